Source: an optimization exercise on an open RTL-to-GDS flow (aim: small area and a short achievable clock period). Production flows keep margins and buffers that such runs may drop.
Where RTL was checked, it was by simulation tests only, not by an equivalence proof against the original.
The runs stand in the order in which they began. Some may have run side by side, so a run need not build on the results above it, and the first need not be the original design.
Not every run is shown, and edits may drop behaviour that the tests do not exercise.
Function not checked in runs 3 to 5 and 11: the RTL went through the layout flow alone.
No activity file was given, so power comes from the tool's default toggle rates.

## flow/run.sh

```bash
#!/bin/bash
# synth_recipe.tcl (not shown) runs the flow's synth.tcl, then flattens the netlist and writes it again
# the make line also repeats each setting of config.mk as NAME=value (left out here)
make -C /OpenROAD-flow-scripts/flow DESIGN_CONFIG=/design/flow/config.mk WORK_HOME=/design/flow/orfs CLKGATE_MAP_FILE= SYNTH_SCRIPT=/design/flow/synth_recipe.tcl finish
```

## flow/design.v

```verilog
 `timescale 1ns / 1ps
module test1 (clk,reset,num_input,cal_input,enter,ans); 
    input clk;
    input reset; 
    input num_input;
    input cal_input;
    input enter;
    output [7:0]ans;
    reg [7:0]ans; 
    reg [127:0]stack_num;
    reg [127:0]stack_cal;
    reg [7:0]tmp_num;
    reg [7:0]tmp_cal;
    reg [7:0]index_cal;
    reg [127:0]tmp;
    reg [7:0]tail;
    reg [7:0]num1;
    reg [7:0]num2;
    reg [7:0]cal1;
    always @(posedge clk) begin
    tmp=tmp+1;
    if(~reset) begin
        tmp=0;
        ans = 0;
        tmp_num=0;
        tmp_cal=0;
        index_cal=0;
        stack_num=0;
        stack_cal=0;
    end
    else begin
        if(tmp>15)begin
            if(num_input==0)
                begin
                tmp=0;
                    if(tmp_cal!=0)begin
                            repeat(3) begin
                                    if(stack_cal[7:0]>=tmp_cal && index_cal) begin
                                        num1= stack_num[7:0];
                                        num2 = stack_num[15:8];
                                        stack_num = stack_num>>8;
                                        cal1 = stack_cal[7:0];
                                        stack_cal = stack_cal>>8;
                                        index_cal = index_cal-1;
                                        if(cal1==2) begin
                                           num1=num1+num2;
                                        end
                                        else if(cal1==3) begin
                                            num1=num2-num1;
                                        end
                                        else if(cal1==4) begin
                                            num1=num1*num2;
                                        end
                                        else if(cal1==5) begin
                                            num1=(num1==0) ? 8'hFF : num2/num1;
                                        end
                                        stack_num[7:0] = num1;
                                    end
                            end
                        stack_cal =(stack_cal<<8);
                        stack_cal = stack_cal + tmp_cal ;
                        index_cal = index_cal+1;
                        tmp_cal= 0;
                    end
                    tmp_num=tmp_num+1;
                    ans=tmp_num;
                end
            else begin
                if(cal_input==0) begin
                    tmp=0;
                    if(tmp_num!=0)begin
                        stack_num =(stack_num<<8);
                        stack_num = stack_num + tmp_num ;
                        tmp_num = 0 ;
                    end
                    tmp_cal=tmp_cal+1;
                    ans=tmp_cal;
                end
                else begin
                    if(enter==0) begin
                        tmp=0;
                        if(tmp_num!=0 || tmp_cal!=0) begin
                            if(tmp_num!=0)begin
                                stack_num =(stack_num<<8);
                                stack_num = stack_num + tmp_num ;
                                tmp_num = 0 ;
                            end 
                            else begin
                            if(tmp_cal!=0)begin
                                stack_cal =(stack_cal<<8);
                                stack_cal = stack_cal + tmp_cal ;
                                index_cal = index_cal+1;
                                tmp_cal= 0;
                            end
                            end
                        end
                        else  begin
                            repeat(4) begin
                                    if(index_cal) begin
                                    num1= stack_num[7:0];
                                    num2 = stack_num[15:8];
                                    stack_num = stack_num>>8;
                                    cal1 = stack_cal[7:0];
                                    stack_cal = stack_cal>>8;
                                    index_cal = index_cal-1;
                                    if(cal1==2) begin
                                       num1=num1+num2;
                                    end
                                    else if(cal1==3) begin
                                        num1=num2-num1;
                                    end
                                    else if(cal1==4) begin
                                        num1=num1*num2;
                                    end
                                    else if(cal1==5) begin
                                        num1=(num1==0) ? 8'hFF : num2/num1;
                                    end
                                    stack_num[7:0] = num1;
                                    end
                            end
                        ans=stack_num[7:0];
                        end
                    end
                end
            end
        end
    end
    end
endmodule
```

## flow/config.mk

```make
export PLATFORM = sky130hd
export DESIGN_NAME = test1
export DESIGN_NICKNAME = test1
export VERILOG_FILES = /design/flow/design.v
export SDC_FILE = /design/flow/constraint.sdc
export NUM_CORES = 4
export LEC_CHECK = 0
export CAP_MARGIN = 20
export CORE_MARGIN = 2
export CORE_UTILIZATION = 25
export SLEW_MARGIN = 20
```

## flow/constraint.sdc

```tcl
create_clock -name core_clock -period 45.0 [get_ports {clk}]
set_input_delay 9.0000 -clock core_clock [delete_from_list [all_inputs] [get_ports {clk}]]
set_output_delay 9.0000 -clock core_clock [all_outputs]
set_load 0.01 [all_outputs]
```

==> out/qor.yml, run 1 <==
status: "complete, no violations"
cts_buffer_depth: 3
first_global_vias: 60620
synth_area_leader_cell: "dfxtp_1"
relSlewSlack: 0.2018
setup_ws_ns: 2.652
wl_met1_mm: 99.37
syn_area_sq_um: 60560
synth_top_area_share: 0.1375
tritoncts: "built"
synth_nets: 9598
hold_viol_final: 0
yosysWarnings: 1
synth_top_cells_by_area: "dfxtp_1 14%, nor2_1 10%, ha_1 9.6%"
dp_slack_ns: -0.5488
clk_pin_slew_ns: 0.06
critical_path_arrival_ns: 42.90
drt_iter0_markers: 8482
vdd_drop_max_v: 0.00003089
wl_met3_mm: 21.23
clock.fmax_mhz: 23.61
cellPowerDensity_nw_per_um2: 14.00
ant_nets: 0
period_needed_ns: 42.35
die_area_sq_um: 246200
vias_per_cell: 5.658
avgSynthCellArea_sq_um: 6.697
leakagePower_nw: 26.08
finalClockSkew_ns: 0.03839
cts_max_level: 2
drc: 0
ys.flop_type: "dfxtp_1"
drt_wl_total_mm: 226.2
holdBufCountCts: 0
final_common_cell: "nor2_1"
yosys.cell_types.count: 126
io_buffer_count: 12
clock_sinks: 416
postSynthCellCount: 9043
vias: 66170
cts_buffers: 56
whs_ns: 0.4553
fin_crit_sh: 0.9411
async_flop_share: 0
startpoint: "stack_num[7]"
wl_met2_mm: 98.51
min_path_type: "reg -> reg"
place_inst: 11550
die_h_um: 496.2
area_growth_pct: 8.516
cp_max_fo: 15
hp-start: "tmp_cal[7]"
design_area_sq_um: 65720
max_stage_delay_ns: 0.64
root_buffer: "clkbuf_16"
synth-seq-cells: 416
stdcell_count: 11690
setup_viol: 0
dp_hpwl_mm: 148.3
report.final.slew_viol_count: 0
r2r_slack_ns: 2.65
placed_area_sq_um: 63080
rr_startpoint: "stack_num[7]"
grt_pass1_wl_mm: 353.1
drtPass1Iterations: 11
crit_required_ns: 45.55
cpMostUsedCell: "o21a_1"
worstSkewPairLatency_ns: 0.68
top_layer: "met5"
die_x_um: 496.2
slowest_stage: "or4b_2"
worstSetupPathType: "reg -> reg"
core-area_sq_um: 240800
gp_congestion: 1.018
synth_edf_count: 0
yosysSeqAreaShare: 0.1375
final_cell_mix: "1589 x nor2_1, 1069 x nand2_1, 578 x a21oi_1, 462 x ha_1, 416 x dfxtp_1"
cap_violations: 0
antenna_found_initial: 8
worst_pin_slew_ns: 1.188
cp-end-kind: "flip-flop"
critPathLaunchType: "flip-flop"
std_cell_rows: 180
track_usage: 0.1745
post_drt_wl_per_cell_um: 19.34
initial_core_util: 0.2515
num-nets-final: 9018
ios: 13
grt-ovfl-total: 0
grt_max_degree: 190
drive_gt1_frac: 0.07794
worst paths after layout:
check            endpoint  depth (start not counted)
max          stack_num[0]                        248
min            tmp_cal[7]                          2
max reg2reg  stack_num[0]                        248
min reg2reg    tmp_cal[7]                          2
registers in the layout, indices dropped and copies added, names as in the netlist:
signal	count
tmp_num	8
tmp	128
ans	8
index_cal	8
tmp_cal	8
stack_cal	128
stack_num	128
worst max-delay path, delay by kind of cell, from the launching register on:
family                     cells  cell delay (ns)
AOI/OAI and AO/OA            119            18.36
adders and majority gates     31             8.76
and+or+nand+nor               64             8.02
muxes                         14             3.71
buffers and inverters         20             3.03
DFF                            1             0.34
cell families (layout without fill, tap and decap cells):
family | after synthesis | count (layout) | share of synthesized area
and+or+nand+nor | 3573 | 3573 | 0.2544
AOI/OAI and AO/OA | 2575 | 2575 | 0.2960
buffers and inverters | 1253 | 717 | 0.07874
adders and majority gates | 550 | 550 | 0.1240
DFF | 416 | 416 | 0.1375
xor gates and xnor gates | 390 | 390 | 0.05893
muxes | 286 | 286 | 0.05037
other | 0 | 2 | 0
repair_timing:
| action | CTS | global route |
|---|---|---|
| buffers inserted | 3 | 38 |
| endpoints found under the setup margin | 2 | 6 |
| gates resized for setup | 7 | 101 |
| pin swaps | 2 | 34 |
cell usage after synthesis (38+ instances only):
| cell | number |
|---|---|
| dfxtp_1 | 416 |
| o21a_1 | 90 |
| o311ai_0 | 46 |
| a21oi_1 | 600 |
| a221oi_1 | 62 |
| a31oi_1 | 119 |
| nor2_1 | 1609 |
| inv_1 | 363 |
| a222oi_1 | 221 |
| a211oi_1 | 119 |
| a21o_1 | 71 |
| ha_1 | 466 |
| o22a_1 | 44 |
| clkbuf_1 | 739 |
| or3_1 | 71 |
| buf_1 | 96 |
| o31ai_1 | 51 |
| fa_1 | 84 |
| nor2b_1 | 42 |
| o211ai_1 | 161 |
| buf_2 | 38 |
| nand4_1 | 58 |
| o21ai_0 | 381 |
| nand2b_1 | 74 |
| o22ai_1 | 186 |
| a311oi_1 | 46 |
| nand2_1 | 1075 |
| and2_1 | 38 |
| mux2_2 | 133 |
| xor2_1 | 141 |
| nand3_1 | 172 |
| nor3_1 | 229 |
| mux2i_1 | 150 |
| xnor2_1 | 238 |
| o211a_1 | 82 |
| and3_1 | 68 |
per-layer routing:
layer | vias to the layer above | global-route usage
li1 | 31280 | -
met1 | 31360 | 0.2454
met2 | 3124 | 0.2700
met3 | 405 | 0.02765
met4 | 4 | 0.05610
met5 | - | 0
per-stage QoR:
step | setup TNS [ns] | total power (W) | utilization
3_3_place_gp | 0 | 0.0004480 | 0.2620
2_1_floorplan | 0 | 0.0004309 | -
3_5_place_dp | -1.002 | 0.0004484 | 0.2620
5_1_grt | -0.4564 | 0.0009507 | 0.2729
6_report | 0 | 0.0009203 | 0.2730
4_1_cts | 0 | 0.0009266 | 0.2701
report_power, final:
| group | internal (W) | switching (W) | total [W] |
|---|---|---|---|
| clock network | 0.000279 | 0.000195 | 0.000474 |
| registers | 0.000369 | 0.000000341 | 0.000369 |
| logic | 0.0000271 | 0.0000506 | 0.0000778 |
cell type report:
| cell class | count | area [sq um] |
|---|---|---|
| clock inverter | 15 | 160.2 |
| clock buffer | 87 | 1729 |
| antenna | 2 | 5.005 |
| timing repair buffer | 242 | 1928 |
| inverter | 373 | 1418 |
| multi-input combinational | 7374 | 48160 |
| sequential | 416 | 8328 |
| tap | 3185 | 3985 |
| fill | 26650 | 175000 |
==> run 2, diff against run 1 <==
==> flow/design.v (replaced) <==
`timescale 1ns / 1ps
module test1 (clk, reset, num_input, cal_input, enter, ans);
    input clk;
    input reset;
    input num_input;
    input cal_input;
    input enter;
    output [7:0] ans;
    reg [7:0] ans;           
    reg rst_q, num_q, cal_q, ent_q;
    reg [3:0] cnt;           
    reg [7:0] tmp_num, tmp_cal, index_cal;
    reg [7:0] ns [0:15];     
    reg [7:0] cs [0:15];     
    reg busy, clr, ment;     
    reg [2:0] left;          
    reg [1:0] step;          
    reg x8;                  
    wire ready  = (cnt == 4'd15);
    wire accept = rst_q & ready & ~(num_q & cal_q & ent_q);
    wire k_num  = accept & ~num_q;
    wire k_cal  = accept & num_q & ~cal_q;
    wire k_ent  = accept & num_q & cal_q;
    wire num_nz = |tmp_num;
    wire cal_nz = |tmp_cal;
    wire idx_nz = |index_cal;
    wire [7:0] a  = ns[0];
    wire [7:0] b  = ns[1];
    wire [7:0] op = cs[0];
    wire is_add = (op == 8'd2);
    wire is_sub = (op == 8'd3);
    wire is_mul = (op == 8'd4);
    wire is_div = (op == 8'd5);
    wire run    = busy & ~clr;
    wire cond   = idx_nz & (left != 3'd0) & (ment | (op >= tmp_cal));
    wire red0   = run & (step == 2'd0) & cond;    
    wire redm   = run & (step == 2'd1);
    wire redl   = run & (step == 2'd2);           
    wire finish = run & (step == 2'd0) & ~cond;
    wire inv = is_sub | is_div;
    wire [7:0] ai = inv ? ~a : a;
    wire [2:0] xb = {x8, b[7], b[6]};
    reg  [7:0] r [0:3];
    reg  [2:0] q;
    reg  [8:0] s;
    reg  [8:0] t;
    reg        en;
    integer j;
    always @* begin
        r[0] = ans;
        for (j = 0; j < 3; j = j + 1) begin
            t  = {r[j], xb[2-j] & ~is_mul};
            en = is_div | (is_mul & xb[2-j]) | ((is_add | is_sub) & redl & (j == 2));
            s  = {1'b0, t[7:0]} + {1'b0, en ? ai : 8'd0} + {8'd0, en & inv};
            q[2-j] = t[8] | s[8];
            r[j+1] = (is_div & ~q[2-j]) ? t[7:0] : s[7:0];
        end
    end
    wire [7:0] quo = {b[4:0], q};
    wire [7:0] res = is_div ? quo : (is_add | is_sub | is_mul) ? r[3] : a;
    wire push_n = (k_cal | k_ent) & num_nz;
    wire push_c = (k_ent & ~num_nz & cal_nz) | (finish & ~ment);
    wire pop    = redl | clr | ~rst_q;
    integer i;
    always @(posedge clk) begin
        rst_q <= reset;
        num_q <= num_input;
        cal_q <= cal_input;
        ent_q <= enter;
        if (push_n) begin
            for (i = 15; i > 0; i = i - 1) ns[i] <= ns[i-1];
            ns[0] <= tmp_num;
        end else if (pop) begin
            for (i = 1; i < 15; i = i + 1) ns[i] <= ns[i+1];
            ns[15] <= 8'd0;
            ns[0] <= clr ? 8'd0 : res;
        end else if (red0 | redm) begin
            ns[1] <= {b[4:0], q};
        end
        if (push_c) begin
            for (i = 15; i > 0; i = i - 1) cs[i] <= cs[i-1];
            cs[0] <= tmp_cal;
        end else if (pop) begin
            for (i = 0; i < 15; i = i + 1) cs[i] <= cs[i+1];
            cs[15] <= 8'd0;
        end
        x8 <= (red0 | redm) ? b[5] : 1'b0;
        if (~rst_q) begin
            cnt <= 4'd0;
            tmp_num <= 8'd0;
            tmp_cal <= 8'd0;
            index_cal <= 8'd0;
            ans <= 8'd0;
            busy <= 1'b1;
            clr <= 1'b1;
            ment <= 1'b0;
            left <= 3'd0;
            step <= 2'd0;
        end else begin
            if (accept) cnt <= 4'd0;
            else if (!ready) cnt <= cnt + 4'd1;
            if (clr) begin
                if (cnt == 4'd14) begin
                    clr <= 1'b0;
                    busy <= 1'b0;
                end
            end else if (k_num) begin
                tmp_num <= tmp_num + 8'd1;
                if (cal_nz) begin
                    busy <= 1'b1;
                    ment <= 1'b0;
                    left <= 3'd3;
                    step <= 2'd0;
                    ans <= 8'd0;
                end else begin
                    ans <= tmp_num + 8'd1;
                end
            end else if (k_cal) begin
                if (num_nz) tmp_num <= 8'd0;
                tmp_cal <= tmp_cal + 8'd1;
                ans <= tmp_cal + 8'd1;
            end else if (k_ent) begin
                if (num_nz) begin
                    tmp_num <= 8'd0;
                end else if (cal_nz) begin
                    tmp_cal <= 8'd0;
                    index_cal <= index_cal + 8'd1;
                end else begin
                    busy <= 1'b1;
                    ment <= 1'b1;
                    left <= 3'd4;
                    step <= 2'd0;
                    ans <= 8'd0;
                end
            end else if (finish) begin
                busy <= 1'b0;
                if (ment) begin
                    ans <= a;
                end else begin
                    ans <= tmp_num;
                    tmp_cal <= 8'd0;
                    index_cal <= index_cal + 8'd1;
                end
            end else if (red0 | redm) begin
                ans <= r[3];
                step <= step + 2'd1;
            end else if (redl) begin
                ans <= 8'd0;
                step <= 2'd0;
                left <= left - 3'd1;
                index_cal <= index_cal - 8'd1;
            end
        end
    end
endmodule
==> out/qor.yml, run 2 <==
antenna_found_initial: 0  # -8
max_stage_delay_ns: 0.65  # about the same
root_buffer: "clkbuf_16"
place_inst: 2097  # -82%
post_drt_wl_per_cell_um: 16.04  # -17%
crit_required_ns: 36.00  # -9.55 ns
yosys.area_share.adder: 0.03996  # -0.08409
antenna_cells: 0  # -2
core-area_sq_um: 62850  # -74%
area_growth_pct: 14.77
path_cells: "clkdlybuf4s50_1"
yosys.cell_types.count: 70  # -44%
critical_path_arrival_ns: 1.68  # -41.22 ns
r2r-end: "ans[2]"
synth_mux_area_frac: 0.1703  # +0.1200
yosysSeqAreaShare: 0.5471  # +0.4095
synth_compound_area_frac: 0.08812  # -0.2079
ant_nets: 0  # unchanged
gp_congestion: 0.8993  # -12%
io_buffer_count: 12  # unchanged
clock.fmax_mhz: 93.61  # +300%
clock_sinks: 305  # -27%
synth_top_area_share: 0.4852  # +0.3476
dp_hpwl_mm: 23.97  # -84%
cp-end-kind: "primary output"
hold_path_depth: 2  # unchanged
ys.flop_type: "edfxtp_1"
cts_max_level: 2  # unchanged
synth_top_cells_by_area: "edfxtp_1 49%, mux2_2 16%, dfxtp_1 6.2%"
yosysWarnings: 4  # +3
synth_most_common_cell: "edfxtp_1"
critical_path_depth: 1  # -99.6%
cts_resized: 0  # -7
r2r_slack_ns: 35.50  # +32.85 ns
slowest_stage: "clkdlybuf4s50_1"
fin_crit_sh: 0.2374  # -0.7037
hold_viol_final: 0  # unchanged
final.fill_count: 6435  # -76%
holdBufCountCts: 0  # unchanged
grt_pass1_wl_mm: 55.28  # -84%
relSlewSlack: 0.2196  # +0.01781
first_global_vias: 9907  # -84%
rr_startpoint: "cs[0][5]"
stdcell_count: 2160  # -82%
drc: 0  # unchanged
critPathLaunchType: "flip-flop"
postSynthCellCount: 1289  # -86%
tritoncts: "built"
avgSynthCellArea_sq_um: 12.29  # +84%
busiest_layer: "met2"
clk_pin_slew_ns: 0.07  # about the same
period_needed_ns: 10.68  # -31.67 ns
yosys.area_share.xor_xnor: 0.02266  # -0.03626
finalSetupTns_ns: 0  # unchanged
synthTopCellsByCount: "256 x edfxtp_1, 221 x mux2_2, 92 x nor2_1"
drt_wl_total_mm: 34.66  # -85%
cp_top_family: "buffers and inverters"
final_cell_mix: "256 x edfxtp_1, 221 x mux2_2, 91 x nor2_1, 69 x nand2_1, 66 x o21ai_0"
cts_buffer_depth: 3  # unchanged
gr-usage-met2: 0.1566  # -0.1134
track_usage: 0.1038  # -0.07067
initial_core_util: 0.2521  # +0.0005771
grt-ovfl-total: 0  # unchanged
yosys.area_share.simple: 0.1061  # -0.1483
status: "complete, no violations"
synth_area_leader_cell: "edfxtp_1"
vias_per_cell: 4.701  # -17%
worst-path-buf-inv: 1  # -95%
worstSkewPairLatency_ns: 0.56  # -0.12 ns
final_common_cell: "edfxtp_1"
drive_gt1_frac: 0.2344  # +0.1565
ios: 13  # unchanged
num-nets-final: 1341  # -85%
die_area_sq_um: 65410  # -73%
cap_violations: 0  # unchanged
synth_top_family_by_area: "multiplexers"
synth_nets: 1341  # -86%
syn_area_sq_um: 15850  # -74%
std_cell_rows: 92  # -49%
drtPass1Iterations: 5  # -6
min_path_type: "reg -> reg"
worstSetupPathType: "reg -> out"
vias: 10160  # -85%
report.final.slew_viol_count: 0  # unchanged
synth-seq-cells: 305  # -27%
rsz0062_at_grt: "no"
r2r_cells: 26  # -90%
cp_max_fo: 6  # -9
grt_max_degree: 97  # -49%
postCtsSetupBuffers: 0  # -3
setup_viol: 0  # unchanged
min_to: "left[2]"
worst_pin_slew_ns: 1.161  # -0.02745 ns
met1_usage: 0.1452  # -0.1002
finalClockSkew_ns: 0.03504  # -0.003353 ns
cts_buffers: 36  # -36%
met3_usage: 0.02297  # -0.004678
die_h_um: 255.8  # -48%
die_x_um: 255.8  # -48%
async_flop_share: 0  # unchanged
hp-start: "left[2]"
synth_edf_count: 256  # +256
drt_iter0_markers: 1000  # -88%
==> run 2: cell types whose count changed after synthesis, moves of 214 or more <==
cell and change:
a21oi_1 -555, o21ai_0 -314, nand2_1 -1005, nor2_1 -1517, edfxtp_1 +256, a222oi_1 -221
dfxtp_1 -367, xnor2_1 -214, inv_1 -318, ha_1 -425, clkbuf_1 -683
==> run 2: worst min-delay path, delay by kind of cell, from the launching register on <==
family          cells  cell delay (ns)
compound gates      1             0.05
flops               1             0.31
simple gates        1             0.06
==> run 2: metrics by stage <==
step	hold slack, ns	worst slack [ns]	cell area, sq um	utilization
floorplan	0.4319	34.42	15850	-
global placement	0.4411	34.94	16910	0.2690
detailed placement	0.4541	34.90	16910	0.2690
CTS	0.4760	34.29	18180	0.2893
global route	0.4960	34.27	18180	0.2893
finish	0.4658	34.32	18180	0.2893
==> run 2: worst max-delay path by stage <==
stage / startpoint / endpoint / slack, ns
after global placement: ans[6] / ans[6] / 34.94
after CTS: ans[6] / ans[6] / 34.29
after detailed placement: ans[6] / ans[6] / 34.90
final: ans[6] / ans[6] / 34.32
after floorplan: cnt[0] / ns[1][0] / 34.42
after global routing: ans[6] / ans[6] / 34.27
==> run 2: area by class of cell <==
type	count	area (sq um)	area share
Clock buffer	50	1013	0.05573
Multi-Input combinational cell	878	6812	0.3746
Inverter	46	172.7	0.009495
Tap cell	846	1059	0.05821
Sequential cell	305	8668	0.4767
Clock inverter	13	261.5	0.01438
Timing Repair Buffer	22	198.9	0.01094
==> run 2: cells by family after synthesis <==
logic type               after synthesis
AND/OR/NAND/NOR                      331
flip-flops                           305
multiplexers                         242
AO/OA/AOI/OAI                        217
buffers and inverters                106
adder cells (fa/ha/maj)               47
XOR/XNOR                              41
==> run 2: layer usage <==
layer / up-vias / share of wire
li1: 4875 / -
met1: 4964 / 0.48
met2: 257 / 0.44
met3: 59 / 0.058
met4: 0 / 0.027
met5: - / 0
Power of run 2 is not shown: the default activity estimate is doubtful for this run.
==> run 3, diff against run 2 <==
--- a/flow/design.v
+++ b/flow/design.v
@@ -10,12 +10,12 @@
     reg rst_q, num_q, cal_q, ent_q;
     reg [3:0] cnt;           
     reg [7:0] tmp_num, tmp_cal, index_cal;
-    reg [7:0] ns [0:15];     
-    reg [7:0] cs [0:15];     
     reg busy, clr, ment;     
     reg [2:0] left;          
     reg [1:0] step;          
     reg x8;                  
+    reg [7:0] ns0, ns1, cs0;  
+    reg nh, nu, nd, ch, cu;   
     wire ready  = (cnt == 4'd15);
     wire accept = rst_q & ready & ~(num_q & cal_q & ent_q);
     wire k_num  = accept & ~num_q;
@@ -24,9 +24,9 @@
     wire num_nz = |tmp_num;
     wire cal_nz = |tmp_cal;
     wire idx_nz = |index_cal;
-    wire [7:0] a  = ns[0];
-    wire [7:0] b  = ns[1];
-    wire [7:0] op = cs[0];
+    wire [7:0] a  = ns0;
+    wire [7:0] b  = ns1;
+    wire [7:0] op = cs0;
     wire is_add = (op == 8'd2);
     wire is_sub = (op == 8'd3);
     wire is_mul = (op == 8'd4);
@@ -58,32 +58,48 @@
     end
     wire [7:0] quo = {b[4:0], q};
     wire [7:0] res = is_div ? quo : (is_add | is_sub | is_mul) ? r[3] : a;
-    wire push_n = (k_cal | k_ent) & num_nz;
-    wire push_c = (k_ent & ~num_nz & cal_nz) | (finish & ~ment);
-    wire pop    = redl | clr | ~rst_q;
+    wire p_pop = ~rst_q | clr | redm;
+    wire p_pn  = (k_cal | k_ent) & num_nz;
+    wire p_pc  = (k_ent & ~num_nz & cal_nz) | (finish & ~ment);
+    reg ph;
+    reg [7:0] nsp [2:15];
+    reg [7:0] csp [1:15];
+    wire [7:0] phv = {8{ph}};
+    wire [7:0] n1e = ns1 ^ phv;         
+    wire [7:0] c0e = cs0 ^ phv;         
+    wire [7:0] n2v = nsp[2] ^ phv;      
+    wire [7:0] c1v = csp[1] ^ phv;      
     integer i;
     always @(posedge clk) begin
         rst_q <= reset;
         num_q <= num_input;
         cal_q <= cal_input;
         ent_q <= enter;
-        if (push_n) begin
-            for (i = 15; i > 0; i = i - 1) ns[i] <= ns[i-1];
-            ns[0] <= tmp_num;
-        end else if (pop) begin
-            for (i = 1; i < 15; i = i + 1) ns[i] <= ns[i+1];
-            ns[15] <= 8'd0;
-            ns[0] <= clr ? 8'd0 : res;
+        nd <= p_pop;
+        nu <= p_pn & ~p_pop;
+        nh <= ~(p_pn | p_pop);
+        cu <= p_pc & ~p_pop;
+        ch <= ~(p_pc | p_pop);
+        ph <= rst_q & ~ph;
+        nsp[2] <= ~(({8{nh}} & nsp[2]) | ({8{nu}} & n1e) | ({8{nd}} & nsp[3]));
+        for (i = 3; i < 15; i = i + 1)
+            nsp[i] <= ~(({8{nh}} & nsp[i]) | ({8{nu}} & nsp[i-1]) | ({8{nd}} & nsp[i+1]));
+        nsp[15] <= ~(({8{nh}} & nsp[15]) | ({8{nu}} & nsp[14]) | ({8{nd}} & phv));
+        csp[1] <= ~(({8{ch}} & csp[1]) | ({8{cu}} & c0e) | ({8{nd}} & csp[2]));
+        for (i = 2; i < 15; i = i + 1)
+            csp[i] <= ~(({8{ch}} & csp[i]) | ({8{cu}} & csp[i-1]) | ({8{nd}} & csp[i+1]));
+        csp[15] <= ~(({8{ch}} & csp[15]) | ({8{cu}} & csp[14]) | ({8{nd}} & phv));
+        if (nu) begin
+            ns1 <= ns0;
+            ns0 <= tmp_num;
+        end else if (nd) begin
+            ns1 <= n2v;
+            ns0 <= redl ? res : 8'd0;
         end else if (red0 | redm) begin
-            ns[1] <= {b[4:0], q};
+            ns1 <= {b[4:0], q};
         end
-        if (push_c) begin
-            for (i = 15; i > 0; i = i - 1) cs[i] <= cs[i-1];
-            cs[0] <= tmp_cal;
-        end else if (pop) begin
-            for (i = 0; i < 15; i = i + 1) cs[i] <= cs[i+1];
-            cs[15] <= 8'd0;
-        end
+        if (cu) cs0 <= tmp_cal;
+        else if (nd) cs0 <= c1v;
         x8 <= (red0 | redm) ? b[5] : 1'b0;
         if (~rst_q) begin
             cnt <= 4'd0;
@@ -99,6 +115,11 @@
         end else begin
             if (accept) cnt <= 4'd0;
             else if (!ready) cnt <= cnt + 4'd1;
+            if (nu) tmp_num <= 8'd0;
+            if (cu) begin
+                tmp_cal <= 8'd0;
+                index_cal <= index_cal + 8'd1;
+            end
             if (clr) begin
                 if (cnt == 4'd14) begin
                     clr <= 1'b0;
@@ -116,16 +137,10 @@
                     ans <= tmp_num + 8'd1;
                 end
             end else if (k_cal) begin
-                if (num_nz) tmp_num <= 8'd0;
                 tmp_cal <= tmp_cal + 8'd1;
                 ans <= tmp_cal + 8'd1;
             end else if (k_ent) begin
-                if (num_nz) begin
-                    tmp_num <= 8'd0;
-                end else if (cal_nz) begin
-                    tmp_cal <= 8'd0;
-                    index_cal <= index_cal + 8'd1;
-                end else begin
+                if (~num_nz & ~cal_nz) begin
                     busy <= 1'b1;
                     ment <= 1'b1;
                     left <= 3'd4;
@@ -134,13 +149,7 @@
                 end
             end else if (finish) begin
                 busy <= 1'b0;
-                if (ment) begin
-                    ans <= a;
-                end else begin
-                    ans <= tmp_num;
-                    tmp_cal <= 8'd0;
-                    index_cal <= index_cal + 8'd1;
-                end
+                ans <= ment ? a : tmp_num;
             end else if (red0 | redm) begin
                 ans <= r[3];
                 step <= step + 2'd1;
==> out/qor.yml, run 3 <==
yosysSeqAreaShare: 0.4695  # -0.07754
antenna_cells: 0  # unchanged
avgSynthCellArea_sq_um: 10.15  # -17%
drt_wl_total_mm: 32.55  # -6.1%
synth_most_common_cell: "dfxtp_1"
min_path_type: "reg -> reg"
cts_buffer_depth: 3  # unchanged
final.fill_count: 5620  # -13%
synth_top_area_share: 0.4172  # -0.06797
cp-end-kind: "primary output"
drive_gt1_frac: 0.07245  # -0.1619
syn_area_sq_um: 13770  # -13%
std_cell_rows: 86  # -6.5%
cellPowerDensity_nw_per_um2: 39.18
postCtsSetupBuffers: 0  # unchanged
final_cell_mix: "281 x dfxtp_1, 216 x a222oi_1, 78 x nand2_1, 69 x nor2_1, 67 x o21ai_0"
pwr-share-clk: 0.441
r2r_slack_ns: 35.68  # +0.18 ns
synth_nets: 1408  # +5.0%
crit_required_ns: 36.00  # about the same
seqPwrFrac: 0.512
p_int_w: 0.0004694
leakagePower_nw: 5.741
synth_top_cells_by_area: "dfxtp_1 42%, a222oi_1 16%, edfxtp_1 5.2%"
critPathLaunchType: "flip-flop"
cap_violations: 0  # unchanged
rr_startpoint: "cs0[3]"
drt_iter0_markers: 1918  # +92%
largest_reg_flops: 120
postSynthCellCount: 1357  # +5.3%
tritoncts: "built"
track_usage: 0.1106  # +0.006751
first_global_vias: 10090  # +1.8%
cts_buffers: 35  # -2.8%
grt_pass1_wl_mm: 52.41  # -5.2%
die_area_sq_um: 56980  # -13%
post-route-util: 0.2840  # -0.005333
comb_power_share: 0.047
slowest_stage: "clkdlybuf4s50_1"
synth_area_leader_cell: "dfxtp_1"
post_drt_wl_per_cell_um: 16.04  # about the same
yosys.area_share.simple: 0.1117  # +0.005619
synth-seq-cells: 311  # +2.0%
top_register: "csp"
r2r-end: "ans[1]"
die_x_um: 238.7  # -6.7%
gp_congestion: 0.8833  # -1.8%
synth_top_family_by_area: "compound AO/OA/AOI/OAI gates"
placed_area_sq_um: 14410  # -15%
ant_nets: 0  # unchanged
cts_max_level: 2  # unchanged
report.final.slew_viol_count: 0  # unchanged
switching_share: 0.2298
area_growth_pct: 12.95
ios: 13  # unchanged
period_needed_ns: 10.55  # -0.1277 ns
initial_core_util: 0.2515  # -0.0006596
finalSetupTns_ns: 0  # unchanged
holdBufCountCts: 0  # unchanged
hold_path_depth: 1  # -1
max_stage_delay_ns: 0.59  # -0.06 ns
synthTopCellsByCount: "287 x dfxtp_1, 216 x a222oi_1, 105 x clkbuf_1"
vias_per_cell: 5.477  # +16%
vdd_drop_max_v: 0.00002665
yosys.cell_types.count: 76  # +8.6%
cp_top_family: "buffers and inverters"
final_common_cell: "dfxtp_1"
die_h_um: 238.7  # -6.7%
clk_pin_slew_ns: 0.07  # about the same
worstSkewPairLatency_ns: 0.54  # -0.02 ns
antenna_found_initial: 0  # unchanged
hold_viol_final: 0  # unchanged
status: "complete, no violations"
grt_max_degree: 121  # +25%
core-area_sq_um: 54770  # -13%
cts_resized: 0  # unchanged
drtPass1Iterations: 15  # +10
yosys.area_share.adder: 0.04661  # +0.006651
hp-start: "nsp[15][7]"
ys.flop_type: "dfxtp_1"
worst-path-buf-inv: 1  # unchanged
fin_crit_sh: 0.2346  # -0.002838
synth_edf_count: 24  # -91%
root_buffer: "clkbuf_16"
whs_ns: 0.4330  # -0.03279 ns
setup_viol: 0  # unchanged
clock_sinks: 311  # +2.0%
grt-ovfl-total: 0  # unchanged
finalClockSkew_ns: 0.02093  # -0.01410 ns
p_sw_w: 0.0001401
drc: 0  # unchanged
dp_hpwl_mm: 21.26  # -11%
design_area_sq_um: 15550  # -14%
synth_compound_area_frac: 0.2685  # +0.1803
yosysWarnings: 4  # unchanged
worst_pin_slew_ns: 0.9887  # -0.1721 ns
rsz0062_at_grt: "no"
clock.fmax_mhz: 94.74  # +1.2%
num-nets-final: 1352  # +0.82%
cp_max_fo: 5  # -1
r2r_cells: 33  # +27%
vias: 11110  # +9.4%
yosys.area_share.xor_xnor: 0.04888  # +0.02622
async_flop_share: 0  # unchanged
synth_mux_area_frac: 0.01154  # -0.1588
min_to: "nsp[14][7]"
relSlewSlack: 0.3408  # +0.1212
worstSetupPathType: "reg -> out"
critical_path_arrival_ns: 1.55  # -0.13 ns
io_buffer_count: 12  # unchanged
path_cells: "clkdlybuf4s50_1"
[run 3: cell count changes after synthesis, sizes merged, moves of 17 or more]
cell | before | now
a221oi | 0 | 17
a222oi | 0 | 216
clkbuf | 57 | 105
dfxtp | 49 | 287
edfxtp | 256 | 24
mux2 | 221 | 7
nor2 | 92 | 70
xor2 | 17 | 37
[run 3: per-stage QoR]
stage	setup slack, ns	power, W	instances
6_report	34.45	0.0006095	2029
5_1_grt	34.38	0.0006366	2029
4_1_cts	34.42	0.0006195	2027
3_5_place_dp	35.01	0.0003464	1966
3_3_place_gp	35.02	0.0003447	1966
2_1_floorplan	35.60	0.0003377	1357
[run 3: power groups by stage]
stage / clock [W] / combinational (W) / sequential (W)
4_1_cts: 0.000279 / 0.0000288 / 0.000312
5_1_grt: 0.000290 / 0.0000318 / 0.000314
6_report: 0.000269 / 0.0000285 / 0.000312
2_1_floorplan: 0 / 0.0000247 / 0.000313
3_5_place_dp: 0 / 0.0000287 / 0.000318
3_3_place_gp: 0 / 0.0000278 / 0.000317
[run 3: metal layers]
layer | GRT usage | up-vias | routed length (um)
met5 | 0 | - | 0
met4 | 0.04432 | 0 | 1016
met3 | 0.02182 | 66 | 1532
met2 | 0.1743 | 276 | 14720
met1 | 0.1479 | 5459 | 15280
li1 | - | 5312 | -
[run 3: logic make-up after synthesis]
group | Yosys count
DFF | 311
and+or+nand+nor | 301
muxes | 15
AOI/OAI and AO/OA | 450
adders and majority gates | 48
buffers and inverters | 156
xor gates and xnor gates | 76
[run 3: worst max-delay path by stage]
stage	start	endpoint	cells after the start
after floorplan	ans[0]	ans[0]	0
final	ans[6]	ans[6]	1
after global routing	ans[0]	ans[0]	1
after global placement	ans[0]	ans[0]	1
after CTS	ans[6]	ans[6]	1
after detailed placement	ans[0]	ans[0]	1
[run 3: layout make-up]
type / instances / area, sq um / area share
multi-input combinational: 890 / 6710 / 0.4314
clock inverter: 11 / 100.1 / 0.006435
clock buffer: 50 / 992.2 / 0.06379
sequential: 311 / 6486 / 0.4170
timing repair buffer: 21 / 227.7 / 0.01464
tap: 704 / 880.8 / 0.05663
inverter: 42 / 157.7 / 0.01014
==> run 4, diff against run 3 <==
--- a/flow/config.mk
+++ b/flow/config.mk
@@ -8,4 +8,5 @@
 export CAP_MARGIN = 20
 export CORE_MARGIN = 2
 export CORE_UTILIZATION = 25
+export CTS_BUF_LIST = sky130_fd_sc_hd__clkbuf_4
 export SLEW_MARGIN = 20
==> out/qor.yml, run 4 <==
status: "complete, no violations"
std_cell_rows: 86  # unchanged
min_to: "nsp[14][7]"
dp_slack_ns: 35.01  # unchanged
ys.flop_type: "dfxtp_1"
cellPowerDensity_nw_per_um2: 37.45  # -4.4%
grt_max_degree: 121  # unchanged
rsz0062_at_grt: "no"
cts_resized: 0  # unchanged
drive_gt1_frac: 0.1229  # +0.05040
syn_area_sq_um: 13770  # unchanged
synth_edf_count: 24  # unchanged
max_stage_delay_ns: 0.58  # about the same
power_w: 0.0005795  # -4.9%
worstSkewPairLatency_ns: 0.78  # +0.24 ns
finalClockSkew_ns: 0.06000  # +0.03907 ns
grt_pass1_wl_mm: 53.20  # +1.5%
fin_crit_sh: 0.2391  # +0.004536
drc: 0  # unchanged
gp_congestion: 0.8833  # unchanged
drt_wl_total_mm: 33.05  # +1.5%
period_needed_ns: 10.76  # +0.2041 ns
postCtsSetupBuffers: 0  # unchanged
holdBufCountCts: 0  # unchanged
r2r_slack_ns: 35.63  # -0.05 ns
cts_buffers: 83  # +140%
die_h_um: 238.7  # unchanged
ios: 13  # unchanged
final_common_cell: "dfxtp_1"
synthTopCellsByCount: "287 x dfxtp_1, 216 x a222oi_1, 105 x clkbuf_1"
cp_top_family: "buffers and inverters"
leakagePower_nw: 5.802  # +1.1%
p_int_w: 0.0004392  # -6.4%
initial_core_util: 0.2515  # unchanged
ant_nets: 0  # unchanged
rr_startpoint: "cs0[3]"
dp_hpwl_mm: 21.26  # unchanged
yosysWarnings: 4  # unchanged
report.final.slew_viol_count: 0  # unchanged
r2r-end: "ans[1]"
die_x_um: 238.7  # unchanged
setup_ws_ns: 34.24  # -0.2041 ns
yosysSeqAreaShare: 0.4695  # unchanged
synth_area_leader_cell: "dfxtp_1"
cap_violations: 0  # unchanged
setup_viol: 0  # unchanged
clock.fmax_mhz: 92.95  # -1.9%
async_flop_share: 0  # unchanged
vdd_drop_max_v: 0.00001422  # -47%
avgSynthCellArea_sq_um: 10.15  # unchanged
path_cells: "clkdlybuf4s50_1"
worstSetupPathType: "reg -> out"
finalSetupTns_ns: 0  # unchanged
synth_nets: 1408  # unchanged
post_drt_wl_per_cell_um: 15.69  # -2.2%
core-area_sq_um: 54770  # unchanged
relSlewSlack: 0.3525  # +0.01165
switching_share: 0.2420  # +0.01222
die_area_sq_um: 56980  # unchanged
slowest_stage: "clkdlybuf4s50_1"
synth_top_area_share: 0.4172  # unchanged
hold_path_depth: 1  # unchanged
seqPwrFrac: 0.538  # +0.026
cp_max_fo: 5  # unchanged
worst_pin_slew_ns: 0.9713  # -0.01748 ns
vias: 11370  # +2.3%
r2r_cells: 33  # unchanged
clock_sinks: 311  # unchanged
cts_max_level: 3  # +1
synth-seq-cells: 311  # unchanged
io_buffer_count: 12  # unchanged
min_path_type: "reg -> reg"
final_cell_mix: "281 x dfxtp_1, 216 x a222oi_1, 117 x clkbuf_4, 78 x nand2_1, 69 x nor2_1"
synth_top_cells_by_area: "dfxtp_1 42%, a222oi_1 16%, edfxtp_1 5.2%"
yosys.cell_types.count: 76  # unchanged
clk_pin_slew_ns: 0.06  # about the same
vias_per_cell: 5.398  # -1.4%
antenna_found_initial: 2  # +2
top_register: "csp"
track_usage: 0.1129  # +0.002313
p_sw_w: 0.0001403  # +0.13%
critPathLaunchType: "flip-flop"
drtPass1Iterations: 17  # +2
cts_buffer_depth: 3  # unchanged
crit_required_ns: 36.00  # about the same
final.fill_count: 5693  # +1.3%
post-route-util: 0.2825  # -0.001462
tritoncts: "built"
grt-ovfl-total: 0  # unchanged
synth_most_common_cell: "dfxtp_1"
area_growth_pct: 12.36
largest_reg_flops: 120  # unchanged
comb_power_share: 0.049  # +0.002
critical_path_arrival_ns: 1.76  # +0.21 ns
root_buffer: "clkbuf_4"
drt_iter0_markers: 1962  # +2.3%
first_global_vias: 10550  # +4.5%
hold_viol_final: 0  # unchanged
worst-path-buf-inv: 1  # unchanged
hp-start: "nsp[15][7]"
pwr-share-clk: 0.412  # -0.029
num-nets-final: 1400  # +3.6%
cp-end-kind: "primary output"
postSynthCellCount: 1357  # unchanged
[run 4: cell count changes in the layout (fill, tap and decap cells not counted), moves of 2 or more]
cell	previous run	this run
clkbuf_8	6	0
clkbuf_16	35	0
clkinv_8	2	0
clkbuf_1	9	0
clkinv_1	0	8
clkinv_4	0	3
clkinv_2	6	4
clkbuf_4	0	117
diode_2	0	3
[run 4: metal layers]
metal,vias up,track usage,wire length (um)
li1,5453,-,-
met1,5539,0.1458,15310
met2,316,0.1754,14950
met3,66,0.02806,1774
met4,0,0.05492,1013
met5,-,0,0
[run 4: worst max path at each step]
stage / startpoint / endpoint / slack (ns) / cells past startpoint
6_report: ans[6] / ans[6] / 34.24 / 1
3_3_place_gp: ans[0] / ans[0] / 35.02 / 1
5_1_grt: ans[0] / ans[0] / 34.10 / 1
3_5_place_dp: ans[0] / ans[0] / 35.01 / 1
4_1_cts: ans[0] / ans[0] / 34.15 / 1
2_1_floorplan: ans[0] / ans[0] / 35.60 / 0
[run 4: worst register-to-register path, delay by kind of cell (launching register included)]
| family | cells | cell delay [ns] |
|---|---|---|
| mux | 1 | 0.39 |
| fa+ha+maj | 4 | 1.73 |
| simple gates | 12 | 3.05 |
| buf+inv | 1 | 0.11 |
| flops | 1 | 0.44 |
| xor+xnor | 1 | 0.37 |
| compound gates | 14 | 3.18 |
[run 4: cell families (layout without fill, tap and decap cells)]
kind of cell             count (synthesis)  in the layout  share of synthesized area
AO/OA/AOI/OAI                          450            450                     0.2685
XOR/XNOR                                76             76                    0.04888
adder cells (fa/ha/maj)                 48             48                    0.04661
multiplexers                            15             15                    0.01154
flip-flops                             311            311                     0.4695
other                                    0              3                          0
buffers and inverters                  156            199                    0.04325
AND/OR/NAND/NOR                        301            301                     0.1117
[run 4: power by group through the flow]
| stage | Combinational (W) | Sequential [W] | Clock (W) |
|---|---|---|---|
| 3_3_place_gp | 0.0000278 | 0.000317 | 0 |
| 4_1_cts | 0.0000288 | 0.000312 | 0.000249 |
| 3_5_place_dp | 0.0000287 | 0.000318 | 0 |
| 6_report | 0.0000285 | 0.000312 | 0.000239 |
| 5_1_grt | 0.0000318 | 0.000314 | 0.000264 |
| 2_1_floorplan | 0.0000247 | 0.000313 | 0 |
[run 4: cell type report]
type / instances / area (sq um) / area share
antenna: 3 / 7.507 / 0.0004851
clock buffer: 117 / 878.3 / 0.05676
clock inverter: 19 / 126.4 / 0.008166
inverter: 42 / 157.7 / 0.01019
multi-input combinational: 890 / 6710 / 0.4336
sequential: 311 / 6486 / 0.4191
tap: 704 / 880.8 / 0.05692
timing repair buffer: 21 / 227.7 / 0.01472
[run 4: stage by stage]
stage          cell area, sq um  instances  hold WS, ns
2_1_floorplan             13770       1357       0.4174
3_5_place_dp              14410       1966       0.4269
4_1_cts                   15410       2102       0.4257
6_report                  15470       2107       0.4339
3_3_place_gp              14410       1966       0.4271
5_1_grt                   15470       2107       0.4381
==> run 5, diff against run 4 <==
--- a/flow/design.v
+++ b/flow/design.v
@@ -11,9 +11,6 @@
     reg [3:0] cnt;           
     reg [7:0] tmp_num, tmp_cal, index_cal;
     reg busy, clr, ment;     
-    reg [2:0] left;          
-    reg [1:0] step;          
-    reg x8;                  
     reg [7:0] ns0, ns1, cs0;  
     reg nh, nu, nd, ch, cu;   
     wire ready  = (cnt == 4'd15);
@@ -31,36 +28,56 @@
     wire is_sub = (op == 8'd3);
     wire is_mul = (op == 8'd4);
     wire is_div = (op == 8'd5);
+    reg st0, st1, st2;
+    always @* begin
+        st0 = 1'b0; st1 = 1'b0; st2 = 1'b0;
+        case (cnt)
+            4'd0, 4'd3, 4'd6, 4'd9, 4'd12: st0 = 1'b1;
+            4'd1, 4'd4, 4'd7, 4'd10:       st1 = 1'b1;
+            4'd2, 4'd5, 4'd8, 4'd11:       st2 = 1'b1;
+            default: ;
+        endcase
+    end
+    wire lim    = ment ? (cnt < 4'd12) : (cnt < 4'd9);
     wire run    = busy & ~clr;
-    wire cond   = idx_nz & (left != 3'd0) & (ment | (op >= tmp_cal));
-    wire red0   = run & (step == 2'd0) & cond;    
-    wire redm   = run & (step == 2'd1);
-    wire redl   = run & (step == 2'd2);           
-    wire finish = run & (step == 2'd0) & ~cond;
+    wire cond   = idx_nz & lim & (ment | (op >= tmp_cal));
+    wire red0   = run & st0 & cond;    
+    wire redm   = run & st1;
+    wire redl   = run & st2;           
+    wire finish = run & st0 & ~cond;
     wire inv = is_sub | is_div;
     wire [7:0] ai = inv ? ~a : a;
-    wire [2:0] xb = {x8, b[7], b[6]};
-    reg  [7:0] r [0:3];
-    reg  [2:0] q;
+    wire ah1 = ~|a[7:1];
+    wire ah2 = ~|a[7:2];
+    wire r7 = is_mul ? (b[7] & a[0]) : (b[7] & ~(is_div & ah1 & a[0]));
+    wire q7 = ah1 & (~a[0] | b[7]);
+    wire [1:0] t6 = {r7, b[6]};
+    wire q6 = ah2 & (t6 >= a[1:0]);
+    wire [1:0] r6 = is_mul ? {r7 ^ (b[6] & a[1]), b[6] & a[0]} :
+                    (is_div & q6) ? (t6 - a[1:0]) : t6;
+    wire [7:0] rin = st0 ? {6'd0, r6} : ans;
+    wire [1:0] xb = st0 ? b[5:4] : b[7:6];
+    reg  [7:0] r [0:2];
+    reg  [1:0] q;
     reg  [8:0] s;
     reg  [8:0] t;
     reg        en;
     integer j;
     always @* begin
-        r[0] = ans;
-        for (j = 0; j < 3; j = j + 1) begin
-            t  = {r[j], xb[2-j] & ~is_mul};
-            en = is_div | (is_mul & xb[2-j]) | ((is_add | is_sub) & redl & (j == 2));
+        r[0] = rin;
+        for (j = 0; j < 2; j = j + 1) begin
+            t  = {r[j], xb[1-j] & ~is_mul};
+            en = is_div | (is_mul & xb[1-j]) | ((is_add | is_sub) & st2 & (j == 1));
             s  = {1'b0, t[7:0]} + {1'b0, en ? ai : 8'd0} + {8'd0, en & inv};
-            q[2-j] = t[8] | s[8];
-            r[j+1] = (is_div & ~q[2-j]) ? t[7:0] : s[7:0];
+            q[1-j] = t[8] | s[8];
+            r[j+1] = (is_div & ~q[1-j]) ? t[7:0] : s[7:0];
         end
     end
-    wire [7:0] quo = {b[4:0], q};
-    wire [7:0] res = is_div ? quo : (is_add | is_sub | is_mul) ? r[3] : a;
+    wire [7:0] quo = {b[5:0], q};
+    wire [7:0] res = is_div ? quo : r[2];
     wire p_pop = ~rst_q | clr | redm;
     wire p_pn  = (k_cal | k_ent) & num_nz;
-    wire p_pc  = (k_ent & ~num_nz & cal_nz) | (finish & ~ment);
+    wire p_pc  = (k_ent & ~num_nz & cal_nz) | (finish & ~ment & cal_nz);
     reg ph;
     reg [7:0] nsp [2:15];
     reg [7:0] csp [1:15];
@@ -69,6 +86,7 @@
     wire [7:0] c0e = cs0 ^ phv;         
     wire [7:0] n2v = nsp[2] ^ phv;      
     wire [7:0] c1v = csp[1] ^ phv;      
+    wire other = ~(is_add | is_sub | is_mul | is_div);
     integer i;
     always @(posedge clk) begin
         rst_q <= reset;
@@ -94,13 +112,15 @@
             ns0 <= tmp_num;
         end else if (nd) begin
             ns1 <= n2v;
-            ns0 <= redl ? res : 8'd0;
-        end else if (red0 | redm) begin
-            ns1 <= {b[4:0], q};
+            if (~redl) ns0 <= 8'd0;
+            else if (~other) ns0 <= res;
+        end else if (red0) begin
+            ns1 <= {b[3:0], q7, q6, q};
+        end else if (redm) begin
+            ns1 <= {b[5:0], q};
         end
         if (cu) cs0 <= tmp_cal;
         else if (nd) cs0 <= c1v;
-        x8 <= (red0 | redm) ? b[5] : 1'b0;
         if (~rst_q) begin
             cnt <= 4'd0;
             tmp_num <= 8'd0;
@@ -110,8 +130,6 @@
             busy <= 1'b1;
             clr <= 1'b1;
             ment <= 1'b0;
-            left <= 3'd0;
-            step <= 2'd0;
         end else begin
             if (accept) cnt <= 4'd0;
             else if (!ready) cnt <= cnt + 4'd1;
@@ -127,14 +145,10 @@
                 end
             end else if (k_num) begin
                 tmp_num <= tmp_num + 8'd1;
+                ans <= tmp_num + 8'd1;
                 if (cal_nz) begin
                     busy <= 1'b1;
                     ment <= 1'b0;
-                    left <= 3'd3;
-                    step <= 2'd0;
-                    ans <= 8'd0;
-                end else begin
-                    ans <= tmp_num + 8'd1;
                 end
             end else if (k_cal) begin
                 tmp_cal <= tmp_cal + 8'd1;
@@ -143,20 +157,13 @@
                 if (~num_nz & ~cal_nz) begin
                     busy <= 1'b1;
                     ment <= 1'b1;
-                    left <= 3'd4;
-                    step <= 2'd0;
-                    ans <= 8'd0;
                 end
             end else if (finish) begin
                 busy <= 1'b0;
                 ans <= ment ? a : tmp_num;
             end else if (red0 | redm) begin
-                ans <= r[3];
-                step <= step + 2'd1;
+                ans <= r[2];
             end else if (redl) begin
-                ans <= 8'd0;
-                step <= 2'd0;
-                left <= left - 3'd1;
                 index_cal <= index_cal - 8'd1;
             end
         end
==> flow/flow/run.sh (new file) <==
#!/bin/bash
# Standard layout, with the port buffers given an explicit cell.
set -euo pipefail
bash standard.sh BUFFER_PORTS_ARGS="-buffer_cell sky130_fd_sc_hd__buf_4" finish > standard_flow.log 2>&1
==> flow/standard.sh (new file) <==
#!/bin/bash
# synth_recipe.tcl (not shown) runs the flow's synth.tcl, then flattens the netlist and writes it again
# the make line also repeats each setting of config.mk as NAME=value (left out here)
make -C /OpenROAD-flow-scripts/flow DESIGN_CONFIG=/design/flow/config.mk WORK_HOME=/design/flow/orfs CLKGATE_MAP_FILE= SYNTH_SCRIPT=/design/flow/synth_recipe.tcl "${@:-finish}"
--- a/flow/config.mk
+++ b/flow/config.mk
@@ -8,5 +8,4 @@
 export CAP_MARGIN = 20
 export CORE_MARGIN = 2
 export CORE_UTILIZATION = 25
-export CTS_BUF_LIST = sky130_fd_sc_hd__clkbuf_4
 export SLEW_MARGIN = 20
removed: flow/run.sh
==> out/qor.yml, run 5 <==
core-area_sq_um: 52760  # -3.7%
hold_viol_final: 0  # unchanged
synthTopCellsByCount: "284 x dfxtp_1, 216 x a222oi_1, 110 x clkbuf_1"
clk_pin_slew_ns: 0.06  # about the same
yosysSeqAreaShare: 0.4782  # +0.008672
fin_crit_sh: 0.2226  # -0.01644
final_common_cell: "dfxtp_1"
track_usage: 0.1032  # -0.009706
finalClockSkew_ns: 0.01441  # -0.04559 ns
p_sw_w: 0.0001410  # +0.53%
vdd_drop_max_v: 0.00002634  # +85%
period_needed_ns: 10.02  # -0.7398 ns
synth_top_cells_by_area: "dfxtp_1 42%, a222oi_1 16%, edfxtp_1 5.4%"
vias_per_cell: 5.400  # about the same
seqPwrFrac: 0.503  # -0.035
max_stage_delay_ns: 0.38  # -0.20 ns
worst-path-buf-inv: 1  # unchanged
cts_resized: 0  # unchanged
met1_usage: 0.1362  # -0.009625
pwr-share-clk: 0.437  # +0.025
synth_area_leader_cell: "dfxtp_1"
worstSkewPairLatency_ns: 0.50  # -0.28 ns
synth-seq-cells: 308  # -0.96%
grt_pass1_wl_mm: 49.18  # -7.6%
gr-usage-met2: 0.1686  # -0.006749
cts_max_level: 2  # -1
slowest_stage: "dfxtp_1"
min_path_type: "reg -> reg"
busiest_layer: "met2"
postSynthCellCount: 1296  # -4.5%
avgSynthCellArea_sq_um: 10.34  # +1.9%
relSlewSlack: 0.3234  # -0.02906
initial_core_util: 0.2539  # +0.002462
async_flop_share: 0  # unchanged
met3_usage: 0.01841  # -0.009650
cts_buffers: 34  # -59%
drt_wl_total_mm: 30.27  # -8.4%
drtPass1Iterations: 14  # -3
cellPowerDensity_nw_per_um2: 41.15  # +9.9%
std_cell_rows: 84  # -2.3%
worstSetupPathType: "reg -> out"
clock.fmax_mhz: 99.81  # +7.4%
dp_hpwl_mm: 19.48  # -8.4%
clock_sinks: 308  # -0.96%
synth_edf_count: 24  # unchanged
largest_reg_flops: 120  # unchanged
path_cells: "buf_4"
status: "complete, no violations"
comb_power_share: 0.060  # +0.011
cp-end-kind: "primary output"
final.fill_count: 5528  # -2.9%
critical_path_arrival_ns: 1.02  # -0.74 ns
setup_ws_ns: 34.98  # +0.7398 ns
first_global_vias: 9671  # -8.3%
ys.flop_type: "dfxtp_1"
drc: 0  # unchanged
post_drt_wl_per_cell_um: 15.55  # -0.88%
cts_buffer_depth: 3  # unchanged
grt-ovfl-total: 0  # unchanged
drt_iter0_markers: 1772  # -9.7%
cp_top_family: "flip-flops"
synth_top_area_share: 0.4244  # +0.007206
cap_violations: 0  # unchanged
rsz0062_at_grt: "no"
setup_viol: 0  # unchanged
die_x_um: 235.5  # -1.3%
root_buffer: "clkbuf_16"
whs_ns: 0.4462  # +0.01226 ns
antenna_found_initial: 0  # -2
num-nets-final: 1282  # -8.4%
tritoncts: "built"
syn_area_sq_um: 13400  # -2.7%
die_area_sq_um: 55450  # -2.7%
dp_slack_ns: 35.50  # +0.4806 ns
yosys.cell_types.count: 72  # -5.3%
finalSetupTns_ns: 0  # unchanged
io_buffer_count: 12  # unchanged
place_inst: 1885  # -4.1%
vias: 10510  # -7.6%
crit_required_ns: 36.00  # about the same
top_register: "csp"
gp_congestion: 0.8972  # +1.6%
ios: 13  # unchanged
p_int_w: 0.0004820  # +9.7%
ant_nets: 0  # unchanged
grt_max_degree: 129  # +6.6%
area_growth_pct: 13.01
drive_gt1_frac: 0.08022  # -0.04263
yosysWarnings: 4  # unchanged
stdcell_count: 1947  # -7.6%
holdBufCountCts: 0  # unchanged
switching_share: 0.2263  # -0.01573
postCtsSetupBuffers: 0  # unchanged
critPathLaunchType: "flip-flop"
synth_nets: 1343  # -4.6%
final_cell_mix: "278 x dfxtp_1, 216 x a222oi_1, 78 x nand2_1, 58 x nor2_1, 52 x o21ai_0"
antenna_cells: 0  # -3
cp_max_fo: 4  # -1
report.final.slew_viol_count: 0  # unchanged
die_h_um: 235.5  # -1.3%
synth_most_common_cell: "dfxtp_1"
worst_pin_slew_ns: 1.015  # +0.04359 ns
leakagePower_nw: 5.427  # -6.5%
==> run 5: cell types whose count changed after synthesis, moves of 6 or more <==
cell,change
mux2i_1,+23
o21ai_0,-15
a21oi_1,-13
nor2b_1,+12
nor2_1,-11
inv_1,-9
nand3_1,+8
nand2b_1,-7
o211ai_1,-7
o211a_1,-6
==> run 5: power groups by stage <==
| stage | logic, W | clock network [W] | registers [W] |
|---|---|---|---|
| floorplan | 0.0000324 | 0 | 0.000312 |
| global placement | 0.0000362 | 0 | 0.000318 |
| detailed placement | 0.0000374 | 0 | 0.000319 |
| CTS | 0.0000375 | 0.000281 | 0.000313 |
| global route | 0.0000422 | 0.000292 | 0.000316 |
| finish | 0.0000373 | 0.000272 | 0.000313 |
==> run 5: cell families (layout without fill, tap and decap cells) <==
kind of cell | count (synthesis) | after routing | share of synthesized area
mux | 37 | 37 | 0.02821
xor+xnor | 71 | 71 | 0.04642
buf+inv | 151 | 114 | 0.04371
compound gates | 393 | 393 | 0.2496
fa+ha+maj | 42 | 42 | 0.04203
simple gates | 294 | 294 | 0.1119
flops | 308 | 308 | 0.4782
==> run 5: area by class of cell <==
cell class	count	area [sq um]	area share
tap	688	860.8	0.05686
inverter	34	128.9	0.008512
clock inverter	8	80.08	0.005289
multi-input combinational	837	6405	0.4231
sequential	308	6426	0.4245
timing repair buffer	20	197.7	0.01306
clock buffer	52	1041	0.06876
==> run 5: routing by layer <==
metal,share of wire,wire (um)
met4,0.025,744
met3,0.056,1689
met2,0.46,13990
met1,0.46,13860
met5,0,0
==> run 5: metrics by stage <==
step	utilization	power (W)	cell area (sq um)
6_report	0.2869	0.0006230	15140
3_5_place_dp	0.2645	0.0003563	13960
4_1_cts	0.2858	0.0006315	15080
2_1_floorplan	-	0.0003447	13400
5_1_grt	0.2869	0.0006503	15140
3_3_place_gp	0.2645	0.0003543	13960
==> run 5: path summary, 6_finish.rpt <==
check | startpoint | endpoint | slack, ns | cells after the start
worst min-delay path | csp[15][7] | csp[14][7] | 0.45 | 1
worst max-delay path | ans[2] | ans[2] | 34.98 | 1
worst min register to register | csp[15][7] | csp[14][7] | 0.45 | 1
worst max register to register | cs0[6] | ans[0] | 37.10 | 26
==> run 6, diff against run 5 <==
--- a/flow/design.v
+++ b/flow/design.v
@@ -9,7 +9,8 @@
     reg [7:0] ans;           
     reg rst_q, num_q, cal_q, ent_q;
     reg [3:0] cnt;           
-    reg [7:0] tmp_num, tmp_cal, index_cal;
+    reg [7:0] tmp, index_cal;  
+    reg is_cal;              
     reg busy, clr, ment;     
     reg [7:0] ns0, ns1, cs0;  
     reg nh, nu, nd, ch, cu;   
@@ -18,8 +19,11 @@
     wire k_num  = accept & ~num_q;
     wire k_cal  = accept & num_q & ~cal_q;
     wire k_ent  = accept & num_q & cal_q;
-    wire num_nz = |tmp_num;
-    wire cal_nz = |tmp_cal;
+    wire tmp_nz = |tmp;
+    wire num_nz = tmp_nz & ~is_cal;
+    wire cal_nz = tmp_nz & is_cal;
+    wire [7:0] tmp_cal = tmp;
+    wire [7:0] tmp_inc = tmp + 8'd1;
     wire idx_nz = |index_cal;
     wire [7:0] a  = ns0;
     wire [7:0] b  = ns1;
@@ -62,13 +66,24 @@
     reg  [8:0] s;
     reg  [8:0] t;
     reg        en;
-    integer j;
+    reg        c, o, p;
+    integer j, k;
     always @* begin
         r[0] = rin;
         for (j = 0; j < 2; j = j + 1) begin
             t  = {r[j], xb[1-j] & ~is_mul};
             en = is_div | (is_mul & xb[1-j]) | ((is_add | is_sub) & st2 & (j == 1));
-            s  = {1'b0, t[7:0]} + {1'b0, en ? ai : 8'd0} + {8'd0, en & inv};
+            if (j == 0) begin
+                c = en & inv;
+                for (k = 0; k < 8; k = k + 1) begin
+                    o = en & ai[k];
+                    p = t[k] ^ o;
+                    s[k] = p ^ c;
+                    c = (t[k] & o) | (p & c);
+                end
+                s[8] = c;
+            end else
+                s  = {1'b0, t[7:0]} + {1'b0, en ? ai : 8'd0} + {8'd0, en & inv};
             q[1-j] = t[8] | s[8];
             r[j+1] = (is_div & ~q[1-j]) ? t[7:0] : s[7:0];
         end
@@ -109,7 +124,7 @@
         csp[15] <= ~(({8{ch}} & csp[15]) | ({8{cu}} & csp[14]) | ({8{nd}} & phv));
         if (nu) begin
             ns1 <= ns0;
-            ns0 <= tmp_num;
+            ns0 <= tmp;
         end else if (nd) begin
             ns1 <= n2v;
             if (~redl) ns0 <= 8'd0;
@@ -119,12 +134,12 @@
         end else if (redm) begin
             ns1 <= {b[5:0], q};
         end
-        if (cu) cs0 <= tmp_cal;
+        if (cu) cs0 <= tmp;
         else if (nd) cs0 <= c1v;
         if (~rst_q) begin
             cnt <= 4'd0;
-            tmp_num <= 8'd0;
-            tmp_cal <= 8'd0;
+            tmp <= 8'd0;
+            is_cal <= 1'b0;
             index_cal <= 8'd0;
             ans <= 8'd0;
             busy <= 1'b1;
@@ -133,9 +148,10 @@
         end else begin
             if (accept) cnt <= 4'd0;
             else if (!ready) cnt <= cnt + 4'd1;
-            if (nu) tmp_num <= 8'd0;
+            if (nu) tmp <= {7'd0, ~ment};
             if (cu) begin
-                tmp_cal <= 8'd0;
+                tmp <= {7'd0, ~ment};
+                if (~ment) is_cal <= 1'b0;
                 index_cal <= index_cal + 8'd1;
             end
             if (clr) begin
@@ -144,23 +160,25 @@
                     busy <= 1'b0;
                 end
             end else if (k_num) begin
-                tmp_num <= tmp_num + 8'd1;
-                ans <= tmp_num + 8'd1;
+                ment <= 1'b0;
                 if (cal_nz) begin
                     busy <= 1'b1;
-                    ment <= 1'b0;
+                end else begin
+                    tmp <= tmp_inc;
+                    ans <= tmp_inc;
+                    is_cal <= 1'b0;
                 end
             end else if (k_cal) begin
-                tmp_cal <= tmp_cal + 8'd1;
-                ans <= tmp_cal + 8'd1;
+                ment <= 1'b0;
+                if (~num_nz) tmp <= tmp_inc;
+                ans <= num_nz ? 8'd1 : tmp_inc;
+                is_cal <= 1'b1;
             end else if (k_ent) begin
-                if (~num_nz & ~cal_nz) begin
-                    busy <= 1'b1;
-                    ment <= 1'b1;
-                end
+                ment <= 1'b1;
+                if (~tmp_nz) busy <= 1'b1;
             end else if (finish) begin
                 busy <= 1'b0;
-                ans <= ment ? a : tmp_num;
+                ans <= ment ? a : 8'd1;
             end else if (red0 | redm) begin
                 ans <= r[2];
             end else if (redl) begin
==> flow/flow/run.sh (replaced) <==
#!/bin/bash
# Standard layout (standard.sh), with buf_2 as the port buffer cell.
set -euo pipefail
bash standard.sh "BUFFER_PORTS_ARGS=-buffer_cell sky130_fd_sc_hd__buf_2" finish > standard_flow.log 2>&1
--- a/flow/config.mk
+++ b/flow/config.mk
@@ -8,4 +8,7 @@
 export CAP_MARGIN = 20
 export CORE_MARGIN = 2
 export CORE_UTILIZATION = 25
+export CTS_BUF_LIST = sky130_fd_sc_hd__clkbuf_8
+export CTS_CLUSTER_DIAMETER = 60
+export CTS_CLUSTER_SIZE = 16
 export SLEW_MARGIN = 20
==> out/qor.yml, run 6 <==
status: "complete, no violations"
grt_pass1_wl_mm: 46.04  # -6.4%
io_buffer_count: 12  # unchanged
synth_compound_area_frac: 0.2617  # +0.01213
cts_max_level: 1  # -1
synth_most_common_cell: "dfxtp_1"
finalClockSkew_ns: 0.02501  # +0.01060 ns
cp_max_fo: 4  # unchanged
cap_violations: 0  # unchanged
grt-ovfl-total: 0  # unchanged
ant_nets: 0  # unchanged
cts_buffer_depth: 3  # unchanged
finalSetupTns_ns: 0  # unchanged
min_path_type: "reg -> reg"
synth_mux_area_frac: 0.01985  # -0.008359
synth_area_leader_cell: "dfxtp_1"
std_cell_rows: 82  # -2.4%
synth_top_family_by_area: "compound AO/OA/AOI/OAI gates"
critical_path_arrival_ns: 1.15  # +0.13 ns
drive_gt1_frac: 0.07106  # -0.009165
leakagePower_nw: 4.842  # -11%
cts_buffers: 26  # -24%
yosys.area_share.adder: 0.04525  # +0.003223
relSlewSlack: 0.3398  # +0.01638
comb_power_share: 0.082  # +0.022
switching_share: 0.2538  # +0.02745
postSynthCellCount: 1201  # -7.3%
synth_nets: 1245  # -7.3%
track_usage: 0.1027  # -0.0004962
gr-usage-met2: 0.1635  # -0.005170
drt_wl_total_mm: 28.32  # -6.5%
grt_max_degree: 121  # -6.2%
avgSynthCellArea_sq_um: 10.50  # +1.6%
area_growth_pct: 9.021
syn_area_sq_um: 12610  # -5.9%
whs_ns: 0.4501  # +0.003967 ns
hold_viol_final: 0  # unchanged
fin_crit_sh: 0.2255  # +0.002889
final_cell_mix: "271 x dfxtp_1, 216 x a222oi_1, 86 x nand2_1, 64 x nor2_1, 55 x o21ai_0"
p_int_w: 0.0003782  # -22%
cp_top_family: "flip-flops"
placed_area_sq_um: 13170  # -5.6%
initial_core_util: 0.2523  # -0.001572
synth_top_area_share: 0.4398  # +0.01542
dp_hpwl_mm: 18.02  # -7.5%
setup_viol: 0  # unchanged
p_sw_w: 0.0001286  # -8.8%
busiest_layer: "met2"
design_area_sq_um: 13750  # -9.2%
critPathLaunchType: "flip-flop"
yosys.cell_types.count: 66  # -8.3%
worstSkewPairLatency_ns: 0.57  # +0.07 ns
worst_pin_slew_ns: 0.9903  # -0.02457 ns
rsz0062_at_grt: "no"
report.final.slew_viol_count: 0  # unchanged
ys.flop_type: "dfxtp_1"
synth_top_cells_by_area: "dfxtp_1 44%, a222oi_1 17%, edfxtp_1 5.7%"
gp_congestion: 0.8889  # -0.93%
synthTopCellsByCount: "277 x dfxtp_1, 216 x a222oi_1, 101 x clkbuf_1"
die_x_um: 228.6  # -2.9%
clock_sinks: 301  # -2.3%
die_h_um: 228.6  # -2.9%
cp-end-kind: "primary output"
first_global_vias: 9032  # -6.6%
vias_per_cell: 5.391  # -0.16%
pwr-share-clk: 0.315  # -0.122
largest_reg_flops: 120  # unchanged
period_needed_ns: 10.15  # +0.1300 ns
max_stage_delay_ns: 0.42  # +0.04 ns
vdd_drop_max_v: 0.00001904  # -28%
ios: 13  # unchanged
worst-path-buf-inv: 1  # unchanged
slowest_stage: "dfxtp_1"
path_cells: "buf_2"
top_register: "csp"
die_area_sq_um: 52250  # -5.8%
clk_pin_slew_ns: 0.10  # +0.04 ns
holdBufCountCts: 0  # unchanged
post_drt_wl_per_cell_um: 15.50  # -0.32%
clock.fmax_mhz: 98.53  # -1.3%
crit_required_ns: 36.00  # about the same
met3_usage: 0.01460  # -0.003814
async_flop_share: 0  # unchanged
yosysWarnings: 4  # unchanged
cts_resized: 0  # unchanged
root_buffer: "clkbuf_8"
tritoncts: "built"
drc: 0  # unchanged
antenna_found_initial: 1  # +1
worstSetupPathType: "reg -> out"
seqPwrFrac: 0.604  # +0.101
met1_usage: 0.1418  # +0.005550
yosysSeqAreaShare: 0.4970  # +0.01878
synth-seq-cells: 301  # -2.3%
yosys.area_share.simple: 0.09001  # -0.02188
num-nets-final: 1185  # -7.6%
vias: 9850  # -6.3%
synth_edf_count: 24  # unchanged
drtPass1Iterations: 15  # +1
postCtsSetupBuffers: 0  # unchanged
core-area_sq_um: 49970  # -5.3%
power_w: 0.0005068  # -19%
drt_iter0_markers: 1771  # -0.056%
yosys.area_share.xor_xnor: 0.04307  # -0.003350
cellPowerDensity_nw_per_um2: 36.87  # -10%
final_common_cell: "dfxtp_1"
## run 6: changes by cell type in the layout (fill, tap and decap cells not counted), moves of 9 or more
cell | before | now
clkbuf_16 | 36 | 0
and2_1 | 19 | 6
buf_2 | 0 | 12
clkbuf_8 | 8 | 29
nor2b_1 | 24 | 11
nand3b_1 | 9 | 0
mux2i_1 | 31 | 16
ha_1 | 37 | 28
## run 6: area by class of cell
type | count | area (sq um)
sequential | 301 | 6286
multi-input combinational | 757 | 5803
timing repair buffer | 22 | 175.2
clock buffer | 29 | 399.1
fill | 5235 | 36220
clock inverter | 12 | 115.1
tap | 672 | 840.8
inverter | 33 | 123.9
antenna | 1 | 2.502
## run 6: power groups by stage
stage	Combinational, W	Sequential [W]	Clock (W)
after floorplan	0.0000343	0.000306	0
after global placement	0.0000403	0.000311	0
after detailed placement	0.0000413	0.000312	0
after CTS	0.0000415	0.000306	0.000166
after global routing	0.0000463	0.000309	0.000178
final	0.0000414	0.000306	0.000160
## run 6: cells by family (layout without fill, tap and decap cells)
| kind of cell | count (synthesis) | after routing |
|---|---|---|
| muxes | 24 | 24 |
| AOI/OAI and AO/OA | 387 | 387 |
| and+or+nand+nor | 245 | 245 |
| adders and majority gates | 39 | 39 |
| other | 0 | 1 |
| DFF | 301 | 301 |
| buffers and inverters | 143 | 96 |
| xor gates and xnor gates | 62 | 62 |
## run 6: stage by stage
step,worst slack [ns],cells,util
6_report,34.85,1827,0.2751
5_1_grt,34.78,1827,0.2751
4_1_cts,34.82,1824,0.2739
3_5_place_dp,35.44,1783,0.2636
3_3_place_gp,35.45,1783,0.2636
2_1_floorplan,35.59,1201,-
## run 6: worst paths after layout
path | startpoint | end | slack [ns] | cells after the start
worst max-delay path | ans[7] | ans[7] | 34.85 | 1
worst min-delay path | nsp[15][7] | nsp[14][7] | 0.45 | 1
worst max register to register | cs0[7] | ans[4] | 35.66 | 30
worst min register to register | nsp[15][7] | nsp[14][7] | 0.45 | 1
## run 6: layer usage
| layer | routed length [um] | vias to the layer above |
|---|---|---|
| met2 | 12860 | 265 |
| met4 | 799 | 0 |
| met1 | 13350 | 4831 |
| met3 | 1309 | 50 |
| met5 | 0 | - |
| li1 | - | 4704 |
==> run 7, diff against run 6 <==
--- a/flow/config.mk
+++ b/flow/config.mk
@@ -8,7 +8,7 @@
 export CAP_MARGIN = 20
 export CORE_MARGIN = 2
 export CORE_UTILIZATION = 25
-export CTS_BUF_LIST = sky130_fd_sc_hd__clkbuf_8
-export CTS_CLUSTER_DIAMETER = 60
-export CTS_CLUSTER_SIZE = 16
+export CTS_BUF_LIST = sky130_fd_sc_hd__clkbuf_16
+export CTS_CLUSTER_DIAMETER = 80
+export CTS_CLUSTER_SIZE = 24
 export SLEW_MARGIN = 20
==> out/qor.yml, run 7 <==
switching_share: 0.2452  # -0.008604
syn_area_sq_um: 12610  # unchanged
hold_viol_final: 0  # unchanged
final_common_cell: "dfxtp_1"
grt-ovfl-total: 0  # unchanged
initial_core_util: 0.2523  # unchanged
die_h_um: 228.6  # unchanged
seqCellArea_sq_um: 6286  # unchanged
cts_buffer_depth: 3  # unchanged
yosysSeqAreaShare: 0.4970  # unchanged
dp_slack_ns: 35.44  # unchanged
cp_max_fo: 4  # unchanged
synth_top_area_share: 0.4398  # unchanged
num-nets-final: 1176  # -0.76%
crit_required_ns: 36.00  # about the same
drc: 0  # unchanged
rsz0062_at_grt: "no"
relSlewSlack: 0.3370  # -0.002826
cellPowerDensity_nw_per_um2: 36.86  # about the same
setup_ws_ns: 34.88  # +0.02620 ns
vias_per_cell: 5.382  # -0.18%
critPathLaunchType: "flip-flop"
setup_viol: 0  # unchanged
path_cells: "buf_2"
min_path_type: "reg -> reg"
placed_area_sq_um: 13170  # unchanged
finalSetupTns_ns: 0  # unchanged
area_growth_pct: 8.922  # about the same
root_buffer: "clkbuf_16"
cts_buffers: 17  # -35%
core-area_sq_um: 49970  # unchanged
cts_resized: 0  # unchanged
hp-start: "nsp[15][7]"
comb_power_share: 0.082  # about the same
synthTopCellsByCount: "277 x dfxtp_1, 216 x a222oi_1, 101 x clkbuf_1"
whs_ns: 0.4473  # -0.002827 ns
gp_congestion: 0.8889  # unchanged
seqPwrFrac: 0.604  # about the same
clock.fmax_mhz: 98.79  # +0.26%
max_stage_delay_ns: 0.43  # about the same
pwr-share-clk: 0.314  # about the same
clock_sinks: 301  # unchanged
first_global_vias: 9007  # -0.28%
largest_reg_flops: 120  # unchanged
drtPass1Iterations: 15  # unchanged
cp_top_family: "flip-flops"
yosys.cell_types.count: 66  # unchanged
p_sw_w: 0.0001241  # -3.5%
synth_most_common_cell: "dfxtp_1"
grt_max_degree: 121  # unchanged
holdBufCountCts: 0  # unchanged
avgSynthCellArea_sq_um: 10.50  # unchanged
yosysWarnings: 4  # unchanged
die_area_sq_um: 52250  # unchanged
std_cell_rows: 82  # unchanged
fin_crit_sh: 0.2250  # -0.0005822
final.fill_count: 5223  # -0.23%
slowest_stage: "dfxtp_1"
ant_nets: 0  # unchanged
leakagePower_nw: 4.828  # -0.29%
vdd_drop_max_v: 0.00002162  # +14%
cp-end-kind: "primary output"
postSynthCellCount: 1201  # unchanged
power_w: 0.0005062  # -0.12%
synth_area_leader_cell: "dfxtp_1"
drt_iter0_markers: 1781  # +0.56%
top_register: "csp"
report.final.slew_viol_count: 0  # unchanged
synth_nets: 1245  # unchanged
cap_violations: 0  # unchanged
postCtsSetupBuffers: 0  # unchanged
status: "complete, no violations"
synth-seq-cells: 301  # unchanged
grt_pass1_wl_mm: 45.70  # -0.75%
design_area_sq_um: 13730  # about the same
worstSetupPathType: "reg -> out"
p_int_w: 0.0003821  # +1.0%
post_drt_wl_per_cell_um: 15.57  # +0.46%
die_x_um: 228.6  # unchanged
ys.flop_type: "dfxtp_1"
ios: 13  # unchanged
startpoint: "ans[7]"
worstSkewPairLatency_ns: 0.52  # -0.05 ns
synth_edf_count: 24  # unchanged
antenna_cells: 0  # -1
cts_max_level: 1  # unchanged
rr_startpoint: "cs0[7]"
final_cell_mix: "271 x dfxtp_1, 216 x a222oi_1, 86 x nand2_1, 64 x nor2_1, 55 x o21ai_0"
drive_gt1_frac: 0.05789  # -0.01316
vias: 9752  # -0.99%
period_needed_ns: 10.12  # -0.02620 ns
drt_wl_total_mm: 28.22  # -0.36%
io_buffer_count: 12  # unchanged
multi_input_area_sq_um: 5803  # unchanged
track_usage: 0.1018  # -0.0009049
finalClockSkew_ns: 0.04706  # +0.02205 ns
antenna_found_initial: 0  # -1
worst-path-buf-inv: 1  # unchanged
dp_hpwl_mm: 18.02  # unchanged
async_flop_share: 0  # unchanged
tritoncts: "built"
critical_path_arrival_ns: 1.12  # -0.03 ns
worst_pin_slew_ns: 0.9945  # +0.004240 ns
synth_top_cells_by_area: "dfxtp_1 44%, a222oi_1 17%, edfxtp_1 5.7%"
clk_pin_slew_ns: 0.09  # about the same
run 7: worst register-to-register path: cells and delay by family (launching register included):
family	cells	cell delay, ns
compound gates	9	2.43
fa+ha+maj	9	3.51
buf+inv	2	0.18
flops	1	0.46
simple gates	9	2.29
mux	1	0.33
run 7: cell type report:
cell class,instances,area share
clock inverter,10,0.005740
clock buffer,17,0.03098
timing repair buffer,22,0.01276
multi-input combinational,757,0.4226
sequential,301,0.4577
tap,672,0.06122
inverter,33,0.009020
run 7: stage by stage:
step	util	std cells
after detailed placement	0.2636	1783
after global placement	0.2636	1783
after floorplan	-	1201
final	0.2749	1812
after global routing	0.2749	1812
after CTS	0.2737	1810
run 7: logic make-up (layout without fill, tap and decap cells):
group | count (synthesis) | in the layout | share of synthesized area
AND/OR/NAND/NOR | 245 | 245 | 0.09001
multiplexers | 24 | 24 | 0.01985
AO/OA/AOI/OAI | 387 | 387 | 0.2617
adder cells (fa/ha/maj) | 39 | 39 | 0.04525
XOR/XNOR | 62 | 62 | 0.04307
flip-flops | 301 | 301 | 0.4970
buffers and inverters | 143 | 82 | 0.04317
run 7: worst paths after layout:
check                to  cells past startpoint  slack, ns
max              ans[7]                      1      34.88
min          nsp[14][7]                      1       0.45
max reg2reg      ans[4]                     30      35.72
min reg2reg  nsp[14][7]                      1       0.45
run 7: power by group through the flow:
stage	clock (W)	combinational, W	sequential (W)
after floorplan	0	0.0000343	0.000306
after global placement	0	0.0000403	0.000311
after detailed placement	0	0.0000413	0.000312
after CTS	0.000165	0.0000415	0.000306
after global routing	0.000176	0.0000463	0.000309
final	0.000159	0.0000413	0.000306
run 7: layer usage:
metal / global-route usage / share of wire / up-vias / wire [um]
li1: - / - / 4681 / -
met1: 0.1396 / 0.47 / 4793 / 13190
met2: 0.1648 / 0.46 / 242 / 13060
met3: 0.01322 / 0.044 / 36 / 1244
met4: 0.03391 / 0.025 / 0 / 714
met5: 0 / 0 / - / 0
==> run 8, diff against run 7 <==
==> flow/flow/run.sh (replaced) <==
#!/bin/bash
# The standard layout, with two changes: the output registers are sized
# up after synthesis, and the port buffers are buf_4.
set -euo pipefail
bash standard.sh synth > standard_synth.log 2>&1
openroad -no_init -exit flow/upsize.tcl > upsize.log 2>&1
bash standard.sh "BUFFER_PORTS_ARGS=-buffer_cell sky130_fd_sc_hd__buf_4" finish > standard_flow.log 2>&1
==> flow/flow/upsize.tcl (new file) <==
# Give the registers that drive the output ports a stronger drive: same cell
# type (dfxtp), larger size. Everything else is the standard layout.
read_db orfs/results/sky130hd/test1/base/1_synth.odb
set m [[ord::get_db] findMaster sky130_fd_sc_hd__dfxtp_4]
set n 0
foreach inst [[ord::get_db_block] getInsts] {
  if {[string range [$inst getName] 0 3] eq "ans\\" && [[$inst getMaster] getName] eq "sky130_fd_sc_hd__dfxtp_1"} {
    $inst swapMaster $m
    incr n
  }
}
puts "upsized $n"
write_db orfs/results/sky130hd/test1/base/1_synth.odb
--- a/flow/config.mk
+++ b/flow/config.mk
@@ -9,6 +9,6 @@
 export CORE_MARGIN = 2
 export CORE_UTILIZATION = 25
 export CTS_BUF_LIST = sky130_fd_sc_hd__clkbuf_16
-export CTS_CLUSTER_DIAMETER = 80
-export CTS_CLUSTER_SIZE = 24
+export CTS_CLUSTER_DIAMETER = 100
+export CTS_CLUSTER_SIZE = 30
 export SLEW_MARGIN = 20
==> out/qor.yml, run 8 <==
status: "complete, no violations"
slowest_stage: "dfxtp_4"
max_stage_delay_ns: 0.38  # -0.05 ns
synth-seq-cells: 301  # unchanged
yosys.cell_types.count: 66  # unchanged
clk_pin_slew_ns: 0.12  # +0.03 ns
async_flop_share: 0  # unchanged
top_register: "csp"
cp_max_fo: 4  # unchanged
gp_congestion: 0.8608  # -3.2%
std_cell_rows: 82  # unchanged
busiest_layer: "met2"
drive_gt1_frac: 0.06256  # +0.004660
clock.fmax_mhz: 99.69  # +0.92%
yosys.area_share.xor_xnor: 0.04307  # unchanged
worst_pin_slew_ns: 1.034  # +0.03921 ns
core-area_sq_um: 50070  # +0.21%
yosys.area_share.adder: 0.04525  # unchanged
die_x_um: 228.8  # +0.12%
grt-ovfl-total: 0  # unchanged
synth_compound_area_frac: 0.2617  # unchanged
post-route-util: 0.2739  # -0.0009640
cp-end-kind: "primary output"
grt_max_degree: 137  # +13%
final_common_cell: "dfxtp_1"
hold_viol_final: 0  # unchanged
dp_hpwl_mm: 18.39  # +2.1%
postSynthCellCount: 1201  # unchanged
drc: 0  # unchanged
cp_top_family: "flip-flops"
antenna_cells: 0  # unchanged
post_drt_wl_per_cell_um: 16.07  # +3.2%
clock_sinks: 301  # unchanged
cts_buffers: 14  # -3
vdd_drop_max_v: 0.00001942  # -10%
report.final.slew_viol_count: 0  # unchanged
postCtsSetupBuffers: 0  # unchanged
drtPass1Iterations: 14  # -1
drt_iter0_markers: 1729  # -2.9%
met3_usage: 0.01272  # -0.0004990
final_cell_mix: "263 x dfxtp_1, 216 x a222oi_1, 86 x nand2_1, 64 x nor2_1, 55 x o21ai_0"
setup_ws_ns: 34.97  # +0.09200 ns
synth_area_leader_cell: "dfxtp_1"
yosysSeqAreaShare: 0.4970  # unchanged
finalSetupTns_ns: 0  # unchanged
leakagePower_nw: 4.796  # -0.66%
cellPowerDensity_nw_per_um2: 36.09  # -2.1%
relSlewSlack: 0.3067  # -0.03030
worstSetupPathType: "reg -> out"
cts_buffer_depth: 3  # unchanged
synth_top_family_by_area: "compound AO/OA/AOI/OAI gates"
met1_usage: 0.1431  # +0.003480
gr-usage-met2: 0.1727  # +0.007884
vias: 9857  # +1.1%
critPathLaunchType: "flip-flop"
grt_pass1_wl_mm: 46.66  # +2.1%
synth_top_cells_by_area: "dfxtp_1 44%, a222oi_1 17%, edfxtp_1 5.7%"
rsz0062_at_grt: "no"
critical_path_arrival_ns: 1.03  # -0.09 ns
synth_edf_count: 24  # unchanged
vias_per_cell: 5.455  # +1.4%
ys.flop_type: "dfxtp_1"
period_needed_ns: 10.03  # -0.09200 ns
synth_mux_area_frac: 0.01985  # unchanged
cts_max_level: 1  # unchanged
die_h_um: 228.8  # +0.12%
ys_chip_area_sq_um: 12610
synth_most_common_cell: "dfxtp_1"
root_buffer: "clkbuf_16"
ant_nets: 0  # unchanged
cap_violations: 0  # unchanged
min_path_type: "reg -> reg"
ios: 13  # unchanged
finalClockSkew_ns: 0.03782  # -0.009241 ns
first_global_vias: 9019  # +0.13%
tritoncts: "built"
num-nets-final: 1173  # -0.26%
yosys.area_share.simple: 0.09001  # unchanged
antenna_found_initial: 0  # unchanged
die_area_sq_um: 52370  # +0.23%
holdBufCountCts: 0  # unchanged
worst-path-buf-inv: 1  # unchanged
syn_area_sq_um: 12640  # +0.24%
synth_nets: 1245  # unchanged
worstSkewPairLatency_ns: 0.51  # about the same
crit_required_ns: 36.00  # about the same
dp_slack_ns: 35.52  # +0.07680 ns
path_cells: "buf_4"
io_buffer_count: 12  # unchanged
final.fill_count: 5278  # +1.1%
initial_core_util: 0.2524  # about the same
setup_viol: 0  # unchanged
fin_crit_sh: 0.2229  # -0.002044
track_usage: 0.1045  # +0.002728
avgSynthCellArea_sq_um: 10.52  # +0.24%
cts_resized: 0  # unchanged
largest_reg_flops: 120  # unchanged
synth_top_area_share: 0.4398  # unchanged
area_growth_pct: 8.504
yosysWarnings: 4  # unchanged
drt_wl_total_mm: 29.04  # +2.9%
synthTopCellsByCount: "277 x dfxtp_1, 216 x a222oi_1, 101 x clkbuf_1"
-- run 8: cell counts after synthesis --
No cell type changed its count.
-- run 8: per-layer routing --
layer	up-vias	wire length, um
met4	0	624
li1	4660	-
met2	243	13660
met5	-	0
met1	4921	13570
met3	33	1181
-- run 8: cell families after synthesis --
logic type / after synthesis
adder cells (fa/ha/maj): 39
flip-flops: 301
buffers and inverters: 143
AO/OA/AOI/OAI: 387
XOR/XNOR: 62
multiplexers: 24
AND/OR/NAND/NOR: 245
-- run 8: path summary, 6_finish.rpt --
check | startpoint | to | slack, ns | cells after the start
max | ans[7] | ans[7] | 34.97 | 1
min reg2reg | nsp[15][7] | nsp[14][7] | 0.46 | 1
max reg2reg | cs0[7] | ans[3] | 35.70 | 30
min | nsp[15][7] | nsp[14][7] | 0.46 | 1
-- run 8: where the power goes --
part           switching, W  internal (W)  leakage, nW
Combinational     0.0000192     0.0000223         1.98
Clock             0.0000853     0.0000627        0.224
Sequential        0.0000171      0.000288         2.59
Total              0.000122      0.000373         4.80
-- run 8: through the flow --
| step | total power, W | instances | hold WS [ns] | area, sq um |
|---|---|---|---|---|
| after CTS | 0.0005014 | 1805 | 0.4520 | 13660 |
| after global placement | 0.0003508 | 1783 | 0.4290 | 13230 |
| final | 0.0004948 | 1807 | 0.4553 | 13710 |
| after detailed placement | 0.0003527 | 1783 | 0.4340 | 13230 |
| after floorplan | 0.0003398 | 1201 | 0.4174 | 12640 |
| after global routing | 0.0005178 | 1807 | 0.4786 | 13710 |
-- run 8: layout make-up --
type / count / area [sq um] / share of cell area
inverters: 33 / 123.9 / 0.009033
well taps: 672 / 840.8 / 0.06131
flip-flops and latches: 301 / 6316 / 0.4606
clock inverters: 7 / 48.80 / 0.003558
multi-input cells: 757 / 5799 / 0.4229
repair buffers: 22 / 209.0 / 0.01524
clock buffers: 15 / 375.4 / 0.02737
==> run 9, diff against run 8 <==
--- a/flow/design.v
+++ b/flow/design.v
@@ -32,16 +32,9 @@
     wire is_sub = (op == 8'd3);
     wire is_mul = (op == 8'd4);
     wire is_div = (op == 8'd5);
-    reg st0, st1, st2;
-    always @* begin
-        st0 = 1'b0; st1 = 1'b0; st2 = 1'b0;
-        case (cnt)
-            4'd0, 4'd3, 4'd6, 4'd9, 4'd12: st0 = 1'b1;
-            4'd1, 4'd4, 4'd7, 4'd10:       st1 = 1'b1;
-            4'd2, 4'd5, 4'd8, 4'd11:       st2 = 1'b1;
-            default: ;
-        endcase
-    end
+    wire st0 = (cnt == 4'd0) | (cnt == 4'd3) | (cnt == 4'd6) | (cnt == 4'd9) | (cnt == 4'd12);
+    wire st1 = (cnt == 4'd1) | (cnt == 4'd4) | (cnt == 4'd7) | (cnt == 4'd10);
+    wire st2 = (cnt == 4'd2) | (cnt == 4'd5) | (cnt == 4'd8) | (cnt == 4'd11);
     wire lim    = ment ? (cnt < 4'd12) : (cnt < 4'd9);
     wire run    = busy & ~clr;
     wire cond   = idx_nz & lim & (ment | (op >= tmp_cal));
==> out/qor.yml, run 9 <==
period_needed_ns: 10.03  # -0.004300 ns
critical_path_depth: 1  # unchanged
worst_pin_slew_ns: 1.010  # -0.02334 ns
ios: 13  # unchanged
rr_startpoint: "ns0[5]"
hold_path_depth: 1  # unchanged
yosysWarnings: 4  # unchanged
finalSetupTns_ns: 0  # unchanged
finalClockSkew_ns: 0.03447  # -0.003344 ns
synthTopCellsByCount: "274 x dfxtp_1, 216 x a222oi_1, 96 x clkbuf_1"
std_cell_rows: 82  # unchanged
min_path_type: "reg -> reg"
first_global_vias: 8610  # -4.5%
yosys.cell_types.count: 81  # +23%
ant_nets: 0  # unchanged
postCtsSetupBuffers: 0  # unchanged
status: "complete, no violations"
cts_buffers: 14  # unchanged
tritoncts: "built"
cts_resized: 0  # unchanged
cp_top_family: "flip-flops"
drt_wl_total_mm: 28.38  # -2.3%
yosysSeqAreaShare: 0.4890  # -0.008014
grt_max_degree: 121  # -12%
synth_area_leader_cell: "dfxtp_1"
drc: 0  # unchanged
async_flop_share: 0  # unchanged
rsz0062_at_grt: "no"
cp-end-kind: "primary output"
die_h_um: 229.6  # +0.33%
clk_pin_slew_ns: 0.11  # about the same
report.final.slew_viol_count: 0  # unchanged
cp_max_fo: 4  # unchanged
die_area_sq_um: 52710  # +0.65%
avgSynthCellArea_sq_um: 10.74  # +2.0%
synth_edf_count: 24  # unchanged
drt_iter0_markers: 1814  # +4.9%
grt-ovfl-total: 0  # unchanged
holdBufCountCts: 0  # unchanged
ys.flop_type: "dfxtp_1"
critical_path_arrival_ns: 1.03  # about the same
postSynthCellCount: 1185  # -1.3%
gp_congestion: 0.9312  # +8.2%
cap_violations: 0  # unchanged
synth-seq-cells: 298  # -1.0%
post_drt_wl_per_cell_um: 15.88  # -1.2%
num-nets-final: 1152  # -1.8%
leakagePower_nw: 4.820  # +0.51%
root_buffer: "clkbuf_16"
dp_slack_ns: 35.51  # -0.003300 ns
critPathLaunchType: "flip-flop"
setup_viol: 0  # unchanged
grt_pass1_wl_mm: 45.84  # -1.8%
synth_top_cells_by_area: "dfxtp_1 43%, a222oi_1 17%, edfxtp_1 5.7%"
hold_viol_final: 0  # unchanged
final_cell_mix: "260 x dfxtp_1, 216 x a222oi_1, 77 x nand2_1, 54 x o21ai_0, 38 x nor2_1"
top_register: "csp"
area_growth_pct: 8.015
slowest_stage: "dfxtp_4"
max_stage_delay_ns: 0.38  # about the same
drive_gt1_frac: 0.07444  # +0.01188
power_w: 0.0004885  # -1.3%
vias: 9774  # -0.84%
fin_crit_sh: 0.2228  # about the same
vias_per_cell: 5.470  # +0.27%
antenna_cells: 0  # unchanged
worstSkewPairLatency_ns: 0.52  # about the same
synth_top_area_share: 0.4322  # -0.007637
synth_nets: 1227  # -1.4%
initial_core_util: 0.2536  # +0.001155
hp-start: "csp[15][7]"
ys_chip_area_sq_um: 12690  # +0.66%
relSlewSlack: 0.3090  # +0.002302
cp-endpoint: "ans[4]"
crit_required_ns: 36.00  # about the same
r2r-end: "ans[5]"
path_cells: "buf_4"
synth_most_common_cell: "dfxtp_1"
track_usage: 0.1030  # -0.001535
dp_hpwl_mm: 18.09  # -1.7%
cts_buffer_depth: 3  # unchanged
r2r_slack_ns: 35.37  # -0.33 ns
antenna_found_initial: 0  # unchanged
r2r_cells: 31  # +3.3%
die_x_um: 229.6  # +0.33%
clock.fmax_mhz: 99.73  # about the same
cts_max_level: 1  # unchanged
setup_ws_ns: 34.97  # +0.004300 ns
core-area_sq_um: 50170  # +0.20%
vdd_drop_max_v: 0.00003009  # +55%
startpoint: "ans[4]"
worstSetupPathType: "reg -> out"
syn_area_sq_um: 12720  # +0.66%
cellPowerDensity_nw_per_um2: 35.55  # -1.5%
largest_reg_flops: 120  # unchanged
io_buffer_count: 12  # unchanged
drtPass1Iterations: 14  # unchanged
final_common_cell: "dfxtp_1"
clock_sinks: 298  # -1.0%
worst-path-buf-inv: 1  # unchanged
[run 9: cell types whose count changed in the layout (fill, tap and decap cells not counted), sizes merged, moves of 4 or more]
cell / previous run / this run
nor3: 21 / 9
and2: 6 / 10
nor2: 64 / 38
nand2: 86 / 78
or3: 1 / 6
nand3b: 0 / 4
a21boi: 1 / 11
nor2b: 11 / 22
nand3: 23 / 18
o21a: 9 / 4
a21oi: 35 / 27
[run 9: worst min path at each step]
stage | end
floorplan | csp[14][7]
global placement | csp[14][7]
detailed placement | csp[14][7]
CTS | csp[14][7]
global route | csp[14][7]
finish | csp[14][7]
[run 9: cell families after synthesis]
| family | count (synthesis) | share of synthesized area |
|---|---|---|
| adder cells (fa/ha/maj) | 37 | 0.04298 |
| AND/OR/NAND/NOR | 225 | 0.09109 |
| buffers and inverters | 145 | 0.04485 |
| multiplexers | 25 | 0.02267 |
| AO/OA/AOI/OAI | 397 | 0.2694 |
| flip-flops | 298 | 0.4890 |
| XOR/XNOR | 58 | 0.04002 |
[run 9: layout make-up]
type | count | area (sq um)
multi-input combinational | 742 | 5917
clock buffer | 15 | 375.4
fill | 5212 | 36430
clock inverter | 6 | 51.30
sequential | 298 | 6256
inverter | 34 | 127.6
timing repair buffer | 20 | 173.9
tap | 672 | 840.8
[run 9: per-layer routing]
| layer | track usage | vias to the layer above | part of all wire |
|---|---|---|---|
| met5 | 0 | - | 0 |
| met4 | 0.03429 | 0 | 0.026 |
| met3 | 0.01581 | 41 | 0.059 |
| met2 | 0.1582 | 324 | 0.45 |
| met1 | 0.1465 | 4794 | 0.47 |
| li1 | - | 4615 | - |
[run 9: report_power, final]
part | total, W | switching [W] | internal, W | leakage, nW
Sequential | 0.000303 | 0.0000177 | 0.000285 | 2.57
Clock | 0.000148 | 0.0000851 | 0.0000630 | 0.223
Combinational | 0.0000378 | 0.0000164 | 0.0000214 | 2.03
Total | 0.000489 | 0.000119 | 0.000369 | 4.82
[run 9: stage by stage]
stage	cell area, sq um	utilization	hold WS, ns	cells
finish	13740	0.2739	0.4434	1787
global route	13740	0.2739	0.4552	1787
CTS	13710	0.2733	0.4475	1786
detailed placement	13280	0.2648	0.4321	1765
global placement	13280	0.2648	0.4248	1765
floorplan	12720	-	0.4174	1185
==> run 10, diff against run 9 <==
--- a/flow/config.mk
+++ b/flow/config.mk
@@ -7,7 +7,7 @@
 export LEC_CHECK = 0
 export CAP_MARGIN = 20
 export CORE_MARGIN = 2
-export CORE_UTILIZATION = 25
+export CORE_UTILIZATION = 40
 export CTS_BUF_LIST = sky130_fd_sc_hd__clkbuf_16
 export CTS_CLUSTER_DIAMETER = 100
 export CTS_CLUSTER_SIZE = 30
==> out/qor.yml, run 10 <==
post_drt_wl_per_cell_um: 18.24  # +15%
r2r-end: "ans[5]"
worstSkewPairLatency_ns: 0.50  # -0.02 ns
synth_top_cells_by_area: "dfxtp_1 43%, a222oi_1 17%, edfxtp_1 5.7%"
drtPass1Iterations: 14  # unchanged
dp_hpwl_mm: 17.45  # -3.5%
cts_resized: 0  # unchanged
synth_nets: 1227  # unchanged
status: "complete, no violations"
stdcell_count: 1515  # -15%
top_register: "csp"
leakagePower_nw: 4.807  # -0.27%
vdd_drop_max_v: 0.00002221  # -26%
cp-endpoint: "ans[7]"
grt_max_degree: 124  # +2.5%
syn_area_sq_um: 12720  # unchanged
async_flop_share: 0  # unchanged
ys.flop_type: "dfxtp_1"
io_buffer_count: 12  # unchanged
num-nets-final: 1152  # unchanged
tritoncts: "built"
max_stage_delay_ns: 0.38  # about the same
cellPowerDensity_nw_per_um2: 36.22  # +1.9%
hold_viol_final: 0  # unchanged
startpoint: "ans[7]"
cp_top_family: "flip-flops"
clk_pin_slew_ns: 0.11  # about the same
r2r_cells: 31  # unchanged
vias_per_cell: 6.367  # +16%
drive_gt1_frac: 0.07547  # +0.001032
die_h_um: 182.3  # -21%
initial_core_util: 0.4042  # +0.1506
critical_path_arrival_ns: 1.00  # -0.03 ns
synth_most_common_cell: "dfxtp_1"
largest_reg_flops: 120  # unchanged
cts_max_level: 1  # unchanged
relSlewSlack: 0.2681  # -0.04092
antenna_cells: 0  # unchanged
crit_required_ns: 36.00  # about the same
synth_top_family_by_area: "compound AO/OA/AOI/OAI gates"
r2r_slack_ns: 35.29  # -0.08 ns
yosysSeqAreaShare: 0.4890  # unchanged
drt_iter0_markers: 1987  # +9.5%
finalSetupTns_ns: 0  # unchanged
drt_wl_total_mm: 27.64  # -2.6%
synth_compound_area_frac: 0.2694  # unchanged
setup_viol: 0  # unchanged
vias: 9646  # -1.3%
final_common_cell: "dfxtp_1"
ios: 13  # unchanged
worstSetupPathType: "reg -> out"
final.fill_count: 3003  # -42%
ant_nets: 0  # unchanged
finalClockSkew_ns: 0.01815  # -0.01632 ns
path_cells: "buf_4"
grt-ovfl-total: 0  # unchanged
synthTopCellsByCount: "274 x dfxtp_1, 216 x a222oi_1, 96 x clkbuf_1"
cp_max_fo: 6  # +2
clock_sinks: 298  # unchanged
fin_crit_sh: 0.2223  # -0.0004978
yosys.area_share.simple: 0.09109  # unchanged
synth_top_area_share: 0.4322  # unchanged
synth_edf_count: 24  # unchanged
yosys.area_share.adder: 0.04298  # unchanged
grt_pass1_wl_mm: 44.88  # -2.1%
cts_buffer_depth: 3  # unchanged
slowest_stage: "dfxtp_4"
worst-path-buf-inv: 1  # unchanged
yosysWarnings: 4  # unchanged
clock.fmax_mhz: 99.96  # +0.22%
first_global_vias: 8499  # -1.3%
core-area_sq_um: 31470  # -37%
std_cell_rows: 65  # -21%
holdBufCountCts: 0  # unchanged
avgSynthCellArea_sq_um: 10.74  # unchanged
gp_congestion: 0.9507  # +2.1%
place_inst: 1495  # -15%
rr_startpoint: "ns0[5]"
antenna_found_initial: 0  # unchanged
area_growth_pct: 5.340
ys_chip_area_sq_um: 12690  # unchanged
synth_mux_area_frac: 0.02267  # unchanged
cts_buffers: 14  # unchanged
cap_violations: 0  # unchanged
period_needed_ns: 10.00  # -0.02240 ns
root_buffer: "clkbuf_16"
critical_path_depth: 1  # unchanged
yosys.area_share.xor_xnor: 0.04002  # unchanged
synth-seq-cells: 298  # unchanged
critPathLaunchType: "flip-flop"
final_cell_mix: "260 x dfxtp_1, 216 x a222oi_1, 77 x nand2_1, 54 x o21ai_0, 38 x nor2_1"
track_usage: 0.1600  # +0.05701
yosys.cell_types.count: 81  # unchanged
worst_pin_slew_ns: 1.098  # +0.08750 ns
die_area_sq_um: 33250  # -37%
report.final.slew_viol_count: 0  # unchanged
synth_area_leader_cell: "dfxtp_1"
rsz0062_at_grt: "no"
postCtsSetupBuffers: 0  # unchanged
min_path_type: "reg -> reg"
cp-end-kind: "primary output"
die_x_um: 182.3  # -21%
drc: 0  # unchanged
postSynthCellCount: 1185  # unchanged
==> run 10: cell count changes in the layout (fill, tap and decap cells not counted) <==
cell      previous run  this run
inv_16               1         0
clkinv_8             0         1
inv_1               37        34
clkinv_4             0         1
buf_6                1         2
buf_4               18        17
==> run 10: stage by stage <==
| stage | hold slack (ns) | cell area [sq um] | total power, W | utilization | worst slack (ns) |
|---|---|---|---|---|---|
| after floorplan | 0.4174 | 12720 | 0.0003352 | - | 35.65 |
| after global placement | 0.4233 | 12950 | 0.0003443 | 0.4113 | 35.52 |
| after detailed placement | 0.4271 | 12950 | 0.0003459 | 0.4113 | 35.37 |
| after CTS | 0.4436 | 13370 | 0.0004931 | 0.4247 | 34.97 |
| after global routing | 0.4694 | 13400 | 0.0005096 | 0.4258 | 34.79 |
| final | 0.4488 | 13400 | 0.0004854 | 0.4258 | 35.00 |
==> run 10: cells by family (layout without fill, tap and decap cells) <==
| family | count (synthesis) | after routing |
|---|---|---|
| xor+xnor | 58 | 58 |
| simple gates | 225 | 225 |
| buf+inv | 145 | 73 |
| compound gates | 397 | 397 |
| mux | 25 | 25 |
| flops | 298 | 298 |
| fa+ha+maj | 37 | 37 |
==> run 10: routing by layer <==
| layer | part of all wire | GRT usage | vias to the layer above |
|---|---|---|---|
| li1 | - | - | 4607 |
| met1 | 0.48 | 0.2338 | 4713 |
| met2 | 0.45 | 0.2458 | 292 |
| met3 | 0.054 | 0.02135 | 34 |
| met4 | 0.022 | 0.04806 | 0 |
| met5 | 0 | 0 | - |
==> run 10: how the worst min path moves through the flow <==
stage                    start  depth (start not counted)         end
floorplan           csp[15][7]                          1  csp[14][7]
global placement    nsp[15][7]                          1  nsp[14][7]
detailed placement  nsp[15][7]                          1  nsp[14][7]
CTS                 nsp[15][7]                          1  nsp[14][7]
global route        nsp[15][7]                          1  nsp[14][7]
finish              nsp[15][7]                          1  nsp[14][7]
==> run 10: final cells by class <==
class | count | area (sq um) | share of cell area
Sequential cell | 298 | 6256 | 0.4668
Multi-Input combinational cell | 742 | 5917 | 0.4415
Tap cell | 402 | 503.0 | 0.03753
Clock buffer | 15 | 375.4 | 0.02801
Timing Repair Buffer | 20 | 177.7 | 0.01326
Inverter | 34 | 127.6 | 0.009523
Clock inverter | 4 | 45.04 | 0.003361
==> run 10: report_power, final <==
| group | internal, W | switching, W | leakage [nW] |
|---|---|---|---|
| logic | 0.0000215 | 0.0000160 | 2.03 |
| registers | 0.000285 | 0.0000176 | 2.57 |
| clock network | 0.0000624 | 0.0000829 | 0.208 |
==> run 11, diff against run 10 <==
--- a/flow/design.v
+++ b/flow/design.v
@@ -7,7 +7,8 @@
     input enter;
     output [7:0] ans;
     reg [7:0] ans;           
-    reg rst_q, num_q, cal_q, ent_q;
+    reg rst_q;
+    reg [1:0] key_q;         
     reg [3:0] cnt;           
     reg [7:0] tmp, index_cal;  
     reg is_cal;              
@@ -15,10 +16,10 @@
     reg [7:0] ns0, ns1, cs0;  
     reg nh, nu, nd, ch, cu;   
     wire ready  = (cnt == 4'd15);
-    wire accept = rst_q & ready & ~(num_q & cal_q & ent_q);
-    wire k_num  = accept & ~num_q;
-    wire k_cal  = accept & num_q & ~cal_q;
-    wire k_ent  = accept & num_q & cal_q;
+    wire accept = rst_q & ready & (key_q != 2'd0);
+    wire k_num  = accept & (key_q == 2'd1);
+    wire k_cal  = accept & (key_q == 2'd2);
+    wire k_ent  = accept & (key_q == 2'd3);
     wire tmp_nz = |tmp;
     wire num_nz = tmp_nz & ~is_cal;
     wire cal_nz = tmp_nz & is_cal;
@@ -98,9 +99,7 @@
     integer i;
     always @(posedge clk) begin
         rst_q <= reset;
-        num_q <= num_input;
-        cal_q <= cal_input;
-        ent_q <= enter;
+        key_q <= ~num_input ? 2'd1 : ~cal_input ? 2'd2 : ~enter ? 2'd3 : 2'd0;
         nd <= p_pop;
         nu <= p_pn & ~p_pop;
         nh <= ~(p_pn | p_pop);
==> out/qor.yml, run 11 <==
cap_violations: 0  # unchanged
initial_core_util: 0.4032  # -0.0009855
yosys.cell_types.count: 77  # -4.9%
worst-path-buf-inv: 1  # unchanged
seqCellArea_sq_um: 6236  # -0.32%
std_cell_rows: 65  # unchanged
synth_top_area_share: 0.4328  # +0.0005985
crit_required_ns: 36.00  # about the same
hold_viol_final: 0  # unchanged
die_area_sq_um: 33090  # -0.49%
fin_crit_sh: 0.2232  # +0.0009111
critical_path_arrival_ns: 1.05  # +0.05 ns
hp-start: "nsp[15][7]"
synth-seq-cells: 297  # -0.34%
cp-end-kind: "primary output"
drt_wl_total_mm: 27.36  # -1.0%
clock.fmax_mhz: 99.55  # -0.41%
dp_hpwl_mm: 17.34  # -0.63%
largest_reg_flops: 120  # unchanged
hold_path_depth: 1  # unchanged
antenna_found_initial: 0  # unchanged
grt_max_degree: 121  # -2.4%
io_buffer_count: 12  # unchanged
post_drt_wl_per_cell_um: 17.88  # -2.0%
min_path_type: "reg -> reg"
cts_max_level: 1  # unchanged
grt_pass1_wl_mm: 45.05  # +0.39%
path_cells: "buf_4"
core-area_sq_um: 31390  # -0.26%
comb_power_share: 0.078  # about the same
synth_top_cells_by_area: "dfxtp_1 43%, a222oi_1 17%, edfxtp_1 5.7%"
cts_resized: 0  # unchanged
rr_startpoint: "cs0[4]"
synth_most_common_cell: "dfxtp_1"
relSlewSlack: 0.2329  # -0.03520
post-route-util: 0.4275  # +0.001701
cellPowerDensity_nw_per_um2: 36.62  # +1.1%
p_sw_w: 0.0001222  # +4.8%
final_common_cell: "dfxtp_1"
seqPwrFrac: 0.607  # -0.017
syn_area_sq_um: 12660  # -0.50%
ys_chip_area_sq_um: 12630  # -0.50%
design_area_sq_um: 13420  # +0.14%
report.final.slew_viol_count: 0  # unchanged
critPathLaunchType: "flip-flop"
final_cell_mix: "259 x dfxtp_1, 216 x a222oi_1, 70 x nand2_1, 62 x o21ai_0, 52 x nor2_1"
final.fill_count: 3025  # +0.73%
synth_edf_count: 24  # unchanged
yosysWarnings: 4  # unchanged
num-nets-final: 1163  # +0.95%
max_stage_delay_ns: 0.40  # +0.02 ns
period_needed_ns: 10.05  # +0.04100 ns
avgSynthCellArea_sq_um: 10.61  # -1.2%
grt-ovfl-total: 0  # unchanged
leakagePower_nw: 4.772  # -0.73%
postSynthCellCount: 1193  # +0.68%
cts_buffers: 15  # +1
drtPass1Iterations: 12  # -2
critical_path_depth: 1  # unchanged
pwr-share-clk: 0.314  # +0.015
ys.flop_type: "dfxtp_1"
rsz0062_at_grt: "no"
clock_sinks: 297  # -0.34%
place_inst: 1504  # +0.60%
finalClockSkew_ns: 0.03259  # +0.01443 ns
first_global_vias: 8768  # +3.2%
cts_buffer_depth: 3  # unchanged
gp_congestion: 0.9407  # -1.1%
status: "complete, no violations"
postCtsSetupBuffers: 0  # unchanged
tritoncts: "built"
synth_area_leader_cell: "dfxtp_1"
stdcell_count: 1530  # +0.99%
startpoint: "ans[7]"
finalSetupTns_ns: 0  # unchanged
vias: 9706  # +0.62%
holdBufCountCts: 0  # unchanged
cp_max_fo: 6  # unchanged
switching_share: 0.2485  # +0.008439
area_growth_pct: 6.020
slowest_stage: "dfxtp_4"
r2r_cells: 28  # -9.7%
ant_nets: 0  # unchanged
synth_nets: 1235  # +0.65%
cp_top_family: "flip-flops"
die_h_um: 181.9  # -0.24%
p_int_w: 0.0003694  # +0.13%
track_usage: 0.1607  # +0.0007131
drc: 0  # unchanged
ios: 13  # unchanged
clk_pin_slew_ns: 0.11  # about the same
root_buffer: "clkbuf_16"
worstSkewPairLatency_ns: 0.52  # +0.02 ns
antenna_cells: 0  # unchanged
vdd_drop_max_v: 0.00002601  # +17%
multi_input_area_sq_um: 5891  # -0.44%
drt_iter0_markers: 1762  # -11%
synthTopCellsByCount: "273 x dfxtp_1, 216 x a222oi_1, 95 x clkbuf_1"
die_x_um: 181.9  # -0.24%
placed_area_sq_um: 12900  # -0.36%
worst_pin_slew_ns: 1.136  # +0.03838 ns
async_flop_share: 0  # unchanged
power_w: 0.0004915  # +1.3%
worstSetupPathType: "reg -> out"
drive_gt1_frac: 0.07358  # -0.001890
top_register: "csp"
vias_per_cell: 6.344  # -0.36%
setup_viol: 0  # unchanged
yosysSeqAreaShare: 0.4898  # +0.0008855
-- run 11: cell families after synthesis --
kind of cell               Yosys count  synth area share
xor gates and xnor gates            59           0.04092
adders and majority gates           37           0.04320
muxes                               15           0.01526
buffers and inverters              145           0.04409
and+or+nand+nor                    232           0.09413
AOI/OAI and AO/OA                  408            0.2726
DFF                                297            0.4898
-- run 11: power groups by stage --
stage	registers, W	clock network, W	logic, W
finish	0.000299	0.000154	0.0000385
global route	0.000301	0.000171	0.0000431
CTS	0.000298	0.000162	0.0000386
detailed placement	0.000304	0	0.0000385
global placement	0.000304	0	0.0000377
floorplan	0.000300	0	0.0000324
-- run 11: layer usage --
layer  wire length, um  vias up  track usage
met4               642        0      0.04645
met1             12560     4766       0.2240
li1                  -     4664            -
met3              1353       40      0.02026
met2             12810      236       0.2619
met5                 0        -            0
-- run 11: path summary, 6_finish.rpt --
kind | end | slack, ns
hold reg to reg | nsp[14][7] | 0.45
setup reg to reg | ans[1] | 36.03
hold / removal | nsp[14][7] | 0.45
setup / recovery | ans[7] | 34.95
-- run 11: final cells by class --
class / count / area share
tap: 402 / 0.03748
timing repair buffer: 20 / 0.01361
clock buffer: 15 / 0.02797
inverter: 36 / 0.01007
clock inverter: 9 / 0.007272
sequential: 297 / 0.4647
multi-input combinational: 751 / 0.4389
-- run 11: through the flow --
| stage | worst slack (ns) | hold slack (ns) |
|---|---|---|
| floorplan | 35.63 | 0.4174 |
| global placement | 35.51 | 0.4212 |
| detailed placement | 35.51 | 0.4343 |
| CTS | 34.94 | 0.4497 |
| global route | 34.93 | 0.4527 |
| finish | 34.95 | 0.4460 |
==> run 12, diff against run 11 <==
--- a/flow/design.v
+++ b/flow/design.v
@@ -7,8 +7,7 @@
     input enter;
     output [7:0] ans;
     reg [7:0] ans;           
-    reg rst_q;
-    reg [1:0] key_q;         
+    reg rst_q, num_q, cal_q, ent_q;
     reg [3:0] cnt;           
     reg [7:0] tmp, index_cal;  
     reg is_cal;              
@@ -16,10 +15,10 @@
     reg [7:0] ns0, ns1, cs0;  
     reg nh, nu, nd, ch, cu;   
     wire ready  = (cnt == 4'd15);
-    wire accept = rst_q & ready & (key_q != 2'd0);
-    wire k_num  = accept & (key_q == 2'd1);
-    wire k_cal  = accept & (key_q == 2'd2);
-    wire k_ent  = accept & (key_q == 2'd3);
+    wire accept = rst_q & ready & ~(num_q & cal_q & ent_q);
+    wire k_num  = accept & ~num_q;
+    wire k_cal  = accept & num_q & ~cal_q;
+    wire k_ent  = accept & num_q & cal_q;
     wire tmp_nz = |tmp;
     wire num_nz = tmp_nz & ~is_cal;
     wire cal_nz = tmp_nz & is_cal;
@@ -99,7 +98,9 @@
     integer i;
     always @(posedge clk) begin
         rst_q <= reset;
-        key_q <= ~num_input ? 2'd1 : ~cal_input ? 2'd2 : ~enter ? 2'd3 : 2'd0;
+        num_q <= num_input;
+        cal_q <= cal_input;
+        ent_q <= enter;
         nd <= p_pop;
         nu <= p_pn & ~p_pop;
         nh <= ~(p_pn | p_pop);
--- a/flow/config.mk
+++ b/flow/config.mk
@@ -7,7 +7,7 @@
 export LEC_CHECK = 0
 export CAP_MARGIN = 20
 export CORE_MARGIN = 2
-export CORE_UTILIZATION = 40
+export CORE_UTILIZATION = 55
 export CTS_BUF_LIST = sky130_fd_sc_hd__clkbuf_16
 export CTS_CLUSTER_DIAMETER = 100
 export CTS_CLUSTER_SIZE = 30
==> out/qor.yml, run 12 <==
status: "complete, no violations"
cts_buffer_depth: 3  # unchanged
drtPass1Iterations: 13  # +1
async_flop_share: 0  # unchanged
root_buffer: "clkbuf_16"
tritoncts: "built"
grt-ovfl-total: 0  # unchanged
ys_chip_area_sq_um: 12690  # +0.51%
cts_max_level: 1  # unchanged
avgSynthCellArea_sq_um: 10.74  # +1.2%
design_area_sq_um: 13270  # -1.1%
synth-seq-cells: 298  # +0.34%
postCtsSetupBuffers: 0  # unchanged
critPathLaunchType: "flip-flop"
grt_max_degree: 121  # unchanged
cp-end-kind: "primary output"
clock.fmax_mhz: 99.76  # +0.21%
cp_top_family: "flip-flops"
cts_buffers: 14  # -1
yosysWarnings: 4  # unchanged
worstSetupPathType: "reg -> out"
setup_viol: 0  # unchanged
path_cells: "buf_4"
synth_most_common_cell: "dfxtp_1"
area_growth_pct: 4.307
rsz0062_at_grt: "no"
ys.flop_type: "dfxtp_1"
synth_top_area_share: 0.4322  # -0.0005985
worst_pin_slew_ns: 0.9553  # -0.1810 ns
clock_sinks: 298  # +0.34%
vias_per_cell: 6.882  # +8.5%
synth_edf_count: 24  # unchanged
post_drt_wl_per_cell_um: 19.56  # +9.4%
finalSetupTns_ns: 0  # unchanged
hold_viol_final: 0  # unchanged
cellPowerDensity_nw_per_um2: 36.70  # +0.21%
die_area_sq_um: 24360  # -26%
relSlewSlack: 0.3631  # +0.1303
drt_wl_total_mm: 27.43  # +0.25%
cp_max_fo: 6  # unchanged
largest_reg_flops: 120  # unchanged
synthTopCellsByCount: "274 x dfxtp_1, 216 x a222oi_1, 96 x clkbuf_1"
worstSkewPairLatency_ns: 0.51  # about the same
first_global_vias: 8670  # -1.1%
final_cell_mix: "260 x dfxtp_1, 216 x a222oi_1, 77 x nand2_1, 54 x o21ai_0, 38 x nor2_1"
final.fill_count: 1931  # -36%
vdd_drop_max_v: 0.00003315  # +27%
top_register: "csp"
setup_ws_ns: 34.98  # +0.02110 ns
core-area_sq_um: 22640  # -28%
report.final.slew_viol_count: 0  # unchanged
vias: 9648  # -0.60%
dp_hpwl_mm: 17.17  # -1.0%
synth_nets: 1227  # -0.65%
period_needed_ns: 10.02  # -0.02110 ns
final_common_cell: "dfxtp_1"
placed_area_sq_um: 12810  # -0.66%
syn_area_sq_um: 12720  # +0.50%
die_x_um: 156.1  # -14%
stdcell_count: 1402  # -8.4%
cts_resized: 0  # unchanged
grt_pass1_wl_mm: 44.46  # -1.3%
finalClockSkew_ns: 0.02354  # -0.009047 ns
worst-path-buf-inv: 1  # unchanged
critical_path_arrival_ns: 1.02  # -0.03 ns
initial_core_util: 0.5619  # +0.1587
drt_iter0_markers: 1766  # +0.23%
io_buffer_count: 12  # unchanged
antenna_found_initial: 0  # unchanged
drc: 0  # unchanged
antenna_cells: 0  # unchanged
track_usage: 0.2189  # +0.05819
min_path_type: "reg -> reg"
drive_gt1_frac: 0.07699  # +0.003410
holdBufCountCts: 0  # unchanged
synth_area_leader_cell: "dfxtp_1"
num-nets-final: 1154  # -0.77%
yosysSeqAreaShare: 0.4890  # -0.0008855
slowest_stage: "dfxtp_4"
die_h_um: 156.1  # -14%
dp_slack_ns: 35.47  # -0.03350 ns
postSynthCellCount: 1185  # -0.67%
clk_pin_slew_ns: 0.11  # about the same
ios: 13  # unchanged
yosys.cell_types.count: 81  # +5.2%
fin_crit_sh: 0.2228  # -0.0004689
crit_required_ns: 36.00  # about the same
gp_congestion: 0.8977  # -4.6%
cap_violations: 0  # unchanged
synth_top_cells_by_area: "dfxtp_1 43%, a222oi_1 17%, edfxtp_1 5.7%"
ant_nets: 0  # unchanged
std_cell_rows: 55  # -15%
place_inst: 1380  # -8.2%
leakagePower_nw: 4.824  # +1.1%
max_stage_delay_ns: 0.38  # -0.02 ns
[run 12: changes by cell type after synthesis, moves of 8 or more]
cell	delta
a21oi_1	-10
nor2b_1	+10
xnor2_1	-8
o21ai_0	-8
nor2_1	-14
[run 12: layout make-up]
cell class	count	area, sq um	share of cell area
repair buffers	22	185.2	0.01395
flip-flops and latches	298	6256	0.4714
clock buffers	15	375.4	0.02829
multi-input cells	742	5917	0.4459
clock inverters	6	52.55	0.003960
well taps	285	356.6	0.02687
inverters	34	127.6	0.009617
[run 12: path summary, 6_finish.rpt]
| kind | startpoint | to | slack, ns | depth (start not counted) |
|---|---|---|---|---|
| hold / removal | nsp[15][7] | nsp[14][7] | 0.45 | 1 |
| setup / recovery | ans[7] | ans[7] | 34.98 | 1 |
| setup reg to reg | ns0[4] | ans[4] | 35.40 | 32 |
| hold reg to reg | nsp[15][7] | nsp[14][7] | 0.45 | 1 |
[run 12: cells by family (layout without fill, tap and decap cells)]
| logic type | count (synthesis) | count (layout) | share of synthesized area |
|---|---|---|---|
| AOI/OAI and AO/OA | 397 | 397 | 0.2694 |
| muxes | 25 | 25 | 0.02267 |
| DFF | 298 | 298 | 0.4890 |
| xor gates and xnor gates | 58 | 58 | 0.04002 |
| buffers and inverters | 145 | 77 | 0.04485 |
| and+or+nand+nor | 225 | 225 | 0.09109 |
| adders and majority gates | 37 | 37 | 0.04298 |
[run 12: routing by layer]
layer,wire [um],global-route usage
met1,13090,0.3171
met2,12530,0.3504
met3,1327,0.02778
met4,489,0.05068
met5,0,0
[run 12: per-stage QoR]
step / hold WS (ns) / utilization / power (W)
floorplan: 0.4174 / - / 0.0003352
global placement: 0.4236 / 0.5660 / 0.0003453
detailed placement: 0.4316 / 0.5660 / 0.0003460
CTS: 0.4470 / 0.5849 / 0.0004932
global route: 0.4612 / 0.5861 / 0.0005100
finish: 0.4489 / 0.5861 / 0.0004870
[run 12: where the power goes]
part | internal (W) | switching [W]
logic | 0.0000215 | 0.0000168
clock network | 0.0000626 | 0.0000841
registers | 0.000285 | 0.0000170

## port drivers added, routing unchanged
In the flow no input, the clock included, has a driving cell. The finished layouts below were timed again as built, in two steps. Step 1 (the two cells are an assumption about what drives the block):
set clk [get_ports {clk}]
set_driving_cell -lib_cell sky130_fd_sc_hd__clkbuf_16 $clk
set_driving_cell -lib_cell sky130_fd_sc_hd__buf_2 [delete_from_list [all_inputs] $clk]
Step 2 moves the port delays by t, midway between the first and last clock arrival at a register: inputs arrive t later, outputs are due t later. That takes back most of the time a late clock gives input paths. Slacks: ideal ports / drivers / drivers and shift; pairs: ideal ports / drivers.
run	t, ns	setup WS [ns]	clock arrival spread, ns
run 1	0.729	2.652 / 2.652 / 2.652	0.038 / 0.038
run 2	0.599	34.317 / 34.265 / 34.864	0.035 / 0.035
run 3	0.585	34.445 / 34.395 / 34.980	0.023 / 0.023
run 4	0.799	34.241 / 34.191 / 34.990	0.061 / 0.060
run 5	0.546	34.981 / 34.929 / 35.475	0.015 / 0.015
run 6	0.615	34.851 / 34.795 / 35.410	0.027 / 0.027
run 7	0.554	34.877 / 34.819 / 35.374	0.049 / 0.049
run 8	0.549	34.969 / 34.911 / 35.460	0.039 / 0.039
run 9	0.556	34.973 / 34.915 / 35.372	0.035 / 0.036
run 10	0.537	34.996 / 34.945 / 35.285	0.019 / 0.018
run 11	0.553	34.955 / 34.904 / 35.458	0.033 / 0.033
run 12	0.546	34.976 / 34.928 / 35.396	0.024 / 0.024
After both steps setup and hold are still met in every run listed.
